This design comes from an exercise in tuning for small area, a short achievable clock period and few clock cycles per item on the open sky130 flow, not from production work.
Where RTL was checked, it was by simulation tests only, not by an equivalence proof against the original.
Runs are listed by start time; runs that overlapped did not see each other's results, and the first one shown may already differ from the original design.
The series may have gaps, and a smaller design here may also do less where the tests do not look.
No functional check of the RTL was part of run 4.
Power and IR drop assume default switching activity.

$ cat config.mk
export PLATFORM = sky130hd
export DESIGN_NAME = gcd
export DESIGN_NICKNAME = gcd
export VERILOG_FILES = /design/flow/design.v
export SDC_FILE = /design/flow/constraint.sdc
export NUM_CORES = 4
export LEC_CHECK = 0
export CAP_MARGIN = 20
export CORE_MARGIN = 2
export CORE_UTILIZATION = 40
export SLEW_MARGIN = 20
$ cat constraint.sdc
create_clock -name core_clock -period 4.0 [get_ports {clk}]
set_input_delay 0.8000 -clock core_clock [delete_from_list [all_inputs] [get_ports {clk}]]
set_output_delay 0.8000 -clock core_clock [all_outputs]
set_load 0.01 [all_outputs]
$ cat design.v
module datapath(
    input         clk,
    input         rst_n,
    input   [7:0] a,
    input   [7:0] b,        
    input   [1:0] sel_a,     
    input   [1:0] sel_b,     
    input         en_a,      
    input         en_b,      
    output        beq0,      
    output        agtb,      
    output  [7:0] res        
);
wire [7:0] ain, bin;
reg  [7:0] areg, breg;
assign ain = (sel_a == 2'b00) ? a         : (
             (sel_a == 2'b01) ? areg-breg : (
             (sel_a == 2'b10) ? breg      : 8'b0));
assign bin = (sel_b == 2'b00) ? b         : (
             (sel_b == 2'b01) ? areg      : (
             (sel_b == 2'b10) ? breg      : 8'b0));
always @ (posedge clk) begin
    if (~rst_n) begin
        areg <= 8'b0;
        breg <= 8'b0;
    end else begin
        if (en_a) 
            areg <= ain;
        if (en_b) 
            breg <= bin;
    end
end
reg [7:0] res_reg;
always @ (posedge clk) begin
    if (~rst_n)
        res_reg <= 8'b0;
    else
        res_reg <= areg;
end
assign res = res_reg;
assign agtb = areg >= breg;
assign beq0 = breg == 8'b0;
endmodule
module control(
    input            clk,
    input            rst_n,
    input            agtb,        
    input            beq0,        
    input            start,       
    input            res_fetch,   
    output           res_rdy,     
    output     [1:0] sel_a,       
    output     [1:0] sel_b,       
    output           en_a,        
    output           en_b         
);
parameter IDLE   = 3'b001;
parameter CALC   = 3'b010;
parameter FINISH = 3'b100;
reg [2:0] cur_state, nxt_state;
always @ (*) begin
    case(cur_state) 
        IDLE   : nxt_state = start     ? CALC   : IDLE;
        CALC   : nxt_state = beq0      ? FINISH : CALC;
        FINISH : nxt_state = res_fetch ? IDLE   : FINISH;
        default: nxt_state = IDLE;
    endcase
end
always @ (posedge clk) begin
    if (~rst_n)
        cur_state <= IDLE;
    else 
        cur_state <= nxt_state;
end
assign res_rdy = cur_state[2];
assign en_a    = cur_state[1] | cur_state[0];
assign en_b    = cur_state[1] | cur_state[0];
assign sel_a   = cur_state[1] ? (agtb ? 2'b01 : 2'b10) : 2'b00;
assign sel_b   = cur_state[1] ? (agtb ? 2'b10 : 2'b01) : 2'b00;
endmodule
module gcd(
    input           clk,
    input           rst_n,
    input [7:0]     a,
    input [7:0]     b,
    input           start,       
    input           res_fetch,   
    output          res_rdy,     
    output [7:0]    res          
);
wire [1:0] sel_a;
wire [1:0] sel_b;
wire       beq0;
wire       agtb;
wire       en_a;
wire       en_b;
datapath dp (
     .clk     (clk)
    ,.rst_n   (rst_n)
    ,.a       (a)
    ,.b       (b)
    ,.sel_a   (sel_a)
    ,.sel_b   (sel_b)
    ,.en_a    (en_a)
    ,.en_b    (en_b)
    ,.beq0    (beq0)
    ,.agtb    (agtb)
    ,.res     (res)
);
control ctrl (
     .clk       (clk)
    ,.rst_n     (rst_n)
    ,.agtb      (agtb)
    ,.beq0      (beq0)
    ,.start     (start)
    ,.res_fetch (res_fetch)
    ,.res_rdy   (res_rdy)
    ,.sel_a     (sel_a)
    ,.sel_b     (sel_b)
    ,.en_a      (en_a)
    ,.en_b      (en_b)
);
endmodule 
$ cat run.sh
#!/bin/bash
# synth_recipe.tcl (not shown) runs the flow's synth.tcl, then flattens the netlist and writes it again
# the make line also repeats each setting of config.mk as NAME=value (left out here)
make -C /OpenROAD-flow-scripts/flow DESIGN_CONFIG=/design/flow/config.mk WORK_HOME=/design/flow/orfs CLKGATE_MAP_FILE= SYNTH_SCRIPT=/design/flow/synth_recipe.tcl finish
==> results.cfg, run 1 <==
[worst_setup_path]
crit_required_ns = 4.16
crit_fanout = 9
critPathCaptureType = flip-flop
crit_arrival_ns = 2.55
crit_path_start_kind = flip-flop
critPathKind = flip-flop to flip-flop

[sta]
tightest_slew_ns = 0.759
slew_headroom_pct = 49.2
finalHoldViolations = 0
holdWs_ns = 0.494
period_share_pct = 59.5
slew_viol_final = 0
setup_viol = 0
max_freq_mhz = 420
rsz0062_at_grt = false
final.setup.tns_ns = 0
finalCriticalPeriod_ns = 2.38
fin_skew_ns = 0.00242

[placed_design]
dp_hpwl_um = 2480
gp_congestion = 0.836
port_buffers = 28
placed_area_um2 = 1800

[global_routing]
met3_usage_pct = 3.94
grt_overflow = 0
grt_pass1_wl_um = 5730
top_usage_layer = met2
grt_max_degree = 28
grt_use_total_pct = 17.1
met2_usage_pct = 29.8
grt_use_met1_pct = 20.6
grt_pass1_vias = 1309
antenna_found_initial = 0

[layout]
area_growth_pct = 21.9
fin_area_um2 = 1850
n_antenna_cell = 0
final_nets = 232
multi_input_area_um2 = 837
drive_gt1_share_pct = 7.43
regArea_um2 = 541
final_cell_mix = clkdlybuf4s50_1, dfxtp_1, inv_1
mostFrequentLayoutCell = clkdlybuf4s50_1
n_fill_cell = 367

[power]
p_sw_w = 0.000258
p_clk_share_pct = 20.6
p_int_w = 0.000493
power.share.switching_pct = 34.3
powerDensity_nw_per_um2 = 407
combPwrFrac_pct = 36.0
leakage_nw = 0.748
vdd_drop_max_uv = 383
sequentialPowerShare_pct = 43.4

[logic_synthesis]
netlist_area_um2 = 1510
synth.distinct_cells = 39
ys_ff_latch = 27
ys_warn_count = 2
synth_top_area_share_pct = 35.7
seq_area_frac_synth_pct = 35.7
synth_nets = 209
synth_top_area_cell = dfxtp_1
synthTopCellsByArea = dfxtp_1, ha_1, a21oi_1
syn_avg_cell_area_um2 = 8.41
synth_cells = 180

[cts]
cts_buffers = 3
cts-root-buf = clkbuf_8
cts_hold_buffers = 0
cts_setup_buffers = 0
cts.clk_slew.worst_paths_ns = 0.09
clock_path_buffers = 2
clkSinkCount = 27
post_cts_resize_count = 0
worstSkewPairLatency_ns = 0.27
ctsHtreeMaxLevel = 1
cts_tree = yes

[outcome]
status = no timing/DRC/antenna violations

[job]
maxCapViolCount = 0

[min_path]
min_path_type = flip-flop to flip-flop

[die]
die-area_um2 = 4290
die_h_um = 65.5
ios = 29
core_area_um2 = 3660
rows = 22
die-width_um = 65.5
initial_core_util_pct = 41.4

[route]
vias_per_cell = 5.30
ant_nets = 0
wl_um = 3430
first_pass_iters = 4
num_vias = 1326
drc = 0
first_iter_violations = 55
wl_per_cell_um = 13.7
==> per-layer routing <==
metal | vias to the layer above | share of wire (%)
met5 | - | 0
met3 | 6 | 3.1
met4 | 0 | 1.6
met2 | 26 | 47
li1 | 683 | -
met1 | 611 | 48
==> power by group through the flow <==
stage                     logic [W]  clock network (W)  registers, W
after floorplan            0.000209                  0      0.000323
after global routing       0.000302           0.000174      0.000329
after detailed placement   0.000270                  0      0.000332
final                      0.000270           0.000155      0.000326
after global placement     0.000265                  0      0.000331
after CTS                  0.000271           0.000160      0.000326
==> per-stage QoR <==
| stage | utilization [%] | total power [W] | cells | worst slack [ns] |
|---|---|---|---|---|
| global placement | 49.2 | 0.000596 | 246 | 1.66 |
| floorplan | - | 0.000532 | 180 | 1.89 |
| CTS | 50.4 | 0.000756 | 250 | 1.62 |
| finish | 50.4 | 0.000751 | 250 | 1.62 |
| detailed placement | 49.2 | 0.000602 | 246 | 1.63 |
| global route | 50.4 | 0.000805 | 250 | 1.49 |
==> layout make-up <==
| class | instances | share of cell area [%] |
|---|---|---|
| multi-input combinational | 121 | 45.4 |
| tap | 48 | 3.25 |
| clock buffer | 4 | 2.44 |
| inverter | 22 | 4.47 |
| timing repair buffer | 28 | 15.2 |
| sequential | 27 | 29.3 |
==> synth_stat cells <==
library cell,count
dfxtp_1,27
inv_1,22
a21oi_1,18
nor2_1,15
o21ai_0,12
and2_1,8
ha_1,8
a31oi_1,7
o221ai_1,7
nand2_1,6
clkbuf_1,5
nand2b_1,4
a221oi_1,3
a221oi_2,3
xnor2_1,3
and3b_1,2
buf_1,2
buf_6,2
nand3b_1,2
nor3_1,2
nor4_1,2
o211ai_1,2
o21a_1,2
a211oi_1,1
a211oi_2,1
a21boi_2,1
a21o_1,1
a21oi_2,1
a21oi_4,1
and3_1,1
and4_2,1
buf_2,1
fa_1,1
nand2b_2,1
nand3_1,1
nand3_2,1
o21ai_2,1
o22ai_1,1
or2_2,1
==> path summary, 6_finish.rpt <==
path | start | end | slack, ns | cells past startpoint
setup / recovery | dp.areg[0]$_SDFFE_PN0P_ | dp.areg[4]$_SDFFE_PN0P_ | 1.62 | 9
hold / removal | dp.areg[0]$_SDFFE_PN0P_ | dp.res_reg[0]$_SDFF_PN0_ | 0.49 | 1
setup reg to reg | dp.areg[0]$_SDFFE_PN0P_ | dp.areg[4]$_SDFFE_PN0P_ | 1.62 | 9
hold reg to reg | dp.areg[0]$_SDFFE_PN0P_ | dp.res_reg[0]$_SDFF_PN0_ | 0.49 | 1
==> worst max-delay path: stages (launching register included) <==
cell	delay [ns]
dfxtp_1	0.35
inv_1	0.06
ha_1	0.20
fa_1	0.40
nand2b_2	0.23
a21oi_4	0.15
o21ai_2	0.10
and3_1	0.35
a221oi_1	0.38
nor2_1	0.06
==> kinds of logic (layout without fill, tap and decap cells) <==
logic type | Yosys count | in the layout | share of synthesized area (%)
buf+inv | 32 | 54 | 9.01
simple gates | 47 | 47 | 16.9
flops | 27 | 27 | 35.7
xor+xnor | 3 | 3 | 1.74
fa+ha+maj | 9 | 9 | 7.93
compound gates | 62 | 62 | 28.8
Testbench counts, summed over its fixed seeds: cycles 229,006, items 8,000.
==> run 2, diff against run 1 <==
==> design.v (replaced) <==
module gcd #(
    parameter S = 2              
)(
    input           clk,
    input           rst_n,
    input [7:0]     a,
    input [7:0]     b,
    input           start,       
    input           res_fetch,   
    output          res_rdy,     
    output [7:0]    res          
);
reg  [7:0] x, y;
reg  [2:0] k;
reg        busy;
wire yz = (y == 8'd0);
wire kz = (k == 3'd0);
wire x0 = x[0];
wire y0 = y[0];
assign res_rdy = busy & yz & kz;
assign res     = x;
wire [6:0] p  = x[7:1];
wire [6:0] q  = y[7:1];
wire       ge = (p >= q);
wire [6:0] ad = ge ? (p - q) : (q - p);
wire [6:0] d1 = ~x0 ? p : (~y0 ? q : ad);
wire       both_even = ~x0 & ~y0;
wire [7:0] ysh = (S > 1 && ~d1[0] && ~both_even) ? {2'b0, d1[6:1]} : {1'b0, d1};
always @(posedge clk) begin
    if (~rst_n)
        busy <= 1'b0;
    else if (~busy)
        busy <= start;
    else if (res_rdy & res_fetch)
        busy <= 1'b0;
end
always @(posedge clk) begin
    if (~busy) begin
        x <= a;
        y <= b;
        k <= 3'd0;
    end else if (yz) begin
        if (~kz) begin
            x <= {x[6:0], 1'b0};
            k <= k - 3'd1;
        end
    end else begin
        y <= ysh;
        if (~x0) begin
            x <= y0 ? y : {1'b0, y[7:1]};
            if (~y0)
                k <= k + 3'd1;
        end else if (y0 & ge) begin
            x <= y;
        end
    end
end
endmodule
==> run 2 against run 1 <==
Net effect:
- still clean on timing, DRC and antenna
- sequential share of layout area shrank 4.6 points
- fmax fell by 28%
- flip-flop and latch count shrank 7
- synthesized area rose by 24%
- clock skew rose by 0.0020 ns
- global-route usage up 2.7 points
- die area grew 23%
- total power rose by 41%
- non-clock buffer count rose by 6
- sequential power down 2%
- via count increased by 31%
==> results.cfg, run 2 <==
[placed_design]
dp_hpwl_um = 3640
placed_area_um2 = 2220
port_buffers = 28
gp_congestion = 0.838
post-place-ws_ns = 0.957

[die]
die-width_um = 72.6
rows = 24
initial_core_util_pct = 42.4
die-area_um2 = 5280
core_area_um2 = 4440
die_h_um = 72.6
ios = 29

[route]
ant_nets = 0
first_iter_violations = 118
num_vias = 1734
wl_um = 4930
first_pass_iters = 4
wl_per_cell_um = 16.6
vias_per_cell = 5.86
drc = 0

[global_routing]
antenna_found_initial = 0
grt_max_degree = 40
grt_overflow = 0
grt_use_total_pct = 19.8
grt_pass1_wl_um = 8160
grt_pass1_vias = 1644

[power]
leakage_nw = 0.904
powerDensity_nw_per_um2 = 465
vdd_drop_max_uv = 227

[worst_setup_path]
slowest_delay_ns = 0.54
crit_fanout = 12
rr_startpoint = x[1]$_DFFE_PP_
crit_path_start_kind = flip-flop
path_cells = nor2_1 > and4_1 > nand3_1 > inv_1 > clkdlybuf4s50_1
rr_endpoint = y[5]$_DFFE_PP_
critPathSlowestCell = and4_1
critPathKind = flip-flop to output port
rr_worst_depth = 9
crit_required_ns = 3.20
critPathCaptureType = output port
reg2reg_slack_ns = 0.94
crit_arrival_ns = 2.49

[sta]
finalCriticalPeriod_ns = 3.29
slew_viol_final = 0
fin_skew_ns = 0.00442
setup_viol = 0
tightest_slew_ns = 0.577
period_share_pct = 82.3
finalHoldViolations = 0
final.setup.tns_ns = 0
rsz0062_at_grt = false
postLayoutSetupSlackWorst_ns = 0.709
max_freq_mhz = 304
slew_headroom_pct = 61.4

[min_path]
whs_path_depth = 2
min_path_type = flip-flop to flip-flop
holdPathEnd = k[2]$_SDFFE_PN0P_
holdCritStartpoint = k[2]$_SDFFE_PN0P_

[logic_synthesis]
netlist_area_um2 = 1880
synth_async_sr_flop_share_pct = 0
yosysMostFrequentCell = a21oi_1
syn_avg_cell_area_um2 = 8.60
synth_nets = 256
yosys_most_used_dff = edfxtp_1
seq_area_frac_synth_pct = 29.7
synth.distinct_cells = 52
synth_top_area_share_pct = 25.5
ys_warn_count = 1
ys_ff_latch = 20
synth_top_area_cell = edfxtp_1
synth_edf_count = 16
synthTopCellsByArea = edfxtp_1, ha_1, a21oi_1
synthTopCellsByCount = a21oi_1, inv_1, o21ai_0, nor2_1, edfxtp_1
synth_cells = 219

[layout]
n_antenna_cell = 0
area_growth_pct = 20.7
fin_area_um2 = 2270
drive_gt1_share_pct = 7.79
final_cell_mix = clkdlybuf4s50_1, a21oi_1, inv_1, o21ai_0, nor2_1
final_nets = 282
mostFrequentLayoutCell = clkdlybuf4s50_1

[cts]
cts.clk_slew.worst_paths_ns = 0.08
cts_setup_buffers = 0
clock_path_buffers = 2
clkSinkCount = 20
cts_tree = yes
cts-root-buf = clkbuf_8
worstSkewPairLatency_ns = 0.26
post_cts_resize_count = 0
ctsHtreeMaxLevel = 1
cts_hold_buffers = 0
cts_buffers = 3

[job]
maxCapViolCount = 0

[outcome]
status = no timing/DRC/antenna violations
## run 2: changes by cell type after synthesis, sizes merged, moves of 6 or more
| cell | previous run | this run |
|---|---|---|
| dfxtp | 27 | 4 |
| edfxtp | 0 | 16 |
| ha | 8 | 14 |
| mux2i | 0 | 6 |
| nand2 | 6 | 13 |
| o21ai | 13 | 19 |
| o221ai | 7 | 0 |
## run 2: power by group
group	switching [W]	total (W)	internal, W
combinational	0.000302	0.000574	0.000272
sequential	0.0000550	0.000321	0.000266
clock	0.0000742	0.000162	0.0000878
total	0.000432	0.00106	0.000626
## run 2: cell type report
class | instances | area, um2
sequential | 20 | 561
multi-input combinational | 167 | 1200
timing repair buffer | 34 | 325
clock buffer | 4 | 55.1
tap | 52 | 65.1
fill | 447 | 2170
inverter | 19 | 71.3
## run 2: cell families after synthesis
kind of cell,after synthesis,synth area share (%)
buffers and inverters,32,6.71
XOR/XNOR,4,1.86
adder cells (fa/ha/maj),17,12.5
multiplexers,7,3.78
flip-flops,20,29.7
AND/OR/NAND/NOR,63,17.7
AO/OA/AOI/OAI,76,27.8
## run 2: layer usage
| metal | vias up | part of all wire (%) | GRT usage (%) | routed length (um) |
|---|---|---|---|---|
| met3 | 5 | 3.9 | 2.62 | 190 |
| met5 | - | 0 | 0 | 0 |
| met2 | 40 | 47 | 32.8 | 2310 |
| met1 | 833 | 48 | 27.2 | 2370 |
| li1 | 856 | - | - | - |
| met4 | 0 | 0.97 | 5.14 | 48 |
## run 2: stage by stage
| stage | instances | power (W) | hold WS, ns | util (%) |
|---|---|---|---|---|
| after global placement | 292 | 0.000901 | 0.484 | 49.9 |
| final | 296 | 0.00106 | 0.496 | 51.2 |
| after CTS | 296 | 0.00106 | 0.498 | 51.2 |
| after detailed placement | 292 | 0.000897 | 0.486 | 49.9 |
| after global routing | 296 | 0.00113 | 0.546 | 51.2 |
| after floorplan | 219 | 0.000726 | 0.464 | - |
## run 2: worst max-delay path, delay by kind of cell, from the launching register on
family	cells	cell delay (ns)
AND/OR/NAND/NOR	3	1.08
buffers and inverters	2	0.64
flip-flops	1	0.51
## run 2: how the worst max path moves through the flow
stage / start / end / slack [ns] / cells after the start
after floorplan: x[1]$_DFFE_PP_ / y[5]$_DFFE_PP_ / 1.15 / 9
after global placement: y[1]$_DFFE_PP_ / res_rdy / 0.99 / 5
after detailed placement: x[1]$_DFFE_PP_ / y[5]$_DFFE_PP_ / 0.96 / 9
after CTS: y[1]$_DFFE_PP_ / res_rdy / 0.69 / 5
after global routing: y[1]$_DFFE_PP_ / res_rdy / 0.58 / 5
final: y[1]$_DFFE_PP_ / res_rdy / 0.71 / 5
Testbench counts for the RTL of run 2, summed over its fixed seeds: cycles 76,406, items 8,000.
==> run 3, diff against run 2 <==
--- a/design.v
+++ b/design.v
@@ -1,5 +1,5 @@
 module gcd #(
-    parameter S = 2              
+    parameter S = 1              
 )(
     input           clk,
     input           rst_n,
==> run 3 against run 2 <==
Net effect:
- still clean on timing, DRC and antenna
- clock power increased by 28%
- hold slack improved by 0.010 ns
- sequential share of layout area up 2.4 points
- largest cell class unchanged
- highest routed layer unchanged
==> results.cfg, run 3 <==
[logic_synthesis]
synth_top_area_share_pct = 28.5
yosys_most_used_dff = edfxtp_1
synth_cells = 193
syn_avg_cell_area_um2 = 8.75
synthTopCellsByCount = nand2_1, inv_1, nor2_1, edfxtp_1, o21ai_0
synth_edf_count = 16
synth_top_area_cell = edfxtp_1
ys_warn_count = 1
seq_area_frac_synth_pct = 33.2
synth_async_sr_flop_share_pct = 0
netlist_area_um2 = 1690
synth_nets = 229
synth.distinct_cells = 38
yosysMostFrequentCell = nand2_1
synthTopCellsByArea = edfxtp_1, ha_1, a221oi_1
ys_ff_latch = 20

[cts]
worstSkewPairLatency_ns = 0.27
cts_hold_buffers = 0
cts-root-buf = clkbuf_8
cts.clk_slew.worst_paths_ns = 0.08
cts_setup_buffers = 0
cts_buffers = 3
post_cts_resize_count = 0
clkSinkCount = 20
clock_path_buffers = 2
ctsHtreeMaxLevel = 1
cts_tree = yes

[layout]
mostFrequentLayoutCell = clkdlybuf4s50_1
drive_gt1_share_pct = 4.61
area_growth_pct = 22.8
final_cell_mix = clkdlybuf4s50_1, nand2_1, inv_1
stdcell_count = 267
final_nets = 254
n_fill_cell = 393
fin_util_pct = 51.4
n_antenna_cell = 0

[route]
first_pass_iters = 4
vias_per_cell = 5.68
first_iter_violations = 106
wl_per_cell_um = 17.1
num_vias = 1517
ant_nets = 0
drc = 0
wl_um = 4570

[die]
die-area_um2 = 4760
die-width_um = 69.0
rows = 23
die_h_um = 69.0
core_area_um2 = 4030
initial_core_util_pct = 41.9
ios = 29

[global_routing]
grt_pass1_vias = 1483
met3_usage_pct = 2.92
grt_use_met1_pct = 28.0
grt_use_total_pct = 20.8
grt_pass1_wl_um = 7220
grt_max_degree = 42
antenna_found_initial = 0
met2_usage_pct = 34.3
grt_overflow = 0
top_usage_layer = met2

[sta]
period_share_pct = 79.3
tightest_slew_ns = 0.627
slew_viol_final = 0
final.setup.tns_ns = 0
slew_headroom_pct = 58.2
finalCriticalPeriod_ns = 3.17
rsz0062_at_grt = false
finalHoldViolations = 0
postLayoutSetupSlackWorst_ns = 0.829
fin_skew_ns = 0.00747
max_freq_mhz = 315
setup_viol = 0

[worst_setup_path]
path_cells = or4_1 > and4b_1 > nand2_1 > inv_1 > clkdlybuf4s50_1
critPathCaptureType = output port
cpLargestDelayFamily = simple AND/OR/NAND/NOR gates
critPathKind = flip-flop to output port
crit_arrival_ns = 2.37
crit_required_ns = 3.20
crit_path_start_kind = flip-flop
critPathSlowestCell = or4_1
slowest_delay_ns = 0.58
critPathBufInv = 2
crit_fanout = 5

[placed_design]
gp_congestion = 0.878
dp_hpwl_um = 3350
place_inst = 263
post-place-ws_ns = 1.16
port_buffers = 28

[job]
maxCapViolCount = 0

[power]
powerDensity_nw_per_um2 = 446
leakage_nw = 0.858
power_w = 0.000924
vdd_drop_max_uv = 262

[min_path]
min_path_type = flip-flop to flip-flop

[outcome]
status = no timing/DRC/antenna violations
-- run 3: area by class of cell --
class | instances | area [um2] | share of cell area (%)
Timing Repair Buffer | 30 | 295 | 14.3
Tap cell | 50 | 62.6 | 3.02
Sequential cell | 20 | 561 | 27.1
Inverter | 21 | 78.8 | 3.80
Multi-Input combinational cell | 142 | 1000 | 48.4
Clock inverter | 1 | 30.0 | 1.45
Clock buffer | 3 | 41.3 | 1.99
-- run 3: path summary, 6_finish.rpt --
path / startpoint / end / slack (ns) / cells after the start
setup / recovery: y[4]$_DFFE_PP_ / res_rdy / 0.83 / 5
hold reg to reg: busy$_SDFF_PN0_ / x[0]$_DFFE_PN_ / 0.51 / 1
hold / removal: busy$_SDFF_PN0_ / x[0]$_DFFE_PN_ / 0.51 / 1
setup reg to reg: x[4]$_DFFE_PP_ / y[5]$_DFFE_PP_ / 1.30 / 8
-- run 3: kinds of logic after synthesis --
group / share of synthesized area (%)
AOI/OAI and AO/OA: 22.2
xor gates and xnor gates: 4.15
adders and majority gates: 13.2
buffers and inverters: 7.34
DFF: 33.2
muxes: 3.56
and+or+nand+nor: 16.4
-- run 3: per-stage QoR --
stage | area [um2] | hold slack [ns]
after floorplan | 1690 | 0.494
after global placement | 2000 | 0.502
after detailed placement | 2000 | 0.501
after CTS | 2070 | 0.515
after global routing | 2070 | 0.537
final | 2070 | 0.506
-- run 3: layer usage --
layer / routed length, um / part of all wire (%)
met5: 0 / 0
met4: 53 / 1.2
met3: 184 / 4.0
met2: 2250 / 49
met1: 2080 / 46
-- run 3: power breakdown --
group	total, W	switching (W)	internal, W
clock network	0.000208	0.0000738	0.000134
registers	0.000314	0.0000515	0.000262
logic	0.000403	0.000217	0.000186
total	0.000924	0.000342	0.000582
Testbench counts for the RTL of run 3, summed over its fixed seeds: cycles 96,964, items 8,000.
==> run 4, diff against run 3 <==
==> design.v (replaced) <==
module gcd (
    input           clk,
    input           rst_n,
    input [7:0]     a,
    input [7:0]     b,
    input           start,       
    input           res_fetch,   
    output          res_rdy,     
    output [7:0]    res          
);
reg  [7:0] x, y;
reg  [2:0] k;
reg        busy;
reg        rdy;
reg        yz;           
assign res = x;
wire x0 = x[0];
wire y0 = y[0];
wire kz = (k == 3'd0);
wire both_even = ~x0 & ~y0;
wire [6:0] p  = x[7:1] & {7{(~x0 | y0) & ~yz}};
wire [6:0] q  = y[7:1] & {7{x0}};
wire [6:0] t = ~(p ^ q);                 
wire [6:0] g = p & ~q;                   
wire [7:0] c;                            
wire [7:0] pa;                           
assign c[0]  = 1'b0;
assign pa[0] = 1'b1;
genvar i;
generate
    for (i = 0; i < 7; i = i + 1) begin : chain
        assign c[i+1]  = g[i] | (t[i] & c[i]);
        assign pa[i+1] = pa[i] & t[i];
    end
endgenerate
wire       gt = c[7];
wire       eq = pa[7];
wire       ge = gt | eq;
wire [6:0] d  = t ^ (c[6:0] | (pa[6:0] & {7{gt}})) ^ {7{~gt}};
wire [7:0] yn = (d[0] | both_even) ? {1'b0, d} : {2'b0, d[6:1]};
assign res_rdy = rdy | (busy & kz & x0 & y0 & (x[7:1] == y[7:1]));
always @(posedge clk) begin
    if (~rst_n) begin
        busy <= 1'b0;
        rdy  <= 1'b0;
    end else if (~busy) begin
        busy <= start;
        rdy  <= start & (b == 8'd0);
    end else if (res_rdy & res_fetch) begin
        busy <= 1'b0;
        rdy  <= 1'b0;
    end else if (yz) begin
        rdy  <= (k[2:1] == 2'd0);
    end else begin
        rdy  <= kz & ~both_even & eq;
    end
end
always @(posedge clk) begin
    y  <= busy ? yn : b;
    yz <= busy ? eq : (b == 8'd0);
end
always @(posedge clk) begin
    if (~busy) begin
        x <= a;
        k <= 3'd0;
    end else if (yz) begin
        if (~kz) begin
            x <= {x[6:0], 1'b0};
            k <= k - 3'd1;
        end
    end else begin
        if (both_even) begin
            x <= {1'b0, y[7:1]};
            k <= k + 3'd1;
        end else if (ge) begin
            x <= y;
        end
    end
end
endmodule
==> flow/run.sh (new file) <==
#!/bin/bash
# Layout flow: the standard flow (standard.sh) with these changes:
#  - synthesis maps the logic with flow/abc.script, an area-recovering ABC
#    script with a 1.2 ns delay target, instead of ORFS's speed script, and
#    does not map adders to the full/half adder cells;
#  - the port buffers are sky130_fd_sc_hd__buf_1.
# Everything else, the registers included, is the standard flow's.
set -euo pipefail
work=$(pwd)
export FLOW_WORK=$work
export MY_ABC_SCRIPT=$work/flow/abc.script
bash standard.sh \
  SYNTH_SCRIPT=$work/flow/synth.tcl \
  ADDER_MAP_FILE= \
  "BUFFER_PORTS_ARGS=-buffer_cell sky130_fd_sc_hd__buf_1" \
  finish > $work/flow_make.log 2>&1
==> flow/abc.script (new file) <==
strash
balance
rewrite
refactor
balance
rewrite
rewrite -z
balance
refactor -z
rewrite -z
balance
dch -f
map -D 1200
buffer -p
upsize -D 1200
dnsize -D 1200
topo
==> flow/synth.tcl (new file) <==
# The standard flow's synthesis script (synth_recipe.tcl) with one change: ABC maps the logic
# with the script in $::env(MY_ABC_SCRIPT) instead of ORFS's speed script.
proc abc {args} {
  set i [lsearch $args -script]
  if {$i >= 0} {
    set args [lreplace $args [expr {$i + 1}] [expr {$i + 1}] $::env(MY_ABC_SCRIPT)]
  }
  puts "abc (flow/synth.tcl): $args"
  yosys abc {*}$args
}
source $::env(FLOW_WORK)/synth_recipe.tcl
==> standard.sh (new file) <==
#!/bin/bash
# synth_recipe.tcl (not shown) runs the flow's synth.tcl, then flattens the netlist and writes it again
# the make line also repeats each setting of config.mk as NAME=value (left out here)
make -C /OpenROAD-flow-scripts/flow DESIGN_CONFIG=/design/flow/config.mk WORK_HOME=/design/flow/orfs CLKGATE_MAP_FILE= SYNTH_SCRIPT=/design/flow/synth_recipe.tcl "${@:-finish}"
removed: run.sh
==> run 4 against run 3 <==
Net effect:
- highest routed layer unchanged
- worst setup slack improved by 0.22 ns
- via count increased by 15%
- still clean on timing, DRC and antenna
- first-iteration DRC count increased by 34%
- count of clock-buffer cells in the layout increased by 1
- synthesized area decreased by 1.0%
==> results.cfg, run 4 <==
[outcome]
status = no timing/DRC/antenna violations

[global_routing]
grt_max_degree = 21
grt_overflow = 0
grt_use_total_pct = 21.3
grt_pass1_wl_um = 7440
antenna_found_initial = 0
grt_pass1_vias = 1517

[sta]
slew_viol_final = 0
finalHoldViolations = 0
slew_headroom_pct = 56.0
tightest_slew_ns = 0.658
max_freq_mhz = 339
setup_viol = 0
period_share_pct = 73.8
finalCriticalPeriod_ns = 2.95
fin_skew_ns = 0.00884
rsz0062_at_grt = false
final.setup.tns_ns = 0
holdWs_ns = 0.475

[die]
die-width_um = 68.6
core_area_um2 = 4000
ios = 29
die_h_um = 68.6
rows = 23
die-area_um2 = 4710
initial_core_util_pct = 41.8

[layout]
final_nets = 290
final_cell_mix = nand2_1, buf_1, nand3_1, inv_1, nor2_1
mostFrequentLayoutCell = nand2_1
fin_area_um2 = 1850
n_antenna_cell = 0
area_growth_pct = 10.6
drive_gt1_share_pct = 6.69
stdcell_count = 319

[route]
first_pass_iters = 4
num_vias = 1752
drc = 0
vias_per_cell = 5.49
wl_per_cell_um = 14.4
first_iter_violations = 142
wl_um = 4580
ant_nets = 0

[cts]
post_cts_resize_count = 0
cts_tree = yes
clkSinkCount = 22
worstSkewPairLatency_ns = 0.27
cts.clk_slew.worst_paths_ns = 0.08
cts_setup_buffers = 0
clock_path_buffers = 2
cts-root-buf = clkbuf_8
ctsHtreeMaxLevel = 1
cts_buffers = 3
cts_hold_buffers = 0

[worst_setup_path]
critPathSlowestCell = dfxtp_1
critPathBufInv = 1
cpLargestDelayFamily = compound AO/OA/AOI/OAI gates
crit_required_ns = 3.96
critPathCaptureType = flip-flop
critPathKind = flip-flop to flip-flop
crit_arrival_ns = 2.91
crit_fanout = 12
cpMostUsedCell = nand2_1
slowest_delay_ns = 0.54
crit_path_start_kind = flip-flop
path_cells = clkinv_1 > a311oi_1 > o21ai_2 > a21oi_4 > o21bai_4 > a21oi_2 > o211ai_2 > nand2_1 > nand2_1 > nand2_1 > nand2_1

[placed_design]
gp_congestion = 0.912
place_inst = 315
placed_area_um2 = 1790
port_buffers = 28
dp_hpwl_um = 3600

[logic_synthesis]
seq_area_frac_synth_pct = 31.2
ys_warn_count = 1
yosys_most_used_dff = dfxtp_1
synth_edf_count = 8
synth_top_family_by_area = simple AND/OR/NAND/NOR gates
synth_nets = 266
syn_avg_cell_area_um2 = 6.79
synthAdderAreaFrac_pct = 0
synth.distinct_cells = 39
synthXorXnorAreaFrac_pct = 4.19
ys_ff_latch = 22
synth_cells = 246
synth_top_area_cell = dfxtp_1
synth-simple-area-share_pct = 30.6
synth_async_sr_flop_share_pct = 0
synthTopCellsByCount = nand2_1, inv_1, nand3_1, nor2_1, a21oi_1
synth_compound_area_share_pct = 24.0
synthTopCellsByArea = dfxtp_1, edfxtp_1, nand2_1
muxShareOfSynthArea_pct = 0
netlist_area_um2 = 1670
yosysMostFrequentCell = nand2_1
synth_top_area_share_pct = 16.8

[power]
vdd_drop_max_uv = 264
powerDensity_nw_per_um2 = 653
leakage_nw = 0.775

[min_path]
min_path_type = flip-flop to flip-flop

[job]
maxCapViolCount = 0
run 4: cell count changes after synthesis, moves of 8 or more:
cell and delta:
a21oi_1 +13, a221oi_1 -10, edfxtp_1 -8, nand3_1 +22
ha_1 -13, nand2_1 +30, dfxtp_1 +10
run 4: final cells by class:
type | count | area (um2)
clock buffer | 4 | 55.1
fill | 437 | 2150
inverter | 30 | 113
multi-input combinational | 184 | 983
sequential | 22 | 520
tap | 50 | 62.6
timing repair buffer | 29 | 113
run 4: cells by family (layout without fill, tap and decap cells):
kind of cell,Yosys count,after routing
AOI/OAI and AO/OA,60,60
xor gates and xnor gates,8,8
DFF,22,22
buffers and inverters,40,63
and+or+nand+nor,116,116
run 4: report_power, final:
group	internal [W]	total, W	switching (W)
Clock	0.0000879	0.000163	0.0000753
Combinational	0.000243	0.000668	0.000425
Sequential	0.000291	0.000374	0.0000837
run 4: layer usage:
metal	vias to the layer above	track usage, %	wire (um)
li1	893	-	-
met1	797	31.4	2170
met2	60	33.8	2090
met3	2	2.92	315
met4	0	2.25	6
met5	-	0	0
run 4: through the flow:
stage | total power [W] | utilization (%) | worst slack (ns)
after CTS | 0.00120 | 46.2 | 1.06
after floorplan | 0.000895 | - | 1.70
after global placement | 0.00104 | 44.8 | 1.17
final | 0.00121 | 46.2 | 1.05
after detailed placement | 0.00104 | 44.8 | 1.08
after global routing | 0.00132 | 46.2 | 0.717
run 4: worst register-to-register path: cells and delay by family (launching register included):
kind / cells / cell delay (ns)
DFF: 1 / 0.54
and+or+nand+nor: 4 / 0.46
AOI/OAI and AO/OA: 6 / 1.22
buffers and inverters: 1 / 0.40
run 4: path summary, 6_finish.rpt:
path	from	to	slack, ns	cells after the start
worst min register to register	k[2]$_SDFFE_PN0P_	k[2]$_SDFFE_PN0P_	0.47	1
worst max register to register	yz$_DFF_P_	x[0]$_DFFE_PP_	1.05	11
worst max-delay path	yz$_DFF_P_	x[0]$_DFFE_PP_	1.05	11
worst min-delay path	k[2]$_SDFFE_PN0P_	k[2]$_SDFFE_PN0P_	0.47	1
==> run 5, diff against run 4 <==
==> design.v (replaced) <==
module gcd (
    input           clk,
    input           rst_n,
    input [7:0]     a,
    input [7:0]     b,
    input           start,       
    input           res_fetch,   
    output          res_rdy,     
    output [7:0]    res          
);
reg  [7:0] x, y;
reg  [2:0] k;
reg        busy;
reg        rdy;
reg        yz;           
reg        mx;           
reg        my;           
assign res = x;
wire x0 = x[0];
wire y0 = y[0];
wire kz = (k == 3'd0);
wire both_even = ~x0 & ~y0;
wire [6:0] p = x[7:1] & {7{mx}};
wire [6:0] q = y[7:1] & {7{my}};
wire [6:0] t = ~(p ^ q);
wire [27:0] gg;                                  
wire [27:0] pp;
assign gg[6:0] = p & ~q;
assign pp[6:0] = t;
genvar l, i;
generate
    for (l = 1; l <= 3; l = l + 1) begin : lv
        for (i = 0; i < 7; i = i + 1) begin : bt
            if (i >= (1 << (l - 1))) begin : jn
                assign gg[7*l+i] = gg[7*(l-1)+i] | (pp[7*(l-1)+i] & gg[7*(l-1)+i-(1 << (l - 1))]);
                assign pp[7*l+i] = pp[7*(l-1)+i] & pp[7*(l-1)+i-(1 << (l - 1))];
            end else begin : kp
                assign gg[7*l+i] = gg[7*(l-1)+i];
                assign pp[7*l+i] = pp[7*(l-1)+i];
            end
        end
    end
endgenerate
wire [6:0] G  = gg[27:21];
wire [6:0] P  = pp[27:21];
wire [6:0] c0 = {G[5:0], 1'b0};                  
wire [6:0] c1 = {G[5:0] | P[5:0], 1'b1};         
wire [6:0] d1 = t ^ c1;                          
wire [6:0] d2 = ~(t ^ c0);                       
wire       ge = G[6] | P[6];                     
wire       eq = P[6];                            
wire       s2  = t[0] & ~both_even;
wire [7:0] y1  = s2 ? {2'b0, d1[6:1]} : {1'b0, d1};
wire [7:0] y2  = s2 ? {2'b0, d2[6:1]} : {1'b0, d2};
wire [7:0] yn  = ge ? y1 : y2;
wire       yn0 = ~t[0] | ~(t[1] | both_even);    
assign res_rdy = rdy | (busy & kz & x0 & y0 & (x[7:1] == y[7:1]));
always @(posedge clk) begin
    if (~rst_n) begin
        busy <= 1'b0;
        rdy  <= 1'b0;
    end else if (~busy) begin
        busy <= start;
        rdy  <= start & (b == 8'd0);
    end else if (res_rdy & res_fetch) begin
        busy <= 1'b0;
        rdy  <= 1'b0;
    end else if (yz) begin
        rdy  <= (k[2:1] == 2'd0);
    end else begin
        rdy  <= kz & ~both_even & eq;
    end
end
always @(posedge clk) begin
    if (~busy) begin
        y  <= b;
        yz <= (b == 8'd0);
        mx <= (~a[0] | b[0]) & (b != 8'd0);
        my <= a[0];
    end else begin
        y  <= yn;
        yz <= eq;
        if (yz) begin
            mx <= 1'b0;
            my <= kz & x0;
        end else if (both_even) begin
            mx <= (~y[1] | x[1]) & ~eq;
            my <= y[1];
        end else begin
            mx <= yn0;
            my <= 1'b1;
        end
    end
end
always @(posedge clk) begin
    if (~busy) begin
        x <= a;
        k <= 3'd0;
    end else if (yz) begin
        if (~kz) begin
            x <= {x[6:0], 1'b0};
            k <= k - 3'd1;
        end
    end else if (both_even) begin
        x <= {1'b0, y[7:1]};
        k <= k + 3'd1;
    end else if (ge) begin
        x <= y;
    end
end
endmodule
==> run 5 against run 4 <==
Net effect:
- synthesized cell count is 11% higher
- clock power is 5% higher
- combinational power down 6.6%
- count of clock-buffer cells in the layout is the same
- sequential power grew 3%
- design area is 9.5% higher
- final cell count up 9.4%
- flip-flop and latch count up 2
- die area increased by 9.5%
- still clean
==> results.cfg, run 5 <==
[logic_synthesis]
ys_warn_count = 1
synth_async_sr_flop_share_pct = 0
synth_top_area_share_pct = 17.4
synth_nets = 294
synth_cells = 274
synthTopCellsByCount = nand2_1, nor2_1, inv_1, nand3_1, a21oi_1
synth_edf_count = 8
netlist_area_um2 = 1840
yosys_most_used_dff = dfxtp_1
syn_avg_cell_area_um2 = 6.71
synth.distinct_cells = 41
yosysMostFrequentCell = nand2_1
seq_area_frac_synth_pct = 30.5
synthTopCellsByArea = dfxtp_1, edfxtp_1, nand2_1
synth_top_area_cell = dfxtp_1
ys_ff_latch = 24

[power]
vdd_drop_max_uv = 273
powerDensity_nw_per_um2 = 583
leakage_nw = 0.873

[sta]
tightest_slew_ns = 0.652
rsz0062_at_grt = false
max_freq_mhz = 390
fin_skew_ns = 0.00279
period_share_pct = 64.1
slew_viol_final = 0
finalCriticalPeriod_ns = 2.56
setup_viol = 0
slew_headroom_pct = 56.4
finalHoldViolations = 0
final.setup.tns_ns = 0
holdWs_ns = 0.491

[die]
ios = 29
die-area_um2 = 5160
initial_core_util_pct = 42.0
die-width_um = 71.8
rows = 24
die_h_um = 71.8
core_area_um2 = 4380

[cts]
clock_path_buffers = 2
post_cts_resize_count = 0
cts-root-buf = clkbuf_8
cts_buffers = 3
cts_tree = yes
worstSkewPairLatency_ns = 0.27
ctsHtreeMaxLevel = 1
cts.clk_slew.worst_paths_ns = 0.09
cts_hold_buffers = 0
clkSinkCount = 24
cts_setup_buffers = 0

[layout]
n_antenna_cell = 0
drive_gt1_share_pct = 6.06
final_cell_mix = nand2_1, nor2_1, inv_1
mostFrequentLayoutCell = nand2_1
final_nets = 318
area_growth_pct = 9.93

[global_routing]
grt_pass1_vias = 1760
antenna_found_initial = 0
grt_pass1_wl_um = 8140
grt_max_degree = 28
grt_overflow = 0
grt_use_total_pct = 19.6

[worst_setup_path]
critPathKind = flip-flop to output port
critPathCaptureType = output port
crit_path_start_kind = flip-flop
crit_arrival_ns = 1.76
crit_required_ns = 3.20
path_cells = buf_4 > nand4_1 > nor4_1 > nand3_1 > o21bai_1 > buf_1
slowest_delay_ns = 0.32
crit_fanout = 27
critPathSlowestCell = dfxtp_1

[placed_design]
dp_hpwl_um = 3650
gp_congestion = 0.920
port_buffers = 28

[route]
first_pass_iters = 4
drc = 0
wl_um = 4680
wl_per_cell_um = 13.4
first_iter_violations = 168
ant_nets = 0
num_vias = 1889
vias_per_cell = 5.41

[min_path]
min_path_type = flip-flop to flip-flop

[job]
maxCapViolCount = 0

[outcome]
status = no timing/DRC/antenna violations
run 5: metal layers:
layer	wire (um)	up-vias	share of wire, %	track usage (%)
met5	0	-	0	0
met4	25	0	0.53	3.35
met3	220	4	4.7	3.09
met2	2150	42	46	31.0
met1	2290	861	49	28.6
li1	-	982	-	-
run 5: cell families (layout without fill, tap and decap cells):
logic type	count (synthesis)	count (layout)	share of synthesized area, %
AOI/OAI and AO/OA	67	67	24.1
xor gates and xnor gates	11	11	5.24
DFF	24	24	30.5
buffers and inverters	41	64	9.25
and+or+nand+nor	131	131	31.0
run 5: final cells by class:
class,count,area [um2]
multi-input cells,209,1110
clock buffers,4,55.1
well taps,52,65.1
repair buffers,30,120
flip-flops and latches,24,561
inverters,30,113
fillers,460,2360
run 5: worst paths after layout:
check                          from                end  slack [ns]  cells after the start
hold / removal    k[1]$_SDFFE_PN0P_  k[1]$_SDFFE_PN0P_        0.49                      2
setup / recovery    busy$_SDFF_PN0_            res_rdy        1.44                      6
hold reg to reg   k[1]$_SDFFE_PN0P_  k[1]$_SDFFE_PN0P_        0.49                      2
setup reg to reg         mx$_DFF_P_     x[4]$_DFFE_PP_        1.50                     11
run 5: stage by stage:
step / worst slack (ns) / utilization, % / std cells / total power [W] / area, um2
6_report: 1.44 / 46.1 / 349 / 0.00118 / 2020
5_1_grt: 1.24 / 46.1 / 349 / 0.00129 / 2020
4_1_cts: 1.44 / 46.1 / 349 / 0.00118 / 2020
3_5_place_dp: 1.52 / 44.9 / 345 / 0.00101 / 1970
3_3_place_gp: 1.60 / 44.9 / 345 / 0.00101 / 1970
2_1_floorplan: 1.53 / - / 274 / 0.000875 / 1840
run 5: worst max-delay path: cells and delay by family (launching register included):
| family | cells | cell delay [ns] |
|---|---|---|
| AO/OA/AOI/OAI | 1 | 0.20 |
| buffers and inverters | 2 | 0.44 |
| flip-flops | 1 | 0.32 |
| AND/OR/NAND/NOR | 3 | 0.53 |
run 5: power breakdown:
group | switching, W | internal (W) | leakage [nW]
combinational | 0.000404 | 0.000221 | 0.628
clock | 0.0000831 | 0.0000881 | 0.0288
sequential | 0.0000791 | 0.000304 | 0.217
total | 0.000566 | 0.000613 | 0.873
Testbench counts for the RTL of run 5, summed over its fixed seeds: cycles 70,428, items 8,000.
==> run 6, diff against run 5 <==
--- a/design.v
+++ b/design.v
@@ -15,6 +15,7 @@
 reg        yz;           
 reg        mx;           
 reg        my;           
+reg        oe;           
 assign res = x;
 wire x0 = x[0];
 wire y0 = y[0];
@@ -53,22 +54,27 @@
 wire [7:0] y1  = s2 ? {2'b0, d1[6:1]} : {1'b0, d1};
 wire [7:0] y2  = s2 ? {2'b0, d2[6:1]} : {1'b0, d2};
 wire [7:0] yn  = ge ? y1 : y2;
-wire       yn0 = ~t[0] | ~(t[1] | both_even);    
-assign res_rdy = rdy | (busy & kz & x0 & y0 & (x[7:1] == y[7:1]));
+wire       yn0 = ~t[0] | ~t[1];                  
+assign res_rdy = rdy | (oe & (x[7:1] == y[7:1]));
 always @(posedge clk) begin
     if (~rst_n) begin
         busy <= 1'b0;
         rdy  <= 1'b0;
+        oe   <= 1'b0;
     end else if (~busy) begin
         busy <= start;
         rdy  <= start & (b == 8'd0);
+        oe   <= start & a[0] & b[0];
     end else if (res_rdy & res_fetch) begin
         busy <= 1'b0;
         rdy  <= 1'b0;
+        oe   <= 1'b0;
     end else if (yz) begin
         rdy  <= (k[2:1] == 2'd0);
+        oe   <= 1'b0;
     end else begin
         rdy  <= kz & ~both_even & eq;
+        oe   <= kz & ~both_even & yn0;
     end
 end
 always @(posedge clk) begin
--- a/flow/run.sh
+++ b/flow/run.sh
@@ -1,7 +1,7 @@
 #!/bin/bash
 # Layout flow: the standard flow (standard.sh) with these changes:
 #  - synthesis maps the logic with flow/abc.script, an area-recovering ABC
-#    script with a 1.2 ns delay target, instead of ORFS's speed script, and
+#    script with a 1.5 ns delay target, instead of ORFS's speed script, and
 #    does not map adders to the full/half adder cells;
 #  - the port buffers are sky130_fd_sc_hd__buf_1.
 # Everything else, the registers included, is the standard flow's.
==> flow/abc.script (replaced) <==
strash
balance
rewrite
refactor
balance
rewrite
rewrite -z
balance
refactor -z
rewrite -z
balance
dch -f
map -D 1500
upsize -D 1500
dnsize -D 1500
topo
==> run 6 against run 5 <==
Net effect:
- register-to-register slack better by 0.18 ns
- worst setup slack better by 0.095 ns
- via count down 3.1%
- synthesized cell count down 8.0%
- combinational power down 4.2%
- critical path depth down 1
- routed wire length down 2.0%
- final cell count down 3.4%
- non-clock buffer count unchanged
- sequential share of layout area up 1.7 points
- critical path type unchanged
- highest routed layer unchanged
==> results.cfg, run 6 <==
[layout]
fin_util_pct = 46.0
n_fill_cell = 460
area_growth_pct = 13.0
mostFrequentLayoutCell = nor2_1
final_cell_mix = nor2_1, nand2_1, buf_1
stdcell_count = 337
final_nets = 306
drive_gt1_share_pct = 8.07
n_antenna_cell = 0

[die]
initial_core_util_pct = 40.7
die-area_um2 = 4910
rows = 24
core_area_um2 = 4290
ios = 29
die-width_um = 70.1
die_h_um = 70.1

[outcome]
status = no timing/DRC/antenna violations

[cts]
worstSkewPairLatency_ns = 0.27
cts-root-buf = clkbuf_8
clock_path_buffers = 2
clkSinkCount = 25
cts.clk_slew.worst_paths_ns = 0.10
cts_buffers = 3
ctsHtreeMaxLevel = 1
post_cts_resize_count = 0
cts_hold_buffers = 0
cts_setup_buffers = 0
cts_tree = yes

[worst_setup_path]
crit_arrival_ns = 1.67
critPathKind = flip-flop to output port
crit_fanout = 6
critPathCaptureType = output port
crit_path_start_kind = flip-flop
crit_required_ns = 3.20

[placed_design]
port_buffers = 28
gp_congestion = 0.881
place_inst = 333
dp_hpwl_um = 3680
post-place-ws_ns = 1.70

[logic_synthesis]
synth_edf_count = 8
seq_area_frac_synth_pct = 33.2
yosysMostFrequentCell = nor2_1
ys_warn_count = 1
syn_avg_cell_area_um2 = 6.94
synth.distinct_cells = 38
synth_top_area_share_pct = 19.5
yosys_most_used_dff = dfxtp_1
synth_nets = 272
synthTopCellsByArea = dfxtp_1, edfxtp_1, nor2_1
synthTopCellsByCount = nor2_1, nand2_1, clkinv_1, o21ai_0, a21oi_1
synth_cells = 252
netlist_area_um2 = 1750
ys_ff_latch = 25
synth_async_sr_flop_share_pct = 0
synth_top_area_cell = dfxtp_1

[route]
first_iter_violations = 152
drc = 0
num_vias = 1830
vias_per_cell = 5.43
wl_per_cell_um = 13.6
wl_um = 4590
ant_nets = 0
first_pass_iters = 5

[sta]
max_freq_mhz = 405
final.setup.tns_ns = 0
finalHoldViolations = 0
slew_viol_final = 0
finalCriticalPeriod_ns = 2.47
postLayoutSetupSlackWorst_ns = 1.53
fin_skew_ns = 0.00914
setup_viol = 0
slew_headroom_pct = 56.6
period_share_pct = 61.7
tightest_slew_ns = 0.649
rsz0062_at_grt = false

[global_routing]
grt_pass1_wl_um = 8110
grt_pass1_vias = 1656
grt_overflow = 0
antenna_found_initial = 0
grt_use_total_pct = 20.1
grt_max_degree = 21

[job]
maxCapViolCount = 0

[min_path]
min_path_type = flip-flop to flip-flop

[power]
leakage_nw = 0.734
power_w = 0.00115
vdd_drop_max_uv = 190
powerDensity_nw_per_um2 = 581
## run 6: cell types whose count changed after synthesis, moves of 5 or more
| cell | change |
|---|---|
| nand2_1 | -13 |
| clkbuf_1 | -7 |
| nand3_1 | -21 |
| clkinv_1 | +24 |
| xor2_1 | -6 |
| o21ai_0 | +9 |
| inv_1 | -27 |
| xnor2_1 | +5 |
## run 6: power breakdown
group / internal [W] / leakage [nW] / total [W] / switching (W)
sequential: 0.000318 / 0.225 / 0.000390 / 0.0000722
clock: 0.0000707 / 0.0217 / 0.000159 / 0.0000887
combinational: 0.000219 / 0.487 / 0.000598 / 0.000379
## run 6: kinds of logic after synthesis
| family | synth area share, % |
|---|---|
| AND/OR/NAND/NOR | 27.7 |
| AO/OA/AOI/OAI | 26.8 |
| buffers and inverters | 6.66 |
| flip-flops | 33.2 |
| XOR/XNOR | 5.01 |
| multiplexers | 0.573 |
## run 6: final cells by class
class,count,area (um2),area share [%]
clock buffer,3,41.3,2.09
clock inverter,1,7.51,0.380
inverter,29,109,5.51
multi-input combinational,197,1050,53.2
sequential,25,581,29.4
tap,52,65.1,3.30
timing repair buffer,30,120,6.08
## run 6: final timing paths
kind	startpoint	end	slack, ns	cells past startpoint
worst min register to register	k[2]$_SDFFE_PN0P_	k[2]$_SDFFE_PN0P_	0.51	2
worst min-delay path	k[2]$_SDFFE_PN0P_	k[2]$_SDFFE_PN0P_	0.51	2
worst max register to register	my$_DFF_P_	x[3]$_DFFE_PP_	1.68	10
worst max-delay path	x[6]$_DFFE_PP_	res_rdy	1.53	5
## run 6: per-stage QoR
step           hold slack [ns]  area [um2]
3_5_place_dp             0.502        1930
6_report                 0.514        1970
2_1_floorplan            0.473        1750
5_1_grt                  0.557        1970
4_1_cts                  0.521        1970
3_3_place_gp             0.496        1930
## run 6: worst max-delay path, stage by stage (launching register included)
cell and delay [ns]:
edfxtp_1 0.49, a22oi_1 0.23, o211ai_1 0.11, nor3_1 0.21, a31o_2 0.20, buf_1 0.15
## run 6: routing by layer
layer | wire length [um] | track usage, % | vias up | share of wire (%)
met5 | 0 | 0 | - | 0
met1 | 2300 | 30.9 | 833 | 50
met3 | 201 | 2.45 | 2 | 4.4
met4 | 17 | 2.78 | 0 | 0.37
met2 | 2070 | 30.9 | 44 | 45
li1 | - | - | 951 | -
Testbench counts for the RTL of run 6, summed over its fixed seeds: cycles 70,428, items 8,000.
==> run 7, diff against run 6 <==
--- a/design.v
+++ b/design.v
@@ -13,14 +13,16 @@
 reg        busy;
 reg        rdy;
 reg        yz;           
+reg        xo;           
 reg        mx;           
 reg        my;           
-reg        oe;           
 assign res = x;
 wire x0 = x[0];
 wire y0 = y[0];
 wire kz = (k == 3'd0);
 wire both_even = ~x0 & ~y0;
+wire yis1 = (y == 8'd1);
+wire sb = (yz | xo) & ~kz;               
 wire [6:0] p = x[7:1] & {7{mx}};
 wire [6:0] q = y[7:1] & {7{my}};
 wire [6:0] t = ~(p ^ q);
@@ -55,26 +57,21 @@
 wire [7:0] y2  = s2 ? {2'b0, d2[6:1]} : {1'b0, d2};
 wire [7:0] yn  = ge ? y1 : y2;
 wire       yn0 = ~t[0] | ~t[1];                  
-assign res_rdy = rdy | (oe & (x[7:1] == y[7:1]));
+assign res_rdy = rdy;
 always @(posedge clk) begin
     if (~rst_n) begin
         busy <= 1'b0;
         rdy  <= 1'b0;
-        oe   <= 1'b0;
     end else if (~busy) begin
         busy <= start;
-        rdy  <= start & (b == 8'd0);
-        oe   <= start & a[0] & b[0];
+        rdy  <= start & ((b == 8'd0) | (a == 8'd1));
     end else if (res_rdy & res_fetch) begin
         busy <= 1'b0;
         rdy  <= 1'b0;
-        oe   <= 1'b0;
-    end else if (yz) begin
+    end else if (yz | sb) begin
         rdy  <= (k[2:1] == 2'd0);
-        oe   <= 1'b0;
     end else begin
-        rdy  <= kz & ~both_even & eq;
-        oe   <= kz & ~both_even & yn0;
+        rdy  <= kz & ~both_even & (eq | (ge ? yis1 : xo));
     end
 end
 always @(posedge clk) begin
@@ -83,18 +80,22 @@
         yz <= (b == 8'd0);
         mx <= (~a[0] | b[0]) & (b != 8'd0);
         my <= a[0];
+        xo <= (a == 8'd1);
     end else begin
-        y  <= yn;
-        yz <= eq;
-        if (yz) begin
+        y  <= sb ? 8'd0 : yn;
+        yz <= eq | sb;
+        if (yz | sb) begin
             mx <= 1'b0;
             my <= kz & x0;
+            xo <= kz & xo;
         end else if (both_even) begin
             mx <= (~y[1] | x[1]) & ~eq;
             my <= y[1];
+            xo <= (y[7:1] == 7'd1);
         end else begin
             mx <= yn0;
             my <= 1'b1;
+            xo <= ge ? yis1 : xo;
         end
     end
 end
@@ -102,7 +103,7 @@
     if (~busy) begin
         x <= a;
         k <= 3'd0;
-    end else if (yz) begin
+    end else if (yz | sb) begin
         if (~kz) begin
             x <= {x[6:0], 1'b0};
             k <= k - 3'd1;
==> flow/run.sh (replaced) <==
#!/bin/bash
# Layout flow: the standard flow (standard.sh) with these changes:
#  - synthesis maps the logic with flow/abc.script, an area-recovering ABC
#    script with a 1.3 ns delay target, instead of ORFS's speed script, and
#    does not map adders to the full/half adder cells;
#  - the port buffers are sky130_fd_sc_hd__buf_1;
#  - repair_timing aims for 1.7 ns of setup slack but only sizes gates up and
#    swaps pins (no buffering), which upsizes the weak gates that drive large
#    loads without growing the design much.
# Everything else, the registers included, is the standard flow's.
set -euo pipefail
work=$(pwd)
export FLOW_WORK=$work
export MY_ABC_SCRIPT=$work/flow/abc.script
bash standard.sh \
  SYNTH_SCRIPT=$work/flow/synth.tcl \
  ADDER_MAP_FILE= \
  "BUFFER_PORTS_ARGS=-buffer_cell sky130_fd_sc_hd__buf_1" \
  SETUP_SLACK_MARGIN=1.7 \
  SETUP_MOVE_SEQUENCE=sizeup,swap \
  finish > $work/flow_make.log 2>&1
==> flow/abc.script (replaced) <==
strash
balance
rewrite
refactor
balance
rewrite
rewrite -z
balance
refactor -z
rewrite -z
balance
dch -f
map -D 1300
upsize -D 1300
dnsize -D 1300
topo
==> run 7 against run 6 <==
Net effect:
- via count is 7.2% higher
- total power up 10%
- clock power down 6%
- worst setup slack better by 0.37 ns
- register-to-register slack improved by 0.22 ns
- die area rose by 4.2%
- largest cell class unchanged
- count of clock-buffer cells in the layout grew 1
- hold slack lost 0.029 ns
- routed wire length increased by 7.3%
- final cell count is 6.2% higher
- sequential share of layout area fell by 1.4 points
- non-clock buffer count did not move
- still clean on timing, DRC and antenna
==> results.cfg, run 7 <==
[outcome]
status = no timing/DRC/antenna violations

[die]
core_area_um2 = 4380
die-area_um2 = 5120
rows = 24
die-width_um = 71.6
die_h_um = 71.6
initial_core_util_pct = 41.6
ios = 29

[sta]
rsz0062_at_grt = false
slew_headroom_pct = 63.1
period_share_pct = 52.6
tightest_slew_ns = 0.551
slew_viol_final = 0
postLayoutSetupSlackWorst_ns = 1.90
final.setup.tns_ns = 0
fin_skew_ns = 0.00146
finalHoldViolations = 0
setup_viol = 0
finalCriticalPeriod_ns = 2.10
max_freq_mhz = 475

[worst_setup_path]
critPathSlowestCell = edfxtp_1
path_cells = nor2_2 > clkinvlp_4 > a211oi_1 > a21oi_1 > o21ai_0
critPathCaptureType = flip-flop
crit_fanout = 13
rr_worst_depth = 5
crit_arrival_ns = 2.20
crit_required_ns = 4.10
reg2reg_slack_ns = 1.90
critPathKind = flip-flop to flip-flop
slowest_delay_ns = 0.46
crit_path_start_kind = flip-flop

[route]
ant_nets = 0
vias_per_cell = 5.48
wl_um = 4920
wl_per_cell_um = 13.7
first_iter_violations = 88
num_vias = 1962
drc = 0
first_pass_iters = 4

[cts]
cts_tree = yes
cts_setup_buffers = 0
cts_buffers = 3
clkSinkCount = 25
ctsHtreeMaxLevel = 1
clock_path_buffers = 2
cts_hold_buffers = 0
cts-root-buf = clkbuf_8
cts.clk_slew.worst_paths_ns = 0.09
worstSkewPairLatency_ns = 0.27

[layout]
n_antenna_cell = 0
final_cell_mix = nand2_1, nor2_1, buf_1
drive_gt1_share_pct = 10.1
mostFrequentLayoutCell = nand2_1
final_nets = 327
area_growth_pct = 14.3

[logic_synthesis]
synth_edf_count = 8
synthTopCellsByCount = nand2_1, nor2_1, clkinv_1, a21oi_1, o21ai_0
synth_top_area_cell = dfxtp_1
ys_ff_latch = 25
synth_nets = 293
ys_warn_count = 1
synth_top_area_share_pct = 18.6
yosysMostFrequentCell = nand2_1
seq_area_frac_synth_pct = 31.8
synth_cells = 273
synth_async_sr_flop_share_pct = 0
synthTopCellsByArea = dfxtp_1, edfxtp_1, nand2_1
yosys_most_used_dff = dfxtp_1
syn_avg_cell_area_um2 = 6.69
synth.distinct_cells = 39
netlist_area_um2 = 1830

[global_routing]
met3_usage_pct = 2.95
grt_pass1_wl_um = 8330
grt_max_degree = 29
antenna_found_initial = 0
grt_use_total_pct = 20.4
grt_pass1_vias = 1811
met2_usage_pct = 32.7
top_usage_layer = met2
grt_overflow = 0
grt_use_met1_pct = 29.7

[power]
powerDensity_nw_per_um2 = 608
leakage_nw = 0.786
vdd_drop_max_uv = 261

[placed_design]
dp_hpwl_um = 3910
port_buffers = 28
gp_congestion = 0.897
post-place-ws_ns = 1.28

[min_path]
min_path_type = flip-flop to flip-flop
whs_path_depth = 2

[job]
maxCapViolCount = 0
run 7: cell count changes after synthesis, moves of 5 or more:
cell / before / now
a221oi_1: 7 / 0
xor2_1: 3 / 8
nand3_1: 5 / 11
nand2_1: 39 / 55
nor2_1: 42 / 33
run 7: what timing repair did:
item / in CTS / in global routing
gates resized for setup: 3 / 7
endpoints found under the hold margin: 0 / 0
setup endpoints to repair: 9 / 18
run 7: area by class of cell:
| type | count | area, um2 |
|---|---|---|
| Tap cell | 52 | 65.1 |
| Multi-Input combinational cell | 212 | 1130 |
| Sequential cell | 25 | 584 |
| Inverter | 35 | 138 |
| Clock buffer | 4 | 45.0 |
| Fill cell | 472 | 2300 |
| Timing Repair Buffer | 30 | 120 |
run 7: worst max-delay path: cells and delay by family, from the launching register on:
family                 cells  cell delay (ns)
AOI/OAI and AO/OA          3             0.59
DFF                        1             0.46
and+or+nand+nor            1             0.46
buffers and inverters      1             0.41
run 7: kinds of logic after synthesis:
family,count (synthesis),share of synthesized area (%)
compound gates,79,26.2
xor+xnor,11,5.28
buf+inv,36,7.75
flops,25,31.8
simple gates,122,29.0
run 7: power breakdown:
group / internal [W] / switching (W)
Clock: 0.0000712 / 0.0000785
Sequential: 0.000323 / 0.0000708
Combinational: 0.000253 / 0.000471
Total: 0.000646 / 0.000621
run 7: worst paths after layout:
| check | start | end |
|---|---|---|
| setup / recovery | x[0]$_DFFE_PP_ | x[2]$_DFFE_PP_ |
| hold / removal | k[2]$_SDFFE_PN0P_ | k[2]$_SDFFE_PN0P_ |
| setup reg to reg | x[0]$_DFFE_PP_ | x[2]$_DFFE_PP_ |
| hold reg to reg | k[2]$_SDFFE_PN0P_ | k[2]$_SDFFE_PN0P_ |
run 7: layer usage:
layer  vias to the layer above  wire [um]
met5                         -          0
met4                         0         21
met3                         2        220
met2                        47       2200
met1                       891       2480
li1                       1022          -
run 7: metrics by stage:
stage | hold WS [ns] | util (%) | std cells | power (W) | area [um2]
3_5_place_dp | 0.479 | 45.7 | 354 | 0.00109 | 2000
4_1_cts | 0.494 | 47.1 | 358 | 0.00126 | 2070
2_1_floorplan | 0.453 | - | 273 | 0.000924 | 1830
3_3_place_gp | 0.471 | 45.7 | 354 | 0.00110 | 2000
5_1_grt | 0.515 | 47.6 | 358 | 0.00138 | 2090
6_report | 0.485 | 47.6 | 358 | 0.00127 | 2090
Testbench counts for the RTL of run 7, summed over its fixed seeds: cycles 63,362, items 8,000.
==> run 8, diff against run 7 <==
--- a/design.v
+++ b/design.v
@@ -52,11 +52,12 @@
 wire [6:0] d2 = ~(t ^ c0);                       
 wire       ge = G[6] | P[6];                     
 wire       eq = P[6];                            
-wire       s2  = t[0] & ~both_even;
-wire [7:0] y1  = s2 ? {2'b0, d1[6:1]} : {1'b0, d1};
-wire [7:0] y2  = s2 ? {2'b0, d2[6:1]} : {1'b0, d2};
+wire       s2  = t[0] & ~t[1] & ~both_even;
+wire       s3  = t[0] & t[1] & ~both_even;
+wire [7:0] y1  = s3 ? {3'b0, d1[6:2]} : s2 ? {2'b0, d1[6:1]} : {1'b0, d1};
+wire [7:0] y2  = s3 ? {3'b0, d2[6:2]} : s2 ? {2'b0, d2[6:1]} : {1'b0, d2};
 wire [7:0] yn  = ge ? y1 : y2;
-wire       yn0 = ~t[0] | ~t[1];                  
+wire       yn0 = ~t[0] | ~(t[1] & t[2]);         
 assign res_rdy = rdy;
 always @(posedge clk) begin
     if (~rst_n) begin
==> run 8 against run 7 <==
Net effect:
- final cell count rose by 3.1%
- still clean
- count of clock-buffer cells in the layout decreased by 1
- flip-flop and latch count did not move
==> results.cfg, run 8 <==
[logic_synthesis]
synth_top_area_cell = dfxtp_1
yosys_most_used_dff = dfxtp_1
synth_cells = 282
synth.distinct_cells = 40
syn_avg_cell_area_um2 = 6.70
netlist_area_um2 = 1890
synth_async_sr_flop_share_pct = 0
ys_warn_count = 1
synthTopCellsByArea = dfxtp_1, edfxtp_1, nand2_1
synthTopCellsByCount = nand2_1, clkinv_1, a21oi_1, nor2_1
synth_edf_count = 8
yosysMostFrequentCell = nand2_1
synth_top_area_share_pct = 18.0
ys_ff_latch = 25
seq_area_frac_synth_pct = 30.7
synth_nets = 302

[sta]
holdWs_ns = 0.490
postLayoutSetupSlackWorst_ns = 1.87
finalHoldViolations = 0
rsz0062_at_grt = false
fin_skew_ns = 0.0113
period_share_pct = 53.3
final.setup.tns_ns = 0
slew_headroom_pct = 69.5
finalCriticalPeriod_ns = 2.13
setup_viol = 0
tightest_slew_ns = 0.454
max_freq_mhz = 469
slew_viol_final = 0

[cts]
worstSkewPairLatency_ns = 0.28
ctsHtreeMaxLevel = 1
clock_path_buffers = 2
cts_buffers = 3
cts_tree = yes
cts-root-buf = clkbuf_8
clkSinkCount = 25
cts_setup_buffers = 0
cts.clk_slew.worst_paths_ns = 0.10

[power]
vdd_drop_max_uv = 244
leakage_nw = 0.816
power.share.switching_pct = 50.7
p_clk_share_pct = 11.2
combPwrFrac_pct = 60.3
sequentialPowerShare_pct = 28.5
power_w = 0.00143
p_sw_w = 0.000725
powerDensity_nw_per_um2 = 656
p_int_w = 0.000705

[layout]
n_antenna_cell = 0
drive_gt1_share_pct = 11.4
regArea_um2 = 591
multi_input_area_um2 = 1210
mostFrequentLayoutCell = nand2_1
n_fill_cell = 496
final_cell_mix = nand2_1, clkinv_1, buf_1
area_growth_pct = 15.2
final_nets = 336

[worst_setup_path]
critPathKind = flip-flop to flip-flop
rr_startpoint = x[2]$_DFFE_PP_
crit_path_start_kind = flip-flop
rr_endpoint = y[4]$_DFF_P_
reg2reg_slack_ns = 1.87
crit_arrival_ns = 2.29
critPathCaptureType = flip-flop
crit_fanout = 4
path_cells = nand2_1 > nand3_2 > a21oi_1 > o21ai_1 > nand2_1 > nand2_1 > xnor2_1 > o21ai_1 > o311ai_1 > o21ai_1
critPathSlowestCell = edfxtp_1
crit_required_ns = 4.16
rr_worst_depth = 10
slowest_delay_ns = 0.47

[placed_design]
gp_congestion = 0.933
post-place-ws_ns = 1.49
port_buffers = 28
dp_hpwl_um = 4260

[global_routing]
antenna_found_initial = 0
grt_max_degree = 21
grt_pass1_vias = 1924
grt_use_total_pct = 21.7
grt_overflow = 0
grt_pass1_wl_um = 9180

[min_path]
whs_path_depth = 2
holdPathEnd = k[2]$_SDFFE_PN0P_
min_path_type = flip-flop to flip-flop
holdCritStartpoint = k[2]$_SDFFE_PN0P_

[die]
initial_core_util_pct = 40.8
core_area_um2 = 4630
die-area_um2 = 5290
ios = 29
die-width_um = 72.8
rows = 25
die_h_um = 72.8

[outcome]
status = no timing/DRC/antenna violations

[job]
maxCapViolCount = 0

[route]
num_vias = 2048
ant_nets = 0
vias_per_cell = 5.55
wl_um = 5420
wl_per_cell_um = 14.7
first_pass_iters = 4
drc = 0
first_iter_violations = 183
-- run 8: through the flow --
step	cells	util, %	instance area [um2]
global placement	365	44.9	2080
finish	369	47.1	2180
CTS	369	46.3	2140
global route	369	47.1	2180
floorplan	282	-	1900
detailed placement	365	44.9	2080
-- run 8: how the worst max path moves through the flow --
stage,slack [ns],cells after the start,from,end
3_5_place_dp,1.49,9,my$_DFF_P_,x[5]$_DFFE_PP_
6_report,1.87,10,x[2]$_DFFE_PP_,y[4]$_DFF_P_
3_3_place_gp,1.57,9,my$_DFF_P_,x[5]$_DFFE_PP_
4_1_cts,1.77,9,mx$_DFF_P_,x[5]$_DFFE_PP_
5_1_grt,1.70,10,x[2]$_DFFE_PP_,y[4]$_DFF_P_
2_1_floorplan,1.87,9,mx$_DFF_P_,x[0]$_DFFE_PP_
-- run 8: kinds of logic after synthesis --
family,count (synthesis),share of synthesized area (%)
buffers and inverters,36,7.35
xor gates and xnor gates,9,4.17
and+or+nand+nor,128,30.6
DFF,25,30.7
AOI/OAI and AO/OA,84,27.1
-- run 8: layout make-up --
class	count	share of cell area, %
sequential	25	27.1
clock inverter	1	0.402
inverter	35	6.20
tap	54	3.10
timing repair buffer	30	5.51
clock buffer	3	1.90
multi-input combinational	221	55.8
-- run 8: layer usage --
layer  global-route usage (%)  vias to the layer above  wire (um)
li1                         -                     1063          -
met1                     31.1                      931       2680
met3                     3.59                        6        255
met2                     34.8                       48       2420
met4                     3.70                        0         56
met5                        0                        -          0
-- run 8: repair_timing --
action | CTS | global route
hold buffers | 0 | 0
setup endpoints to repair | 11 | 17
gates resized for setup | 5 | 12
-- run 8: power groups by stage --
stage	Sequential (W)	Clock, W	Combinational (W)
6_report	0.000408	0.000160	0.000862
5_1_grt	0.000416	0.000177	0.000961
4_1_cts	0.000403	0.000167	0.000822
3_5_place_dp	0.000408	0	0.000809
3_3_place_gp	0.000409	0	0.000820
2_1_floorplan	0.000387	0	0.000629
-- run 8: worst max-delay path: cells and delay by family, from the launching register on --
family	cells	cell delay (ns)
AOI/OAI and AO/OA	5	0.88
DFF	1	0.47
xor gates and xnor gates	1	0.28
and+or+nand+nor	4	0.40
Testbench counts for the RTL of run 8, summed over its fixed seeds: cycles 58,916, items 8,000.
==> run 9, diff against run 8 <==
==> design.v (replaced) <==
module gcd (
    input           clk,
    input           rst_n,
    input [7:0]     a,
    input [7:0]     b,
    input           start,       
    input           res_fetch,   
    output          res_rdy,     
    output [7:0]    res          
);
reg  [7:0] x, y;
reg  [2:0] k;
reg        busy;
reg        rdy;
reg        yz;           
reg        xo;           
reg        mx;           
reg        my;           
assign res = x;
wire [7:0] m = 8'd1 << k;
wire [6:0] p = x[7:1] & {7{mx}};
wire [6:0] q = y[7:1] & {7{my}};
wire [6:0] t = ~(p ^ q);
wire [27:0] gg;                                  
wire [27:0] pp;
assign gg[6:0] = p & ~q;
assign pp[6:0] = t;
genvar l, i;
generate
    for (l = 1; l <= 3; l = l + 1) begin : lv
        for (i = 0; i < 7; i = i + 1) begin : bt
            if (i >= (1 << (l - 1))) begin : jn
                assign gg[7*l+i] = gg[7*(l-1)+i] | (pp[7*(l-1)+i] & gg[7*(l-1)+i-(1 << (l - 1))]);
                assign pp[7*l+i] = pp[7*(l-1)+i] & pp[7*(l-1)+i-(1 << (l - 1))];
            end else begin : kp
                assign gg[7*l+i] = gg[7*(l-1)+i];
                assign pp[7*l+i] = pp[7*(l-1)+i];
            end
        end
    end
endgenerate
wire [6:0] G  = gg[27:21];
wire [6:0] P  = pp[27:21];
wire [6:0] c0 = {G[5:0], 1'b0};                  
wire [6:0] c1 = {G[5:0] | P[5:0], 1'b1};         
wire [6:0] d1 = t ^ c1;                          
wire [6:0] d2 = ~(t ^ c0);                       
wire       ge = G[6] | P[6];                     
wire       eq = P[6];                            
wire [9:0] tx  = {3'b111, t};
wire       tk0 = tx[k];
wire       tk1 = tx[k + 1];
wire       tk2 = tx[k + 2];
wire       s2  = tk0 & ~tk1;
wire       s3  = tk0 & tk1;
wire [7:0] y1  = s3 ? {3'b0, d1[6:2]} : s2 ? {2'b0, d1[6:1]} : {1'b0, d1};
wire [7:0] y2  = s3 ? {3'b0, d2[6:2]} : s2 ? {2'b0, d2[6:1]} : {1'b0, d2};
wire [7:0] yn  = ge ? y1 : y2;
wire       ynk = ~tk0 | ~(tk1 & tk2);            
function pow2;
    input [7:0] v;
    pow2 = (v != 8'd0) & ((v & (v - 8'd1)) == 8'd0);
endfunction
wire [7:0] ab  = a | b;
wire [7:0] ml  = ab & (~ab + 8'd1);              
wire [2:0] kl  = {|(ml & 8'hf0), |(ml & 8'hcc), |(ml & 8'haa)};
wire       al  = |(a & ml);
wire       bl  = |(b & ml);
assign res_rdy = rdy;
always @(posedge clk) begin
    if (~rst_n) begin
        busy <= 1'b0;
        rdy  <= 1'b0;
    end else if (~busy) begin
        busy <= start;
        rdy  <= start & ((b == 8'd0) | (pow2(a) & al));
    end else if (res_rdy & res_fetch) begin
        busy <= 1'b0;
        rdy  <= 1'b0;
    end else if (yz) begin
        rdy  <= 1'b1;
    end else begin
        rdy  <= eq | (ge ? pow2(y) : xo);
    end
end
always @(posedge clk) begin
    if (~busy) begin
        y  <= b;
        yz <= (b == 8'd0);
        mx <= (~al | bl) & (b != 8'd0);
        my <= al;
        xo <= pow2(a) & al;
    end else begin
        y  <= yn;
        yz <= eq;
        mx <= ynk & ~eq;
        my <= 1'b1;
        if (~yz & ge)
            xo <= pow2(y);
    end
end
always @(posedge clk) begin
    if (~busy) begin
        x <= a;
        k <= kl;
    end else if (~yz & ge) begin
        x <= y;
    end
end
endmodule
==> flow/run.sh (replaced) <==
#!/bin/bash
# Layout flow: the standard flow (standard.sh) with these changes:
#  - synthesis maps the logic with flow/abc.script, an area-recovering ABC
#    script with a 1.5 ns delay target, instead of ORFS's speed script, and
#    does not map adders to the full/half adder cells;
#  - the port buffers are sky130_fd_sc_hd__buf_1;
#  - repair_timing aims for 1.5 ns of setup slack but only sizes gates up and
#    swaps pins (no buffering), which upsizes the weak gates that drive large
#    loads without growing the design much.
# Everything else, the registers included, is the standard flow's.
set -euo pipefail
work=$(pwd)
export FLOW_WORK=$work
export MY_ABC_SCRIPT=$work/flow/abc.script
bash standard.sh \
  SYNTH_SCRIPT=$work/flow/synth.tcl \
  ADDER_MAP_FILE= \
  "BUFFER_PORTS_ARGS=-buffer_cell sky130_fd_sc_hd__buf_1" \
  SETUP_SLACK_MARGIN=1.5 \
  SETUP_MOVE_SEQUENCE=sizeup,swap \
  finish > $work/flow_make.log 2>&1
==> flow/abc.script (replaced) <==
strash
balance
rewrite
refactor
balance
rewrite
rewrite -z
balance
refactor -z
rewrite -z
balance
dch -f
map -D 1500
upsize -D 1500
dnsize -D 1500
topo
==> run 9 against run 8 <==
Net effect:
- register-to-register slack got worse by 0.18 ns
- non-clock buffer count fell by 1
- routed wire length rose by 2.1%
- global-route usage fell by 0.48 points
- final cell count rose by 6.8%
- fmax fell by 9.5%
- core utilization rose by 0.68 points
- synthesized area rose by 5.4%
- first-iteration DRC count fell by 6.6%
- flip-flop and latch count did not move
- critical endpoint is now xo$_DFFE_PP_
==> results.cfg, run 9 <==
[layout]
area_growth_pct = 13.9
final_cell_mix = nand2_1, a21oi_1, clkinv_1, nor2_1, buf_1
n_antenna_cell = 0
fin_util_pct = 47.7
mostFrequentLayoutCell = nand2_1
drive_gt1_share_pct = 12.8
final_nets = 348
fin_area_um2 = 2270

[cts]
cts_setup_buffers = 0
worstSkewPairLatency_ns = 0.27
cts_buffers = 3
cts.clk_slew.worst_paths_ns = 0.10
clock_path_buffers = 2
cts_tree = yes
cts-root-buf = clkbuf_8
ctsHtreeMaxLevel = 1
clkSinkCount = 25

[route]
vias_per_cell = 5.47
wl_met1_um = 2620
dr_wl_met3_um = 265
drc = 0
first_pass_iters = 5
wl_per_cell_um = 14.0
ant_nets = 0
num_vias = 2156
wl_um = 5530
first_iter_violations = 171
wl_met2_um = 2610
top_layer_used = met4

[die]
initial_core_util_pct = 41.9
die-area_um2 = 5560
die-width_um = 74.6
rows = 25
core_area_um2 = 4750
die_h_um = 74.6
ios = 29

[logic_synthesis]
yosysMostFrequentCell = nand2_1
synth.distinct_cells = 40
synth_cells = 294
synth_top_area_share_pct = 18.1
seq_area_frac_synth_pct = 31.2
syn_avg_cell_area_um2 = 6.78
synth_async_sr_flop_share_pct = 0
ys_ff_latch = 25
netlist_area_um2 = 1990
synthTopCellsByCount = nand2_1, a21oi_1, nor2_1, o21ai_0, clkinv_1
synthTopCellsByArea = edfxtp_1, dfxtp_1, nand2_1
yosys_most_used_dff = dfxtp_1
synth_top_area_cell = edfxtp_1
synth_edf_count = 12
ys_warn_count = 1
synth_nets = 314

[sta]
slew_headroom_pct = 67.9
slew_viol_final = 0
rsz0062_at_grt = true
fin_skew_ns = 0.0117
tightest_slew_ns = 0.482
finalCriticalPeriod_ns = 2.36
max_freq_mhz = 424
final.setup.tns_ns = 0
period_share_pct = 58.9
setup_viol = 0
finalHoldViolations = 0

[worst_setup_path]
slowest_delay_ns = 0.41
crit_path_start_kind = input pin
critPathSlowestCell = a2111oi_0
crit_arrival_ns = 2.46
critPathKind = input pin to flip-flop
crit_required_ns = 4.10
cpMostUsedCell = nand2_1
crit_fanout = 5
path_cells = buf_1 > nor3_2 > nand4_1 > a2111oi_0 > nand2_1 > nor4_2 > nand2_1 > o21ai_0
critPathCaptureType = flip-flop

[global_routing]
antenna_found_initial = 0
grt_use_total_pct = 21.2
grt_max_degree = 30
grt_pass1_wl_um = 9050
grt_pass1_vias = 1904
grt_overflow = 0

[placed_design]
dp_hpwl_um = 4560
port_buffers = 28
gp_congestion = 0.981
placed_area_um2 = 2190

[power]
leakage_nw = 0.825
vdd_drop_max_uv = 194
powerDensity_nw_per_um2 = 522

[outcome]
status = no timing/DRC/antenna violations

[job]
maxCapViolCount = 0

[min_path]
min_path_type = flip-flop to flip-flop
## run 9: cell count changes after synthesis, moves of 5 or more
cell / change
a21oi_1: +13
a211oi_1: -8
o21ai_0: +12
nand3_1: -5
## run 9: power by group
group          total [W]  switching (W)  leakage [nW]  internal [W]
Clock           0.000156      0.0000828        0.0261     0.0000729
Sequential      0.000373      0.0000521         0.237      0.000321
Combinational   0.000656       0.000437         0.562      0.000219
Total            0.00118       0.000572         0.825      0.000613
## run 9: cells by family after synthesis
kind of cell | count (synthesis) | share of synthesized area (%)
buffers and inverters | 37 | 7.03
DFF | 25 | 31.2
AOI/OAI and AO/OA | 102 | 30.5
and+or+nand+nor | 125 | 28.7
xor gates and xnor gates | 5 | 2.58
## run 9: per-layer routing
metal  vias to the layer above  track usage [%]
met4                         0             2.98
met1                       980             29.4
met3                         2             2.03
li1                       1095                -
met5                         -                0
met2                        79             36.9
## run 9: worst paths after layout
kind,from,to,slack (ns),cells past startpoint
worst min-delay path,y[0]$_DFF_P_,x[0]$_DFFE_PP_,0.60,2
worst min register to register,y[0]$_DFF_P_,x[0]$_DFFE_PP_,0.60,2
worst max register to register,my$_SDFF_PP1_,xo$_DFFE_PP_,1.69,10
worst max-delay path,a[2],xo$_DFFE_PP_,1.64,8
## run 9: through the flow
step / hold WS [ns] / std cells / setup WS, ns / total power (W)
2_1_floorplan: 0.510 / 294 / 1.70 / 0.000861
3_3_place_gp: 0.572 / 390 / 1.23 / 0.00102
3_5_place_dp: 0.575 / 390 / 1.17 / 0.00101
4_1_cts: 0.583 / 394 / 1.50 / 0.00117
5_1_grt: 0.649 / 394 / 1.49 / 0.00128
6_report: 0.598 / 394 / 1.64 / 0.00118
## run 9: final cells by class
cell class / count / area, um2
timing repair buffer: 29 / 113
fill: 518 / 2480
tap: 67 / 83.8
clock inverter: 1 / 8.76
clock buffer: 3 / 41.3
inverter: 37 / 140
sequential: 25 / 626
multi-input combinational: 232 / 1260
## run 9: worst max-delay path, delay by kind of cell
kind / cells / cell delay [ns]
AO/OA/AOI/OAI: 2 / 0.50
AND/OR/NAND/NOR: 5 / 1.03
buffers and inverters: 1 / 0.13
## run 9: what timing repair did
action / CTS / global route
setup endpoints to repair: 11 / 19
gates resized for setup: 2 / 8
hold buffers: 0 / 0
hold endpoints to repair: 0 / 0
Testbench counts for the RTL of run 9, summed over its fixed seeds: cycles 53,759, items 8,000.

==> afterwards: timing with drivers on the ports <==
Ports are ideal in the flow. The routed layouts listed here were re-timed in OpenROAD. Step 1 sets driving cells, clkbuf_16 on the clock port and buf_2 on the other inputs (assumed; they add their load-dependent delay and slew). Step 2, shift: input delay + t, output delay - t, t = (earliest + latest rising clock arrival at the registers) / 2. This alone moves slack from input paths to output paths. a / b / c = ideal ports / drivers / drivers and shift; a / b = the first two.
run	t, ns	setup WS [ns]	worst hold slack (ns)	latest minus earliest clock arrival (ns)	pins driven straight from the clock port
run 1	0.292	1.618 / 1.618 / 1.618	0.494 / 0.494 / 0.494	0.003 / 0.002	1
run 2	0.288	0.709 / 0.683 / 0.940	0.496 / 0.496 / 0.496	0.005 / 0.005	1
run 3	0.286	0.829 / 0.805 / 1.092	0.506 / 0.506 / 0.506	0.008 / 0.007	1
run 4	0.287	1.049 / 1.049 / 1.049	0.475 / 0.475 / 0.475	0.009 / 0.008	1
run 5	0.293	1.435 / 1.412 / 1.497	0.491 / 0.491 / 0.491	0.003 / 0.002	1
run 6	0.295	1.531 / 1.505 / 1.681	0.514 / 0.514 / 0.514	0.009 / 0.009	1
run 7	0.294	1.897 / 1.897 / 1.897	0.485 / 0.485 / 0.485	0.001 / 0.001	1
run 8	0.297	1.868 / 1.868 / 1.868	0.490 / 0.490 / 0.490	0.011 / 0.011	1
run 9	0.293	1.643 / 1.648 / 1.355	0.598 / 0.598 / 0.598	0.012 / 0.012	1
After both steps setup and hold are still met in every run listed. For run 9, which loses most, drivers alone change the setup slack by +0.005 ns; drivers and shift together by -0.288 ns.
